This design comes from an exercise in tuning for small area on the open sky130 flow, not from production work. Where RTL was checked, it was by simulation tests only, not by an equivalence proof against the original. Order is by start time. A run may have started before the one above it ended, and the first run may already hold edits. Some runs may be left out. An edit can pass the tests and still lose a function that they never use. For runs 3 to 5, only the layout was checked, not whether the RTL still works. The clock cells of runs 11 to 13 come from the design's own scripts or RTL, not from TritonCTS. The clock port is modelled as an ideal driver, which makes a skipped or thinned clock tree look cheaper than it is; a real chip needs a root buffer or a tree.

[run.sh]
#!/bin/bash
# synth_recipe.tcl (not shown) runs the flow's synth.tcl, then flattens the netlist and writes it again
# the make line also repeats each setting of config.mk as NAME=value (left out here)
make -C /OpenROAD-flow-scripts/flow DESIGN_CONFIG=/design/flow/config.mk WORK_HOME=/design/flow/orfs CLKGATE_MAP_FILE= SYNTH_SCRIPT=/design/flow/synth_recipe.tcl finish
[config.mk]
export PLATFORM = sky130hd
export DESIGN_NAME = digital_loc
export DESIGN_NICKNAME = digital_loc
export VERILOG_FILES = /design/flow/design.v
export SDC_FILE = /design/flow/constraint.sdc
export NUM_CORES = 4
export LEC_CHECK = 0
export CAP_MARGIN = 20
export CORE_MARGIN = 2
export CORE_UTILIZATION = 40
export SLEW_MARGIN = 20
[constraint.sdc]
create_clock -name core_clock -period 10.0 [get_ports {clk}]
set_input_delay 2.0000 -clock core_clock [delete_from_list [all_inputs] [get_ports {clk}]]
set_output_delay 2.0000 -clock core_clock [all_outputs]
set_load 0.01 [all_outputs]
[design.v]
`timescale 1ns / 1ps
module D_flipflop(
    input D,
    input clk,
    input en,
    input reset,
	 output reg Q
    );
always @ (posedge clk or negedge reset)
if (!reset)
Q <= 1'b0;
else if (en)
Q <= D;
endmodule
`timescale 1ns / 1ps
module Debouncing(
    input In,
    input clk,
    input en,
	 input rst,
    output X
    );
	 wire temp1,temp2,temp3;
D_flipflop ONE(In,clk,en,rst,temp1),
			  TWO(temp1,clk,en,rst,temp2),
			  Three(temp2,clk,en,rst,temp3);
assign X= temp1 && temp2 && temp3 ;
endmodule
`timescale 1ns / 1ps
module Rising_Edge_Detector(
input LEVEL,
input clk,
input en,
input rst,
output Z
    );
reg [1:0] state, nextState;
parameter ONE=2'b00, ZERO=2'b01, EDGE=2'b10, X = 2'b11 ;
always @ (LEVEL or state)  begin
 case (state)
 ONE: if (LEVEL) nextState = ONE;
	else nextState = ZERO;
 ZERO: if (LEVEL) nextState = EDGE;
	else nextState = ZERO;
 EDGE: if (LEVEL) nextState = ONE;
	else nextState = ZERO;
 default:
	nextState = X;
 endcase
 end
always @ (posedge clk or negedge rst) begin
 if(!rst) state <= ZERO;
 else if (en) state <= nextState;
end
assign Z = (state == EDGE);
endmodule
`timescale 1ns / 1ps
module ClockDivider( clk, tick, rst);
	input clk,rst;
	output tick;
	reg out;
	integer i;
	assign tick = (i >= 3) && !out;
	always@(posedge clk or negedge rst) begin
		if(!rst) begin
			i <= 0;
			out <= 1'b0;
		end
		else begin
				if(i<3)
					i <= i+1;
				else begin
					out <= !out;
					i <= 0;
				end
			end
	end
endmodule
`timescale 1ns / 1ps
module UpCounter_SyncReset(clk, en, rst, Q);
input clk, en, rst;
output reg [1:0] Q;
always @ (posedge clk or negedge rst) begin
	if(!rst)
		Q<=2'b00;  
	else if (en) begin
		if(Q == 2'b11)
			Q<=2'b00;
		else
			Q<=Q+1'b1;
			end
end
endmodule
`timescale 1ns / 1ps
module dec(
	input [5:0] sec,
	input [3:0] min2,
	input [3:0] min1,
	input [3:0] H2,
	input [2:0] H1,
	input condition,
	input [3:0] Amin2,
	input [3:0] Amin1,
	input [3:0] AH2,
	input [1:0] AH1,
	input clk,
	input tick,
	input reset,
	output reg [6:0] out,
	output reg [3:0]selector
	);
	reg [6:0] out_min2;
	reg [6:0] out_min1;
	reg [6:0] out_H2;
	reg [6:0] out_H1;
	reg [6:0] out_Amin2;
	reg [6:0] out_Amin1;
	reg [6:0] out_AH2;
	reg [6:0] out_AH1;
always @ (*)
begin
	 case (min2)
			4'b0000: out_min2=7'b0000001;  
			4'b0001: out_min2=7'b1001111;  
			4'b0010: out_min2=7'b0010010;
			4'b0011: out_min2=7'b0000110; 
			4'b0100: out_min2=7'b1001100; 
			4'b0101: out_min2=7'b0100100;
			4'b0110: out_min2=7'b0100000;  
			4'b0111: out_min2=7'b0001111; 
			4'b1000: out_min2=7'b0000000; 
			4'b1001: out_min2=7'b0000100;
			4'b1010: out_min2=7'b0001000;  
			4'b1111: out_min2=7'b1101010;  
			default: out_min2=7'b1111111;  
		endcase
case (min1)
			4'b0000: out_min1=7'b0000001;  
			4'b0001: out_min1=7'b1001111;  
			4'b0010: out_min1=7'b0010010;
			4'b0011: out_min1=7'b0000110; 
			4'b0100: out_min1=7'b1001100; 
			4'b0101: out_min1=7'b0100100;
			4'b0110: out_min1=7'b0100000;  
			4'b0111: out_min1=7'b0001111; 
			4'b1000: out_min1=7'b0000000; 
			4'b1001: out_min1=7'b0000100;
			4'b1010: out_min1=7'b1110000;  
			4'b1111: out_min1=7'b0001000;  
			default: out_min1=7'b1111111;  
		endcase
		case (H2)
			4'b0000: out_H2=7'b0000001;  
			4'b0001: out_H2=7'b1001111;  
			4'b0010: out_H2=7'b0010010;
			4'b0011: out_H2=7'b0000110; 
			4'b0100: out_H2=7'b1001100; 
			4'b0101: out_H2=7'b0100100;
			4'b0110: out_H2=7'b0100000;  
			4'b0111: out_H2=7'b0001111; 
			4'b1000: out_H2=7'b0000000; 
			4'b1001: out_H2=7'b0000100; 
			4'b1010: out_H2=7'b0010000;  
			4'b1111: out_H2=7'b1110001;  
			default: out_H2=7'b1111111;  
		endcase
		case (H1)
			3'b000: out_H1=7'b0000001;  
			3'b001: out_H1=7'b1001111;  
			3'b010: out_H1=7'b0010010;
			3'b011: out_H1=7'b0100100;		 
			3'b111: out_H1=7'b0001000;		 
			default: out_H1=7'b1111111;  
		endcase
case (Amin2)
			4'b0000: out_Amin2=7'b0000001;  
			4'b0001: out_Amin2=7'b1001111;  
			4'b0010: out_Amin2=7'b0010010;
			4'b0011: out_Amin2=7'b0000110; 
			4'b0100: out_Amin2=7'b1001100; 
			4'b0101: out_Amin2=7'b0100100;
			4'b0110: out_Amin2=7'b0100000;  
			4'b0111: out_Amin2=7'b0001111; 
			4'b1000: out_Amin2=7'b0000000; 
			4'b1001: out_Amin2=7'b0000100;
			default: out_Amin2=7'b1111111;  
		endcase
case (Amin1)
			4'b0000: out_Amin1=7'b0000001;  
			4'b0001: out_Amin1=7'b1001111;  
			4'b0010: out_Amin1=7'b0010010;
			4'b0011: out_Amin1=7'b0000110; 
			4'b0100: out_Amin1=7'b1001100; 
			4'b0101: out_Amin1=7'b0100100;
			4'b0110: out_Amin1=7'b0100000;  
			4'b0111: out_Amin1=7'b0001111; 
			4'b1000: out_Amin1=7'b0000000; 
			4'b1001: out_Amin1=7'b0000100;
			default: out_Amin1=7'b1111111;  
		endcase
		case (AH2)
			4'b0000: out_AH2=7'b0000001;  
			4'b0001: out_AH2=7'b1001111;  
			4'b0010: out_AH2=7'b0010010;
			4'b0011: out_AH2=7'b0000110; 
			4'b0100: out_AH2=7'b1001100; 
			4'b0101: out_AH2=7'b0100100;
			4'b0110: out_AH2=7'b0100000;  
			4'b0111: out_AH2=7'b0001111; 
			4'b1000: out_AH2=7'b0000000; 
			4'b1001: out_AH2=7'b0000100; 
			default: out_AH2=7'b1111111;  
		endcase
		case (AH1)
			2'b00: out_AH1=7'b0000001;  
			2'b01: out_AH1=7'b1001111;  
			2'b10: out_AH1=7'b0010010;	
			default: out_AH1=7'b1111111;  
		endcase
end
wire [1:0] kk;
UpCounter_SyncReset clock_only(clk,tick,reset,kk);
always @(*)
if(condition==1'b1)
	case(kk) 
	2'b00:begin selector= 4'b1110; out=out_Amin2; end
	2'b01:begin selector= 4'b1101; out=out_Amin1; end
	2'b10:begin selector= 4'b1011; out=out_AH2; end
	2'b11:begin selector= 4'b0111; out=out_AH1; end
	endcase	
else
	case(kk) 
	2'b00:begin selector= 4'b1110; out=out_min2; end
	2'b01:begin selector= 4'b1101; out=out_min1; end
	2'b10:begin selector= 4'b1011; out=out_H2; end
	2'b11:begin selector= 4'b0111; out=out_H1; end
	endcase
endmodule
`timescale 1ns / 1ps
module clk1 (
	input clk,
	input rst,
	input clr,
	output rise,
	output reg out);
	integer i;
	assign rise = !clr && (i >= 5) && !out;
	always@(posedge clk or negedge rst) begin
		if(!rst) begin
			i <= 0;
			out <= 1'b0;
		end
		else if(clr) begin
			i <= 0;
			out <= 1'b0;
		end
		else begin
				if(i<5)
					i <= i+1;
				else begin
					out <= !out;
					i <= 0;
				end
			end
	end
endmodule
`timescale 1ns / 1ps
module clk2 (
	input clk,
	input rst,
	input clr,
	output rise,
	output reg out);
	integer i;
	assign rise = !clr && (i >= 799) && !out;
	always@(posedge clk or negedge rst) begin
		if(!rst) begin
			i <= 0;
			out <= 1'b0;
		end
		else if(clr) begin
			i <= 0;
			out <= 1'b0;
		end
		else begin
				if(i<799)
					i <= i+1;
				else begin
					out <= !out;
					i <= 0;
				end
			end
	end
endmodule
`timescale 1ns / 1ps
module clk3 (
	input clk,
	input rst,
	input clr,
	output rise,
	output reg out);
	integer i;
	assign rise = !clr && (i >= 24) && !out;
	always@(posedge clk or negedge rst) begin
		if(!rst) begin
			i <= 0;
			out <= 1'b0;
		end
		else if(clr) begin
			i <= 0;
			out <= 1'b0;
		end
		else begin
				if(i<24)
					i <= i+1;
				else begin
					out <= !out;
					i <= 0;
				end
			end
	end
endmodule
`timescale 1ns / 1ps
module I2s(
	 input CLK,
	 input rst,
	 input enable,
	 output S_CLK,
	 output LR_CLK,
	 output M_CLK,
	 output reg Sin
    );
wire [15:0] data= 16'b1101101101101110;
wire clk1,clk2,clk3;
wire rise1,rise2,rise3;
clk1  five_hundred_500KHz	 (CLK,rst,!enable,rise1,clk1);
clk2  four_4KHz			 	 (CLK,rst,!enable,rise2,clk2);
clk3 thirty_two_times_128KHz(CLK,rst,!enable,rise3,clk3);
assign M_CLK = clk1;
assign LR_CLK = clk2;
assign S_CLK = clk3;
integer i;
always @(posedge CLK or negedge rst)
begin
	if (!rst)
		begin
		i <=0;
		Sin <= 1'b0;
		end
	else if (!enable)
		begin
		i <=0;
		Sin <= 1'b0;
		end
	else if (rise3)
		begin
		Sin<=data[i[3:0]];
		i <= i+1;
		end
end
endmodule
`timescale 1ns / 1ps
module digital_loc(
    input key_a,
    input key_b,
    input key_c,
    input key_d,
    input reset,
	 input clk,
    output [6:0] postion_state,
	 output  [3:0] x,
	 output reg [1:0] Led2,
	 output  [3:0] selector,
	 output reg dot,
	 output S_CLK,
	 output LR_CLK,
	 output M_CLK,
	 output  Sin
    );
	  wire tick;
	 reg [3:0] min2; reg[3:0] min1; reg[2:0] H1; reg [3:0] H2;
	 reg [3:0] A_min2; reg [3:0] A_min1; reg [1:0] A_H1; reg [3:0] A_H2;
	 reg [5:0] sec;
	 ClockDivider twohundredHZ(clk, tick, reset);
	 wire tempa, tempb, tempc, tempd;
	 Debouncing a(key_a,clk,tick,reset,tempa),
					b(key_b,clk,tick,reset,tempb),
					c(key_c,clk,tick,reset,tempc),
					d(key_d,clk,tick,reset,tempd);
	 wire tempAA,tempBB,tempCC,tempDD;
	Rising_Edge_Detector		AA(tempa,clk,tick,reset,tempAA),
									BB(tempb,clk,tick,reset,tempBB),
									CC(tempc,clk,tick,reset,tempCC),
									DD(tempd,clk,tick,reset,tempDD);
integer interal_counter;
reg alarm_sound;
reg [20:0] old_value;
reg condition_alarm;
 reg [3:0] state, nextState;
parameter state_Clock=4'b0001        ,state_Adjust_min2= 4'b0010;
parameter state_Adjust_min1= 4'b0011 ,state_Adjust_H2= 4'b0100;
parameter state_Adjust_H1= 4'b0101   ,state_Adjust_Amin2= 4'b0110;
parameter state_Adjust_Amin1= 4'b0111,state_Adjust_AH2= 4'b1000;
parameter state_Adjust_AH1= 4'b1001  ,state_Pause=4'b1010;
parameter state_Stop_A= 4'b1011      , state_Adjust_X=4'b1111;
assign x = state;
always @(*)
	condition_alarm = (state == state_Adjust_Amin2) || (state == state_Adjust_Amin1) ||
	                  (state == state_Adjust_AH2)   || (state == state_Adjust_AH1);
always @ (*)
if(!tempAA && !tempBB   )
	nextState=state;
else
 case (state)
	state_Clock: begin if(tempAA) nextState = state_Adjust_min2;
	else if(tempBB) nextState =state_Pause;
	else  nextState = state_Clock; end
	state_Pause: begin if(tempBB) nextState=state_Clock;
	else nextState=state_Pause; end
	state_Adjust_min2: begin if(tempAA) nextState= state_Adjust_min1;
	else nextState= state_Clock; end
	state_Adjust_min1: begin if(tempAA) nextState= state_Adjust_H2;
	else nextState= state_Clock; end
	state_Adjust_H2: begin if(tempAA) nextState= state_Adjust_H1;
	else nextState= state_Clock; end
	state_Adjust_H1: begin if(tempAA) nextState= state_Adjust_Amin2;
	else nextState= state_Clock; end
	state_Adjust_Amin2: begin if(tempAA) nextState= state_Adjust_Amin1;
	else nextState= state_Clock; end
	state_Adjust_Amin1: begin if(tempAA) nextState= state_Adjust_AH2;
	else nextState= state_Clock; end
	state_Adjust_AH2:begin if(tempAA) nextState= state_Adjust_AH1;
	else nextState= state_Clock; end
	state_Adjust_AH1:begin if(tempAA) nextState= state_Adjust_min2;
	else nextState= state_Clock; end
 default: nextState = state_Adjust_X;
 endcase
always @ (posedge clk or negedge reset)
begin
	if(!reset)
		state <= state_Clock;
	else if(tick)
		state <= nextState;
end
always @(posedge clk or negedge reset)
	if(!reset )
			begin
				min2<=0;
				min1<=0;
				H1 <=0;
				H2 <=0;
				sec<=0;
				A_min2<=0;
				A_min1<=4'b0000;
				A_H1 <=0;
				A_H2 <=0;
				Led2<=2'b00;
				alarm_sound<=0;
				interal_counter<=0;
				dot<=0;
				old_value<=21'b0;
			end
else if(tick) begin
if(interal_counter<199)
					interal_counter<=interal_counter+1;
else begin
							interal_counter<=0;
							dot<=!dot;
if(state == state_Pause) begin min2<=min2; min1<=min1; H1<=H1; H2<=H2; dot<=0; end   
else if(Led2==2'b11)
							begin
							Led2<=2'b00; alarm_sound<=0; sec<=old_value[5:0];
							min2<=old_value[9:6]; min1<= old_value[13:10]; H2<= old_value[17:14]; H1<= old_value[20:18];
							old_value <=21'b000000000000000000000;
							end
else begin
							if(sec == 6'b111011)
								begin
								sec <= 6'b000000;
								if(min2==4'b1001)
									begin
									min2<=4'b0000;
									if(min1==4'b0101)
										begin
										min1<=4'b0000;
										if( (H1==3'b010) && (H2==4'b0011) )
											begin H1<=3'b000; H2<=4'b0000; end
										else if(H2==4'b1001)
											begin H2<=4'b0000; H1<=H1+1'b1; end
										else
											H2<=H2+1'b1;
										end
									else
										min1<=min1+1'b1;
									end
								else
									min2<=min2+1'b1;
								end
							else
								sec <= sec+1'b1;
							if( (H1==A_H1) && (H2==A_H2) && (min1==A_min1) && (min2==A_min2) && (sec==6'b000000))
								begin
								Led2<=2'b11; alarm_sound<=1;
								old_value <={H1,H2,min1,min2,(sec+1'b1)};
								min2<= 4'b1111; min1<= 4'b1111; H2<= 4'b1111; H1<= 3'b111;
								end
		end
		end
if((state != state_Clock) && (state != state_Pause))
		begin
		dot<=0;
		begin min2<=min2; min1<=min1; H1<=H1; H2<=H2; end
		 if((tempCC==1) && (state == state_Adjust_min2))
			if(min2==4'b1001)
					min2 <= 4'b0000;
			else	min2<=min2+1'b1;
	else if((tempCC==1) && (state == state_Adjust_min1))
			if(min1==4'b0101)
					min1 <= 4'b0000;
			else	min1<=min1+1'b1;
	else if((tempCC==1) && (state == state_Adjust_H2))
			if( H2==4'b1001)
					H2<=4'b0000;
			else
					H2<=H2+1'b1;
	else if((tempCC==1) && (state == state_Adjust_H1))
			if(H1==3'b010)
				H1<=3'b000;
			else	H1<=H1+1'b1;
	else if((tempCC==1) && (state == state_Adjust_Amin2))
			begin
			if(A_min2==4'b1001)
					A_min2 <= 4'b0000;
			else	A_min2<= A_min2+1'b1;
			end
	else if((tempCC==1) && (state == state_Adjust_Amin1))
			begin
			if(A_min1==4'b0101)
					A_min1 <= 4'b0000;
			else	A_min1<=A_min1+1'b1;
			end
	else if((tempCC==1) && (state == state_Adjust_AH2))
			begin
			if( A_H2==4'b1001)
					A_H2<=4'b0000;
			else
					A_H2<=A_H2+1'b1;
			end
	else if((tempCC==1) && (state == state_Adjust_AH1))
			begin
			if(A_H1==2'b10)
				A_H1<=2'b00;
			else	A_H1<=A_H1+1'b1;
			end
if((tempDD==1) && (state == state_Adjust_min2))
			if( min2==0)
					min2<= 4'b1001;
			else
					min2<=min2-1'b1;
	else if((tempDD==1) && (state == state_Adjust_min1))
			if(min1==0)
				min1 <= 4'b0101;
			else
				min1<=min1-1'b1;
	else if((tempDD==1) && (state == state_Adjust_H2))
			if( H2==0)
				H2<=4'b1001;
			else
				H2<=H2-1'b1;
	else if((tempDD==1) && (state == state_Adjust_H1))
			if (H1==0)
				H1 <= 3'b010;
			else
				H1 <= H1-1'b1;
	else if((tempDD==1) && (state == state_Adjust_Amin2))
			begin
			if( A_min2==0)
					A_min2<= 4'b1001;
			else
					A_min2<=A_min2-1'b1;
			end
	else if((tempDD==1) && (state == state_Adjust_Amin1))
			begin
			if(A_min1==0)
				A_min1 <= 4'b0101;
			else
				A_min1<=A_min1-1'b1;
			end
	else if((tempDD==1) && (state == state_Adjust_AH2))
			begin
			if( A_H2==0)
				A_H2<=4'b1001;
			else
				A_H2<=A_H2-1'b1;
			end
	else if((tempDD==1) && (state == state_Adjust_AH1))
			begin
			if (A_H1==0)
				A_H1 <= 2'b10;
			else
				A_H1 <= A_H1-1'b1;
			end
end
end
I2s sound(clk,reset,alarm_sound,S_CLK,LR_CLK,M_CLK,Sin);
dec print_satus(sec,min2,min1,H2,H1,condition_alarm,A_min2, A_min1, A_H2,A_H1,clk,tick,reset, postion_state,selector);
endmodule
==> results_dict.tcl, run 1 <==
set metrics [dict create \
    final_area_um2 17600 \
    core_um2 39500 \
    post_cts_resized 0 \
    maxSlewHeadroom_pct 28.9 \
    yosys.area.top_type "dfrtp_1" \
    hold_viol 0 \
    netlist_area_um2 16000 \
    period_needed_ps 5640 \
    required_ps 8000 \
    reg2reg_slack_ps 6820 \
    postCtsHoldBufs 0 \
    ioPinCount 28 \
    wl_um 38300 \
    cts_tree "built" \
    pre_cts_ws_ps 5050 \
    mostFrequentLayoutCells "dfrtp_1 (248), nor2_1 (204), nand2_1 (178), o21ai_0 (134), nand3_1 (87)" \
    grt_remaining_overflow 0 \
    worstRegToRegCells 6 \
    die_w_um 204 \
    antenna_found_initial 0 \
    rr_endpoint "min2[3]" \
    synth.distinct_cells 85 \
    final.fill_count 3846 \
    cts.sink_count 253 \
    final_common_cell "dfrtp_1" \
    seqCellArea_um2 6340 \
    grt_use_total_pct 18.4 \
    die_h_um 204 \
    post_dp_cell_area_um2 16600 \
    drt_iter0_drc 908 \
    antenna-diode-count 0 \
    rsz0062_at_grt "false" \
    syn_area_per_cell_um2 8.65 \
    die_area_um2 41500 \
    outcome "no timing/DRC/antenna violations" \
    via_count 13300 \
    synthesis.instances 1847 \
    hold_start "d.Three.Q" \
    grt_pass1_wl_um 64200 \
    yosysTopAreaCellShare_pct 38.9 \
    clock_latency_ps 570 \
    synth_async_sr_flop_share_pct 100 \
    grt_pass1_vias 12900 \
    nets 1899 \
    gp_congestion 0.900 \
    crit_end "postion_state[2]" \
    multiInputGateArea_um2 8950 \
    yosys_warnings 10 \
    yosysSeqAreaShare_pct 39.7 \
    fmax_ghz 0.177 \
    holdPathStages 2 \
    clk_pin_slew_ps 60 \
    wl_per_cell_um 16.2 \
    syn2layout_area_growth_pct 10.4 \
    finClkSkew_ps 26.0 \
    cts_made_buffers 29 \
    synth_seq_cells 253 \
    drc 0 \
    crit_path_end_kind "primary output" \
    crit_type "flop to primary output" \
    drive_above_1_share_pct 6.13 \
    cap_violations 0 \
    grt_max_degree 129 \
    dr.pass1.iters 7 \
    initial_core_util_pct 40.4 \
    timing.rr.start "min1[2]" \
    clockBufferDepth 3 \
    num_rows 73 \
    ys_top_cells_by_area "dfrtp_1 (39%), ha_1 (5.6%), nor2_1 (4.8%)" \
    tns_ps 0 \
    fin_ws_ps 4360 \
    cts-htree-levels 1 \
    critPathLaunch "state[3]" \
    cp.arrival_ps 3640 \
    via_per_inst 5.63 \
    cp-start-kind "flop" \
    cp_max_fo 23 \
    tightest_slew_ps 1060 \
    root_buffer "clkbuf_16" \
    worst_hold_path_type "flop to flop" \
    setup_viol 0 \
    dp_hpwl_um 26300 \
    finalCritPeriodShare_pct 56.4 \
    slew_viol_final 0 \
    synth_ff_type "dfrtp_1" \
    synth-edff-count 0 \
    post_cts_buffers 0 \
    portBuffers 27 \
    ant_nets 0 \
    syn_nets 1925 \
]
layout make-up:
cell class | instances | area share [%]
inverter | 83 | 1.77
tap | 525 | 3.73
clock inverter | 22 | 1.09
clock buffer | 32 | 4.35
sequential | 253 | 35.9
timing repair buffer | 42 | 2.31
multi-input combinational | 1412 | 50.8
registers in the layout, indices dropped and copies added, names as in the netlist, 6 cells and up:
signal	cells
interal_counter	32
old_value	21
sec	6
sound.five_hundred_500KHz.i	32
sound.four_4KHz.i	32
sound.thirty_two_times_128KHz.i	32
twohundredHZ.i	32
cell usage after synthesis, types with 7 or more instances:
cell type and count:
dfrtp_1 248, nor2_1 205, nand2_1 178, o21ai_0 134, nand3_1 87, inv_1 83
clkbuf_1 78, xnor2_1 77, a21oi_1 73, ha_1 72, xor2_1 66, nor4_1 53
nand4_1 50, nor3_1 38, and3_1 36, nor2b_1 24, mux2i_1 23, or3_1 20
o211ai_1 19, nand2b_1 18, a31oi_1 17, o41ai_1 17, and4_1 16, o31ai_1 14
and2_1 13, buf_2 12, mux2_2 12, a21boi_0 11, a221oi_1 9, o21a_1 8
buf_1 7
worst max-delay path, cell delays in order, from the launching register on:
cell and delay, ps:
dfrtp_1 620, nand2b_1 390, mux2i_1 800, a221oi_1 110
nand2_1 150, o22ai_1 100, o31ai_1 300, clkdlybuf4s50_1 590
per-layer routing:
metal  routed length [um]  global-route usage (%)
met5                    0                       0
met3                 1700                    2.54
met1                18000                    25.3
met2                17400                    29.6
met4                 1190                    6.75
stage by stage:
step	hold WS [ps]	utilization (%)	std cells
2_1_floorplan	438	-	1847
3_3_place_gp	451	42.1	2314
5_1_grt	498	44.6	2369
3_5_place_dp	459	42.1	2314
4_1_cts	475	44.5	2368
6_report	466	44.6	2369
how the worst min path moves through the flow:
stage / slack [ps] / end
2_1_floorplan: 440 / a.Three.Q
3_3_place_gp: 450 / d.Three.Q
3_5_place_dp: 460 / d.Three.Q
4_1_cts: 480 / d.Three.Q
5_1_grt: 500 / interal_counter[7]
6_report: 470 / d.Three.Q
kinds of logic (layout without fill, tap and decap cells):
logic type               Yosys count  in the layout  share of synthesized area [%]
AND/OR/NAND/NOR                  769            769                           23.9
AO/OA/AOI/OAI                    387            387                           15.7
flip-flops                       253            253                           39.7
buffers and inverters            182            179                           4.42
XOR/XNOR                         143            143                           7.84
adder cells (fa/ha/maj)           72             72                           5.64
multiplexers                      41             41                           2.85
Power of run 1 is not shown: the default activity estimate is doubtful for this run.
==> run 2: changes to the inputs <==
==> design.v (replaced) <==
`timescale 1ns / 1ps
module keyedge(
	input clk,
	input rst,
	input en,
	input in,
	output z
	);
	reg [2:0] s;
	assign z = (s == 3'd4) || (s == 3'd6);
	always @(posedge clk or negedge rst)
		if (!rst)
			s <= 3'd0;
		else if (en) begin
			if (in)
				s <= (s == 3'd5) ? 3'd5 : (s == 3'd6) ? 3'd1 : s + 3'd1;
			else
				s <= (s == 3'd3) ? 3'd6 : 3'd0;
		end
endmodule
module digital_loc(
    input key_a,
    input key_b,
    input key_c,
    input key_d,
    input reset,
	 input clk,
    output [6:0] postion_state,
	 output  [3:0] x,
	 output [1:0] Led2,
	 output reg [3:0] selector,
	 output reg dot,
	 output S_CLK,
	 output LR_CLK,
	 output M_CLK,
	 output reg Sin
    );
	reg [5:0] r;
	reg [4:0] q;
	wire [4:0] gm = r[4:0] + {q[3:0], 1'b0} + {q[0], 4'b0};    
	wire tick = (gm[2:0] == 3'b111);
	wire [1:0] kk = gm[4:3];
	wire second = tick && (q == 5'd31) && (r == 6'd49);
	always @(posedge clk or negedge reset)
		if (!reset) begin
			r <= 6'd4;
			q <= 5'd0;
		end else if (r == 6'd49) begin
			r <= 6'd0;
			q <= q + 5'd1;
		end else
			r <= r + 6'd1;
	wire ka, kb, kc, kd;
	keyedge ea(clk, reset, tick, key_a, ka);
	keyedge eb(clk, reset, tick, key_b, kb);
	keyedge ec(clk, reset, tick, key_c, kc);
	keyedge ed(clk, reset, tick, key_d, kd);
	reg [3:0] state;
	assign x = state;
	localparam S_CLOCK = 4'd1, S_PAUSE = 4'd10;
	wire adjust = (state != S_CLOCK) && (state != S_PAUSE);
	wire condition = (state == 4'd6) || (state == 4'd7) || (state == 4'd8) || (state == 4'd9);
	always @(posedge clk or negedge reset)
		if (!reset)
			state <= S_CLOCK;
		else if (tick && (ka || kb)) begin
			case (state)
				S_CLOCK: state <= ka ? 4'd2 : S_PAUSE;
				S_PAUSE: state <= kb ? S_CLOCK : S_PAUSE;
				4'd2, 4'd3, 4'd4, 4'd5, 4'd6, 4'd7, 4'd8:
				         state <= ka ? state + 4'd1 : S_CLOCK;
				4'd9:    state <= ka ? 4'd2 : S_CLOCK;
				default: state <= 4'd15;
			endcase
		end
	reg [3:0] min2, min1, H2;
	reg [2:0] H1;
	reg [3:0] A_min2, A_H2;
	reg [2:0] A_min1;
	reg [1:0] A_H1;
	reg [5:0] sec;
	reg alarm;
	reg [14:0] old;
	assign Led2 = {alarm, alarm};
	function [3:0] step;
		input [3:0] v;
		input [3:0] top;
		input down;
		begin
			if (down)
				step = (v == 4'd0) ? top : v - 4'd1;
			else
				step = (v == top) ? 4'd0 : v + 4'd1;
		end
	endfunction
	wire edit = kc || kd;
	wire down = kd;
	wire [3:0] H1s = step({1'b0, H1}, 4'd2, down);
	wire [3:0] AH1s = step({2'b0, A_H1}, 4'd2, down);
	wire [3:0] Am1s = step({1'b0, A_min1}, 4'd5, down);
	always @(posedge clk or negedge reset)
		if (!reset) begin
			min2 <= 0; min1 <= 0; H1 <= 0; H2 <= 0; sec <= 0;
			A_min2 <= 0; A_min1 <= 0; A_H1 <= 0; A_H2 <= 0;
			alarm <= 0; dot <= 0; old <= 0;
		end else if (tick) begin
			if (second) begin
				dot <= !dot;
				if (state == S_PAUSE)
					dot <= 0;
				else if (alarm) begin
					alarm <= 0; sec <= 6'd1;
					{H1, H2, min1, min2} <= old;
				end else begin
					if (sec == 6'd59) begin
						sec <= 0;
						if (min2 == 4'd9) begin
							min2 <= 0;
							if (min1 == 4'd5) begin
								min1 <= 0;
								if (H1 == 3'd2 && H2 == 4'd3) begin
									H1 <= 0; H2 <= 0;
								end else if (H2 == 4'd9) begin
									H2 <= 0; H1 <= H1 + 3'd1;
								end else
									H2 <= H2 + 4'd1;
							end else
								min1 <= min1 + 4'd1;
						end else
							min2 <= min2 + 4'd1;
					end else
						sec <= sec + 6'd1;
					if (H1 == {1'b0, A_H1} && H2 == A_H2 && min1 == {1'b0, A_min1} &&
					    min2 == A_min2 && sec == 6'd0) begin
						alarm <= 1;
						old <= {H1, H2, min1, min2};
						min2 <= 4'd15; min1 <= 4'd15; H2 <= 4'd15; H1 <= 3'd7;
					end
				end
			end
			if (adjust) begin
				dot <= 0;
				min2 <= min2; min1 <= min1; H1 <= H1; H2 <= H2;
				if (edit)
					case (state)
						4'd2: min2 <= step(min2, 4'd9, down);
						4'd3: min1 <= step(min1, 4'd5, down);
						4'd4: H2 <= step(H2, 4'd9, down);
						4'd5: H1 <= H1s[2:0];
						4'd6: A_min2 <= step(A_min2, 4'd9, down);
						4'd7: A_min1 <= Am1s[2:0];
						4'd8: A_H2 <= step(A_H2, 4'd9, down);
						4'd9: A_H1 <= AH1s[1:0];
						default: ;
					endcase
			end
		end
	reg [3:0] v;
	always @(*) begin
		case ({condition, kk})
			3'b000: v = min2;
			3'b001: v = min1;
			3'b010: v = H2;
			3'b011: v = {1'b0, H1};
			3'b100: v = A_min2;
			3'b101: v = {1'b0, A_min1};
			3'b110: v = A_H2;
			default: v = {2'b0, A_H1};
		endcase
		case (kk)
			2'd0: selector = 4'b1110;
			2'd1: selector = 4'b1101;
			2'd2: selector = 4'b1011;
			default: selector = 4'b0111;
		endcase
	end
	reg [6:0] seg;
	always @(*) begin
		case (v)
			4'd0: seg = 7'b0000001;
			4'd1: seg = 7'b1001111;
			4'd2: seg = 7'b0010010;
			4'd3: seg = 7'b0000110;
			4'd4: seg = 7'b1001100;
			4'd5: seg = 7'b0100100;
			4'd6: seg = 7'b0100000;
			4'd7: seg = 7'b0001111;
			4'd8: seg = 7'b0000000;
			4'd9: seg = 7'b0000100;
			4'd10: seg = (kk == 2'd0) ? 7'b0001000 : (kk == 2'd1) ? 7'b1110000 : 7'b0010000;
			4'd15: seg = (kk == 2'd0) ? 7'b1101010 : (kk == 2'd1) ? 7'b0001000 : 7'b1110001;
			default: seg = 7'b1111111;
		endcase
		if (kk == 2'd3)
			case (v[2:0])
				3'd3: seg = 7'b0100100;
				3'd4, 3'd5, 3'd6: seg = 7'b1111111;
				3'd7: seg = 7'b0001000;
				default: ;
			endcase
	end
	assign postion_state = seg;
	reg [2:0] mi;
	reg mo;
	assign M_CLK = mo;
	assign S_CLK = alarm && (r >= 6'd25);
	assign LR_CLK = alarm && q[4];
	wire [15:0] data = 16'b1101101101101110;
	always @(posedge clk or negedge reset)
		if (!reset) begin
			mi <= 0; mo <= 0; Sin <= 0;
		end else if (!alarm) begin
			mi <= 0; mo <= 0; Sin <= 0;
		end else begin
			if (mi == 3'd5) begin
				mi <= 0; mo <= !mo;
			end else
				mi <= mi + 3'd1;
			if (r == 6'd24)
				Sin <= data[q[3:0]];
		end
endmodule
==> results_dict.tcl, run 2 <==
set metrics [dict create \
    cts_made_buffers 9 \
    dp_hpwl_um 11400 \
    die_area_um2 17900 \
    synth.area.mux_share_pct 5.80 \
    synth.distinct_cells 84 \
    hold_path_end "old[7]" \
    yosysSeqAreaShare_pct 30.9 \
    required_ps 8000 \
    drive_above_1_share_pct 8.31 \
    clockBufferDepth 2 \
    die_w_um 134 \
    rr_endpoint "old[5]" \
    yosysMostFrequentCell "nand2_1" \
    drc 0 \
    grt_pass1_vias 5267 \
    outcome "no timing/DRC/antenna violations" \
    mostFrequentLayoutCells "nand2_1 (95), dfrtp_1 (81), o21ai_0 (73), nor2_1 (56), a21oi_1 (53)" \
    nets 828 \
    die_h_um 134 \
    period_needed_ps 7040 \
    holdPathStages 1 \
    gp_congestion 0.857 \
    yosys.area_share.xor_xnor_pct 5.61 \
    reg2reg_slack_ps 6620 \
    synthSimpleGateAreaFrac_pct 21.2 \
    core_um2 16500 \
    hold_viol 0 \
    drt_iter0_drc 507 \
    maxSlewHeadroom_pct 47.0 \
    timing.rr.start "sec[0]" \
    synth-edff-count 0 \
    fmax_ghz 0.142 \
    postCtsHoldBufs 0 \
    clock_latency_ps 350 \
    cts_tree "built" \
    finClkSkew_ps 11.8 \
    rsz0062_at_grt "false" \
    final_common_cell "nand2_1" \
    grt_remaining_overflow 0 \
    yosysTopAreaCellShare_pct 30.1 \
    ioPinCount 28 \
    wl_per_cell_um 16.0 \
    worstRegToRegCells 7 \
    wl_um 16200 \
    largest_register "old" \
    antenna_found_initial 0 \
    yosys.area.top_type "dfrtp_1" \
    antenna-diode-count 0 \
    synth_ff_type "dfrtp_1" \
    synthAdderAreaFrac_pct 6.25 \
    cp.arrival_ps 5040 \
    syn_nets 844 \
    synth_commonest_cells "nand2_1 (95), dfrtp_1 (81), o21ai_0 (73)" \
    ant_nets 0 \
    synthesis.instances 805 \
    cp-start-kind "flop" \
    slew_viol_final 0 \
    largest_register_ffs 15 \
    ys_top_cells_by_area "dfrtp_1 (30%), ha_1 (5.9%), o21ai_0 (5.4%)" \
    crit_slowest_cell "fa_1" \
    synth_async_sr_flop_share_pct 100 \
    num_rows 47 \
    setup_viol 0 \
    tightest_slew_ps 794 \
    syn_area_per_cell_um2 8.36 \
    post_cts_resized 0 \
    crit_type "flop to primary output" \
    post_cts_buffers 0 \
    portBuffers 27 \
    grt_pass1_wl_um 27300 \
    clk_pin_slew_ps 60 \
    via_count 5739 \
    worst_hold_path_type "flop to flop" \
    cp_max_fo 21 \
    grt_max_degree 57 \
    initial_core_util_pct 40.7 \
    synth_top_family_by_area "compound AO/OA/AOI/OAI gates" \
    cap_violations 0 \
    top_regs "old: 15 flops, r: 6 flops, sec: 6 flops" \
    via_per_inst 5.66 \
    cts.sink_count 83 \
    crit_path_end_kind "primary output" \
    yosys_warnings 2 \
    cts-htree-levels 3 \
    netlist_area_um2 6730 \
    tns_ps 0 \
    synth_compound_area_share_pct 23.0 \
    hold_start "old[7]" \
    finalCritPeriodShare_pct 70.4 \
    cp_cell_sequence "ha_1 > ha_1 > inv_1 > fa_1 > inv_1 > or4_1 > o311ai_4 > o31ai_4 > nand2_2 > nor2_2 > a22o_1 > a222oi_1 > clkdlybuf4s50_1" \
    dr.pass1.iters 5 \
    syn2layout_area_growth_pct 7.90 \
    grt_use_total_pct 18.9 \
    synth_seq_cells 83 \
    cpPeakStageDelay_ps 1000 \
    root_buffer "clkbuf_16" \
]
-- run 2: how the worst max path moves through the flow --
stage / end / from / slack (ps) / depth (start not counted)
2_1_floorplan: postion_state[5] / r[2] / 4550 / 14
3_3_place_gp: postion_state[5] / r[2] / 3430 / 13
3_5_place_dp: postion_state[5] / r[2] / 3340 / 13
4_1_cts: postion_state[5] / r[2] / 2960 / 13
5_1_grt: postion_state[5] / r[2] / 2620 / 13
6_report: postion_state[5] / r[2] / 2960 / 13
-- run 2: per-stage QoR --
step,hold slack [ps],utilization (%),instances,instance area (um2),setup slack [ps]
final,489,44.0,1014,7260,2960
after floorplan,441,-,805,6730,4550
after CTS,490,44.0,1014,7260,2960
after global placement,463,42.2,998,6970,3430
after global routing,511,44.0,1014,7260,2620
after detailed placement,474,42.2,998,6970,3340
-- run 2: cell type report --
class,instances,area (um2)
Inverter,36,138
Fill cell,1651,9260
Clock buffer,10,229
Multi-Input combinational cell,626,4170
Sequential cell,83,2080
Timing Repair Buffer,33,313
Clock inverter,6,63.8
Tap cell,220,275
-- run 2: worst max-delay path, delay by kind of cell, from the launching register on --
kind	cells	cell delay, ps
flip-flops	1	600
AND/OR/NAND/NOR	3	970
buffers and inverters	3	990
adder cells (fa/ha/maj)	3	1280
AO/OA/AOI/OAI	4	840
-- run 2: logic make-up after synthesis --
logic type / count (synthesis)
AO/OA/AOI/OAI: 232
XOR/XNOR: 37
adder cells (fa/ha/maj): 33
buffers and inverters: 96
flip-flops: 83
multiplexers: 32
AND/OR/NAND/NOR: 292
-- run 2: per-layer routing --
layer  vias up  share of wire, %  GRT usage [%]
li1       2856                 -              -
met1      2734                51           27.5
met2       132                43           28.8
met3        17               4.2           3.69
met4         0               1.3           4.85
met5         -                 0              0
Power of run 2 is not shown: the default activity estimate is doubtful for this run.
==> run 3: changes to the inputs <==
--- a/design.v
+++ b/design.v
@@ -95,9 +95,25 @@
 	endfunction
 	wire edit = kc || kd;
 	wire down = kd;
-	wire [3:0] H1s = step({1'b0, H1}, 4'd2, down);
-	wire [3:0] AH1s = step({2'b0, A_H1}, 4'd2, down);
-	wire [3:0] Am1s = step({1'b0, A_min1}, 4'd5, down);
+	reg [3:0] ev, etop;
+	always @(*) begin
+		case (state)
+			4'd2: ev = min2;
+			4'd3: ev = min1;
+			4'd4: ev = H2;
+			4'd5: ev = {1'b0, H1};
+			4'd6: ev = A_min2;
+			4'd7: ev = {1'b0, A_min1};
+			4'd8: ev = A_H2;
+			default: ev = {2'b0, A_H1};
+		endcase
+		case (state[1:0])
+			2'd3: etop = 4'd5;
+			2'd1: etop = 4'd2;
+			default: etop = 4'd9;
+		endcase
+	end
+	wire [3:0] es = step(ev, etop, down);
 	always @(posedge clk or negedge reset)
 		if (!reset) begin
 			min2 <= 0; min1 <= 0; H1 <= 0; H2 <= 0; sec <= 0;
@@ -143,14 +159,14 @@
 				min2 <= min2; min1 <= min1; H1 <= H1; H2 <= H2;
 				if (edit)
 					case (state)
-						4'd2: min2 <= step(min2, 4'd9, down);
-						4'd3: min1 <= step(min1, 4'd5, down);
-						4'd4: H2 <= step(H2, 4'd9, down);
-						4'd5: H1 <= H1s[2:0];
-						4'd6: A_min2 <= step(A_min2, 4'd9, down);
-						4'd7: A_min1 <= Am1s[2:0];
-						4'd8: A_H2 <= step(A_H2, 4'd9, down);
-						4'd9: A_H1 <= AH1s[1:0];
+						4'd2: min2 <= es;
+						4'd3: min1 <= es;
+						4'd4: H2 <= es;
+						4'd5: H1 <= es[2:0];
+						4'd6: A_min2 <= es;
+						4'd7: A_min1 <= es[2:0];
+						4'd8: A_H2 <= es;
+						4'd9: A_H1 <= es[1:0];
 						default: ;
 					endcase
 			end
--- a/config.mk
+++ b/config.mk
@@ -5,7 +5,11 @@
 export SDC_FILE = /design/flow/constraint.sdc
 export NUM_CORES = 4
 export LEC_CHECK = 0
+export ABC_AREA = 1
 export CAP_MARGIN = 20
 export CORE_MARGIN = 2
 export CORE_UTILIZATION = 40
+export CTS_BUF_LIST = sky130_fd_sc_hd__clkbuf_8
+export CTS_CLUSTER_DIAMETER = 100
+export CTS_CLUSTER_SIZE = 30
 export SLEW_MARGIN = 20
==> results_dict.tcl, run 3 <==
set metrics [dict create \
    synthSimpleGateAreaFrac_pct 31.2 \
    cap_violations 0 \
    rr_endpoint "H2[1]" \
    ys_top_cells_by_area "dfrtp_1 (33%), nand2_1 (12%), inv_1 (7.5%)" \
    post_cts_resized 0 \
    yosys.area_share.xor_xnor_pct 2.96 \
    cts-htree-levels 3 \
    wl_um 16800 \
    finClkSkew_ps 14.6 \
    largest_register_ffs 15 \
    crit_path_end_kind "primary output" \
    cts_made_buffers 9 \
    postCtsHoldBufs 0 \
    root_buffer "clkbuf_8" \
    holdPathStages 1 \
    grt_max_degree 77 \
    synthAdderAreaFrac_pct 6.16 \
    nets 953 \
    cts_tree "built" \
    synth-edff-count 0 \
    worst_hold_path_type "flop to flop" \
    antenna_found_initial 0 \
    synth.distinct_cells 52 \
    cp-start-kind "flop" \
    synth_commonest_cells "nand2_1 (193), inv_1 (124), nor2_1 (106)" \
    dp_cells 1094 \
    syn_nets 936 \
    required_ps 8000 \
    cts.sink_count 83 \
    hold_path_end "mo" \
    netlist_area_um2 6220 \
    clock_latency_ps 390 \
    holdWs_ps 478 \
    ant_nets 0 \
    synthesis.instances 900 \
    maxSlewHeadroom_pct 46.7 \
    post_cts_buffers 0 \
    die_area_um2 16600 \
    portBuffers 27 \
    drc 0 \
    fin_util_pct 45.0 \
    num_rows 45 \
    timing.rr.start "state[0]" \
    grt_use_total_pct 21.4 \
    drive_above_1_share_pct 7.38 \
    yosysTopAreaCellShare_pct 32.6 \
    synth_seq_cells 83 \
    via_per_inst 5.26 \
    yosys.area.top_type "dfrtp_1" \
    die_h_um 129 \
    yosysMostFrequentCell "nand2_1" \
    ioPinCount 28 \
    synth_async_sr_flop_share_pct 100 \
    synth_compound_area_share_pct 15.7 \
    die_w_um 129 \
    dr.pass1.iters 6 \
    synth_ff_type "dfrtp_1" \
    finalCritPeriodShare_pct 65.9 \
    cp.arrival_ps 4590 \
    initial_core_util_pct 40.9 \
    wl_per_cell_um 15.1 \
    cp_max_fo 18 \
    top_regs "old: 15 flops, r: 6 flops, sec: 6 flops" \
    via_count 5840 \
    largest_register "old" \
    grt_pass1_wl_um 28000 \
    tightest_slew_ps 798 \
    finalNonFillerCells 1110 \
    grt_remaining_overflow 0 \
    drt_iter0_drc 449 \
    period_needed_ps 6590 \
    reg2reg_slack_ps 6480 \
    mostFrequentLayoutCells "nand2_1 (193), inv_1 (124), nor2_1 (106), dfrtp_1 (81), o21ai_0 (66)" \
    fmax_ghz 0.152 \
    rsz0062_at_grt "false" \
    synth_top_family_by_area "simple AND/OR/NAND/NOR gates" \
    clk_pin_slew_ps 100 \
    hold_start "mo" \
    clockBufferDepth 2 \
    crit_type "flop to primary output" \
    tns_ps 0 \
    grt_pass1_vias 5413 \
    setup_viol 0 \
    synth.area.mux_share_pct 0.161 \
    worstRegToRegCells 13 \
    hold_viol 0 \
    gp_congestion 0.903 \
    outcome "no timing/DRC/antenna violations" \
    dp_hpwl_um 12200 \
    syn_area_per_cell_um2 6.91 \
    final_common_cell "nand2_1" \
    slew_viol_final 0 \
    core_um2 15200 \
    antenna-diode-count 0 \
    syn2layout_area_growth_pct 9.98 \
    yosys_warnings 2 \
    yosysSeqAreaShare_pct 33.4 \
]
[run 3: changes by cell type after synthesis, moves of 16 or more]
cell / change
nand4_1: +23
mux2_2: -16
nor2_1: +50
inv_1: +89
clkbuf_1: -30
xnor2_1: -22
nand2_1: +98
o22ai_1: +17
[run 3: cells by family (layout without fill, tap and decap cells)]
| logic type | Yosys count | count (layout) |
|---|---|---|
| AO/OA/AOI/OAI | 173 | 173 |
| XOR/XNOR | 21 | 21 |
| adder cells (fa/ha/maj) | 30 | 30 |
| buffers and inverters | 163 | 185 |
| flip-flops | 83 | 83 |
| multiplexers | 1 | 1 |
| AND/OR/NAND/NOR | 429 | 429 |
[run 3: how the worst max path moves through the flow]
stage | from | end | cells past startpoint
6_report | r[2] | postion_state[3] | 17
5_1_grt | r[2] | postion_state[3] | 17
4_1_cts | r[2] | postion_state[5] | 17
3_5_place_dp | r[2] | postion_state[5] | 17
3_3_place_gp | r[2] | postion_state[3] | 17
2_1_floorplan | r[2] | postion_state[4] | 17
[run 3: cell type report]
class,count,area [um2]
inverter,138,518
fill,1598,8360
clock buffer,9,124
timing repair buffer,31,302
sequential,83,2080
tap,188,235
multi-input combinational,654,3490
clock inverter,7,86.3
[run 3: critical path: stages, from the launching register on]
cell	delay, ps
dfstp_2	620
ha_1	160
ha_1	130
inv_1	40
fa_1	990
inv_1	380
nand4_1	360
nand2_1	80
nor2_1	120
nand2_2	130
nor2_2	190
inv_1	60
nor2_1	150
nor2_1	70
nand3_1	70
nand2_1	50
nand2_1	50
clkdlybuf4s50_1	540
[run 3: per-layer routing]
metal,routed length [um],vias to the layer above,global-route usage (%),part of all wire [%]
met3,888,26,4.70,5.3
met2,7270,140,33.0,43
met5,0,-,0,0
met4,425,0,6.52,2.5
met1,8180,2687,30.2,49
li1,-,2987,-,-
[run 3: metrics by stage]
step | area [um2] | setup WS [ps]
CTS | 6830 | 3450
global route | 6840 | 3070
finish | 6840 | 3410
global placement | 6620 | 3970
detailed placement | 6620 | 3900
floorplan | 6220 | 5050
Power of run 3 is not shown: the default activity estimate is doubtful for this run.
==> run 4: changes to the inputs <==
==> config.mk (replaced) <==
export PLATFORM = sky130hd
export DESIGN_NAME = digital_loc
export DESIGN_NICKNAME = digital_loc
export VERILOG_FILES = /design/flow/design.v
export SDC_FILE = /design/flow/constraint.sdc
export NUM_CORES = 4
export LEC_CHECK = 0
export CAP_MARGIN = 20
export CORE_MARGIN = 2
export CORE_UTILIZATION = 40
export SLEW_MARGIN = 20
==> results_dict.tcl, run 4 <==
set metrics [dict create \
    outcome "no timing/DRC/antenna violations" \
    cp_max_fo 12 \
    ioPinCount 28 \
    yosys_warnings 2 \
    wl_per_cell_um 17.7 \
    yosysMostFrequentCell "nand2_1" \
    core_um2 15100 \
    worst_hold_path_type "flop to flop" \
    pre_cts_ws_ps 3690 \
    drive_above_1_share_pct 8.19 \
    hold_path_end "old[12]" \
    wl_met2_um 7690 \
    antenna-diode-count 0 \
    postCtsHoldBufs 0 \
    antenna_found_initial 0 \
    period_needed_ps 6720 \
    clockBufferDepth 2 \
    synthesis.instances 735 \
    synth_commonest_cells "nand2_1 (90), dfrtp_1 (81), o21ai_0 (63)" \
    tightest_slew_ps 989 \
    synth_async_sr_flop_share_pct 100 \
    via_count 5543 \
    cp-start-kind "flop" \
    die_area_um2 16400 \
    finClkSkew_ps 10.1 \
    clock_latency_ps 360 \
    cts-htree-levels 3 \
    grt_pass1_vias 5309 \
    cp.arrival_ps 4720 \
    maxSlewHeadroom_pct 33.6 \
    ys_top_cells_by_area "dfrtp_1 (33%), ha_1 (5.9%), nand2_1 (5.5%)" \
    top_layer_used "met4" \
    yosysTopAreaCellShare_pct 32.9 \
    cap_violations 0 \
    yosys.area.top_type "dfrtp_1" \
    ant_nets 0 \
    clk_pin_slew_ps 70 \
    synth-edff-count 0 \
    root_buffer "clkbuf_16" \
    hold_viol 0 \
    die_h_um 128 \
    syn_nets 771 \
    post_cts_buffers 0 \
    wl_met1_um 7340 \
    wl_um 16300 \
    crit_type "flop to primary output" \
    via_per_inst 6.02 \
    grt_use_total_pct 20.9 \
    cts_tree "built" \
    largest_register_ffs 15 \
    syn2layout_area_growth_pct 10.2 \
    dp_cells 905 \
    setup_viol 0 \
    hold_start "old[12]" \
    slew_viol_final 0 \
    nets 764 \
    synth.distinct_cells 78 \
    rsz0062_at_grt "false" \
    grt_max_degree 55 \
    rr_endpoint "min2[1]" \
    syn_area_per_cell_um2 8.38 \
    finalCritPeriodShare_pct 67.2 \
    gp_congestion 0.879 \
    drt_iter0_drc 417 \
    timing.rr.start "state[0]" \
    reg2reg_slack_ps 6150 \
    tns_ps 0 \
    grt_remaining_overflow 0 \
    portBuffers 27 \
    mostFrequentLayoutCells "nand2_1 (90), dfrtp_1 (81), o21ai_0 (63), nor2_1 (55), a21oi_1 (43)" \
    largest_register "old" \
    crit_path_end_kind "primary output" \
    worstRegToRegCells 13 \
    die_w_um 128 \
    cts_made_buffers 9 \
    netlist_area_um2 6160 \
    synth_ff_type "dfrtp_1" \
    fmax_ghz 0.149 \
    final_common_cell "nand2_1" \
    top_regs "old: 15 flops, r: 6 flops, sec: 6 flops" \
    met3_length_um 941 \
    required_ps 8000 \
    synth_seq_cells 83 \
    yosysSeqAreaShare_pct 33.7 \
    initial_core_util_pct 40.7 \
    fin_ws_ps 3280 \
    num_rows 45 \
    final_area_um2 6790 \
    dr.pass1.iters 5 \
    holdPathStages 2 \
    cts.sink_count 83 \
    post_cts_resized 0 \
    grt_pass1_wl_um 27200 \
    post_dp_cell_area_um2 6480 \
    drc 0 \
    dp_hpwl_um 11400 \
    finalNonFillerCells 921 \
]
[run 4: cell types whose count changed in the layout (fill, tap and decap cells not counted), moves of 13 or more]
cell     previous run  this run
mux2_2              0        18
nand4_1            31         7
inv_1             124        34
xnor2_1             8        23
nand2_1           193        90
and2_1              0        13
nor2_1            106        55
[run 4: worst max-delay path: stages (launching register included)]
cell and delay (ps):
dfstp_2 600, ha_1 170, ha_1 150, inv_1 50, fa_1 370, xnor3_1 300
xnor2_1 800, a211oi_1 170, a211oi_1 340, nor3_2 150, nand2_1 160, a21oi_1 100
a21o_1 170, a221oi_1 240, clkdlybuf4s50_1 580
[run 4: cell families after synthesis]
| kind of cell | Yosys count | share of synthesized area [%] |
|---|---|---|
| XOR/XNOR | 32 | 4.89 |
| buffers and inverters | 82 | 5.40 |
| multiplexers | 34 | 6.50 |
| adder cells (fa/ha/maj) | 31 | 6.38 |
| AO/OA/AOI/OAI | 213 | 23.1 |
| AND/OR/NAND/NOR | 260 | 19.9 |
| flip-flops | 83 | 33.7 |
[run 4: through the flow]
step / hold slack (ps) / util [%]
final: 486 / 44.8
after detailed placement: 474 / 42.8
after global placement: 461 / 42.8
after floorplan: 445 / -
after global routing: 517 / 44.8
after CTS: 490 / 44.8
[run 4: cell type report]
class | instances | area [um2]
inverters | 34 | 128
multi-input cells | 570 | 3750
clock buffers | 11 | 243
flip-flops and latches | 83 | 2080
repair buffers | 30 | 290
well taps | 188 | 235
clock inverters | 5 | 62.6
fillers | 1461 | 8360
[run 4: worst max path at each step]
stage / from / endpoint / cells past startpoint
2_1_floorplan: r[2] / postion_state[1] / 12
3_3_place_gp: r[2] / postion_state[6] / 14
3_5_place_dp: r[2] / postion_state[6] / 14
4_1_cts: r[2] / postion_state[6] / 14
5_1_grt: r[2] / postion_state[5] / 14
6_report: r[2] / postion_state[6] / 14
[run 4: metal layers]
layer	global-route usage, %	vias to the layer above
met4	9.50	0
met3	3.26	28
met5	0	-
met2	32.8	176
li1	-	2635
met1	28.4	2704
Power of run 4 is not shown: the default activity estimate is doubtful for this run.
==> run 5: changes to the inputs <==
==> flow/run.sh (new file) <==
#!/bin/bash
# Own flow: the standard synthesis, its combinational logic re-mapped with a deeper ABC script
# (registers untouched), then the standard ORFS layout with lighter clock tree and port buffers.
set -euo pipefail
W=$PWD
R=$W/orfs/results/$FLOW_PLATFORM/digital_loc/base
bash standard.sh synth > $W/std_synth.log 2>&1
cp $R/1_2_yosys.v $W/1_2_yosys_standard.v
if python3 $W/flow/resynth.py $W/1_2_yosys_standard.v $W/1_2_yosys_resynth.v $W > $W/resynth.log 2>&1; then
  cp $W/1_2_yosys_resynth.v $R/1_2_yosys.v
  rm -f $R/1_synth.odb $R/1_synth.sdc
else
  echo "resynthesis failed, keeping the standard netlist" >> $W/resynth.log
fi
export BUFFER_PORTS_ARGS="-buffer_cell sky130_fd_sc_hd__buf_1"
export CTS_ARGS="-sink_clustering_enable -repair_clock_nets -dont_use_dummy_load"
bash standard.sh finish > $W/std_finish.log 2>&1
==> flow/resynth.py (new file) <==
"""Re-map the combinational logic of the standard synthesis netlist with a deeper ABC script.
Registers (instances, names, cell types) are kept as the standard synthesis made them."""
import os, re, subprocess, sys

src, dst, work = sys.argv[1], sys.argv[2], sys.argv[3]
plat = os.environ.get("FLOW_PLATFORM", "sky130hd")
flow_home = os.environ["FLOW_HOME"]
lib = f"{flow_home}/platforms/{plat}/lib/sky130_fd_sc_hd__tt_025C_1v80.lib"
cfg = open(f"{flow_home}/platforms/{plat}/config.mk").read()
m = re.search(r"DONT_USE_CELLS \+= \\\n((?:.*\\\n)*.*\n)", cfg)
dont = re.findall(r"sky130_fd_sc_hd__\w+", m.group(1)) if m else []
tmp = os.path.join(work, "resynth_out.v")
ys = open(os.path.join(os.path.dirname(__file__), "resynth.ys.in")).read()
ys = (ys.replace("@LIB@", lib).replace("@IN@", src).replace("@TOP@", os.environ.get("FLOW_TOP", "digital_loc"))
        .replace("@DONTUSE@", " ".join("-dont_use " + c for c in dont))
        .replace("@T@", os.environ.get("RESYNTH_T", "60"))
        .replace("@STAT@", os.path.join(work, "resynth_stat.txt")).replace("@OUT@", tmp))
open(os.path.join(work, "resynth.ys"), "w").write(ys)
with open(os.path.join(work, "resynth_yosys.log"), "w") as log:
    subprocess.run(["yosys", "-s", os.path.join(work, "resynth.ys")], stdout=log, stderr=subprocess.STDOUT, check=True)

text = open(tmp).read()
# keep only the top module (the register cells were kept as modules for flattening)
mods = re.split(r"(?=^module )", text, flags=re.M)
top = [x for x in mods if x.startswith("module " + os.environ.get("FLOW_TOP", "digital_loc") + "(")]
assert len(top) == 1
out = top[0]
out = out[: out.index("endmodule") + len("endmodule")] + "\n"

def regs(t):
    return sorted(re.findall(r"^\s*(sky130_fd_sc_hd__df\w+)\s+(\S+)\s*\(", t, flags=re.M))

a, b = regs(open(src).read()), regs(out)
assert a == b and len(a) > 0, "registers changed"
assert "assign" not in out, "assign left in netlist"
open(dst, "w").write(out)
print(f"resynth ok: {len(a)} registers kept")
==> flow/resynth.ys.in (new file) <==
read_liberty -ignore_miss_func @LIB@
read_verilog @IN@
hierarchy -top @TOP@
setattr -mod -set keep_hierarchy 1 sky130_fd_sc_hd__df*
flatten
rename -hide w:*.*
opt_clean -purge
abc -liberty @LIB@ @DONTUSE@ -script +strash;&get,-n;&deepsyn,-T,@T@;&put;dch,-f;amap;topo
opt_clean -purge
hilomap -singleton -hicell sky130_fd_sc_hd__conb_1 HI -locell sky130_fd_sc_hd__conb_1 LO
splitnets
opt_clean -purge
insbuf -buf sky130_fd_sc_hd__buf_1 A X
opt_clean -purge
tee -o @STAT@ stat -liberty @LIB@
write_verilog -noattr -noexpr -nohex -nodec @OUT@
==> standard.sh (new file) <==
#!/bin/bash
# synth_recipe.tcl (not shown) runs the flow's synth.tcl, then flattens the netlist and writes it again
# the make line also repeats each setting of config.mk as NAME=value (left out here)
make -C /OpenROAD-flow-scripts/flow DESIGN_CONFIG=/design/flow/config.mk WORK_HOME=/design/flow/orfs CLKGATE_MAP_FILE= SYNTH_SCRIPT=/design/flow/synth_recipe.tcl "${@:-finish}"
removed: run.sh
==> results_dict.tcl, run 5 <==
set metrics [dict create \
    maxSlewHeadroom_pct 35.7 \
    via_count 4837 \
    drt_iter0_drc 411 \
    cts_made_buffers 9 \
    cts_tree "built" \
    reg2reg_slack_ps 4440 \
    cp.arrival_ps 4780 \
    cts-htree-levels 3 \
    post_cts_buffers 0 \
    grt_remaining_overflow 0 \
    rr_endpoint "H1[2]" \
    syn_area_per_cell_um2 7.68 \
    synthesis.instances 625 \
    gp_congestion 0.983 \
    dr.pass1.iters 5 \
    worst_hold_path_type "flop to flop" \
    die_area_um2 12900 \
    fin_ws_ps 3220 \
    finalCritPeriodShare_pct 67.8 \
    postCtsHoldBufs 0 \
    ant_nets 0 \
    portBuffers 27 \
    yosys_warnings 2 \
    initial_core_util_pct 40.5 \
    pre_cts_ws_ps 3680 \
    clock_latency_ps 350 \
    grt_use_total_pct 24.4 \
    netlist_area_um2 4800 \
    final_area_um2 5330 \
    tns_ps 0 \
    finClkSkew_ps 8.27 \
    crit_path_end_kind "primary output" \
    drc 0 \
    core_um2 11900 \
    dp_hpwl_um 11400 \
    outcome "no timing/DRC/antenna violations" \
    antenna-diode-count 0 \
    cap_violations 0 \
    cp-start-kind "flop" \
    ioPinCount 28 \
    required_ps 8000 \
    syn2layout_area_growth_pct 11.0 \
    wl_per_cell_um 18.6 \
    setup_viol 0 \
    clk_pin_slew_ps 50 \
    cp_max_fo 10 \
    post_cts_resized 0 \
    grt_max_degree 48 \
    nets 669 \
    worstRegToRegCells 17 \
    slew_viol_final 0 \
    final.fill_count 1211 \
    largest_register "old" \
    tightest_slew_ps 955 \
    mostFrequentLayoutCells "nor2_1 (136), clkinv_1 (101), dfrtp_1 (81), a21oi_1 (54)" \
    top_regs "old: 15 flops, r: 6 flops, sec: 6 flops" \
    via_per_inst 5.99 \
    rsz0062_at_grt "false" \
    die_h_um 114 \
    wl_um 15000 \
    clockBufferDepth 2 \
    fmax_ghz 0.147 \
    holdPathStages 1 \
    hold_viol 0 \
    syn_nets 631 \
    timing.rr.start "state[0]" \
    antenna_found_initial 0 \
    drive_above_1_share_pct 2.42 \
    die_w_um 114 \
    largest_register_ffs 15 \
    post_dp_cell_area_um2 5100 \
    cts.sink_count 83 \
    grt_pass1_vias 4621 \
    hold_start "mi[0]" \
    hold_path_end "mi[0]" \
    num_rows 40 \
    root_buffer "clkbuf_16" \
    period_needed_ps 6780 \
    grt_pass1_wl_um 24600 \
    final_common_cell "nor2_1" \
    crit_type "flop to primary output" \
]
==> run 5: worst max-delay path by stage <==
stage	to	start	cells after the start
CTS	postion_state[5]	state[2]	18
detailed placement	postion_state[5]	state[2]	18
global route	postion_state[5]	state[2]	18
finish	postion_state[5]	state[2]	18
global placement	postion_state[5]	state[2]	18
floorplan	postion_state[5]	state[2]	15
==> run 5: critical path: stages (launching register included) <==
cell and delay [ps]:
dfrtp_1 490, nor2_1 380, clkinv_1 330, o32ai_1 230, buf_4 240, clkinv_1 220
o22ai_1 370, o32ai_1 220, nor3_1 320, clkinv_1 200, a21oi_1 220, nor2_1 70
a21oi_1 170, nor2_1 70, a31oi_1 200, a21boi_0 290, nor2_1 70, nor3_1 170
buf_1 170
==> run 5: cell type report <==
type | instances | area (um2) | area share [%]
Multi-Input combinational cell | 437 | 2320 | 43.6
Sequential cell | 83 | 2080 | 39.0
Inverter | 101 | 379 | 7.12
Clock buffer | 9 | 225 | 4.23
Tap cell | 147 | 184 | 3.45
Timing Repair Buffer | 31 | 135 | 2.54
==> run 5: stage by stage <==
| step | hold slack [ps] | util, % | cells |
|---|---|---|---|
| CTS | 452 | 44.9 | 808 |
| global placement | 444 | 43.0 | 799 |
| detailed placement | 445 | 43.0 | 799 |
| global route | 476 | 44.9 | 808 |
| floorplan | 426 | - | 625 |
| finish | 448 | 44.9 | 808 |
==> run 5: routing by layer <==
layer  part of all wire, %  GRT usage [%]  vias to the layer above
met5                     0              0                        -
met4                   2.5           9.51                        0
met3                   6.3           4.73                       25
met2                    45           38.2                      186
met1                    46           33.7                     2309
li1                      -              -                     2317
Power of run 5 is not shown: the default activity estimate is doubtful for this run.
==> run 6: changes to the inputs <==
--- a/design.v
+++ b/design.v
@@ -7,15 +7,14 @@
 	output z
 	);
 	reg [2:0] s;
-	assign z = (s == 3'd4) || (s == 3'd6);
+	assign z = s[1] && !s[0];
 	always @(posedge clk or negedge rst)
 		if (!rst)
-			s <= 3'd0;
+			s <= 3'b000;
 		else if (en) begin
-			if (in)
-				s <= (s == 3'd5) ? 3'd5 : (s == 3'd6) ? 3'd1 : s + 3'd1;
-			else
-				s <= (s == 3'd3) ? 3'd6 : 3'd0;
+			s[0] <= in && !s[2];
+			s[1] <= s[0] && (in || (s[2] && s[1]));
+			s[2] <= in && (s[2] || (s[1] && s[0]));
 		end
 endmodule
 module digital_loc(
@@ -38,14 +37,15 @@
 	reg [5:0] r;
 	reg [4:0] q;
 	wire [4:0] gm = r[4:0] + {q[3:0], 1'b0} + {q[0], 4'b0};    
-	wire tick = (gm[2:0] == 3'b111);
+	wire tick = r[0] && (gm[2:1] == 2'b11);
 	wire [1:0] kk = gm[4:3];
-	wire second = tick && (q == 5'd31) && (r == 6'd49);
+	wire r49 = r[5] && r[4] && r[0];           
+	wire second = (q == 5'd31) && r49;          
 	always @(posedge clk or negedge reset)
 		if (!reset) begin
 			r <= 6'd4;
 			q <= 5'd0;
-		end else if (r == 6'd49) begin
+		end else if (r49) begin
 			r <= 6'd0;
 			q <= q + 5'd1;
 		end else
@@ -119,7 +119,7 @@
 			min2 <= 0; min1 <= 0; H1 <= 0; H2 <= 0; sec <= 0;
 			A_min2 <= 0; A_min1 <= 0; A_H1 <= 0; A_H2 <= 0;
 			alarm <= 0; dot <= 0; old <= 0;
-		end else if (tick) begin
+		end else if (tick || second) begin
 			if (second) begin
 				dot <= !dot;
 				if (state == S_PAUSE)
@@ -128,7 +128,7 @@
 					alarm <= 0; sec <= 6'd1;
 					{H1, H2, min1, min2} <= old;
 				end else begin
-					if (sec == 6'd59) begin
+					if (sec[5] && sec[4] && sec[3] && sec[1] && sec[0]) begin    
 						sec <= 0;
 						if (min2 == 4'd9) begin
 							min2 <= 0;
--- a/flow/run.sh
+++ b/flow/run.sh
@@ -13,5 +13,5 @@
   echo "resynthesis failed, keeping the standard netlist" >> $W/resynth.log
 fi
 export BUFFER_PORTS_ARGS="-buffer_cell sky130_fd_sc_hd__buf_1"
-export CTS_ARGS="-sink_clustering_enable -repair_clock_nets -dont_use_dummy_load"
+export CTS_ARGS="-sink_clustering_enable -repair_clock_nets -dont_use_dummy_load -buf_list sky130_fd_sc_hd__clkbuf_8 -root_buf sky130_fd_sc_hd__clkbuf_8 -sink_clustering_size 90 -sink_clustering_max_diameter 500"
 bash standard.sh finish > $W/std_finish.log 2>&1
==> results_dict.tcl, run 6 <==
set metrics [dict create \
    wl_um 14100 \
    initial_core_util_pct 40.9 \
    largest_register_ffs 15 \
    wl_per_cell_um 17.7 \
    worst_hold_path_type "flop to flop" \
    via_count 4757 \
    ant_nets 0 \
    grt_pass1_vias 4604 \
    largest_register "old" \
    clk_pin_slew_ps 90 \
    grt_pass1_wl_um 23500 \
    holdPathStages 1 \
    top_regs "old: 15 flops, r: 6 flops, sec: 6 flops" \
    root_buffer "clkbuf_8" \
    cts_made_buffers 9 \
    dr.pass1.iters 6 \
    synthesis.instances 615 \
    period_needed_ps 6510 \
    die_area_um2 12600 \
    drt_iter0_drc 576 \
    clockBufferDepth 2 \
    cts-htree-levels 3 \
    grt_max_degree 74 \
    antenna_found_initial 0 \
    worstRegToRegCells 15 \
    portBuffers 27 \
    outcome "no timing/DRC/antenna violations" \
    die_h_um 112 \
    rsz0062_at_grt "false" \
    required_ps 8000 \
    drc 0 \
    mostFrequentLayoutCells "nor2_1 (134), clkinv_1 (95), dfrtp_1 (81), o21ai_0 (57), a21oi_1 (56)" \
    tns_ps 0 \
    cts_tree "built" \
    netlist_area_um2 4670 \
    fmax_ghz 0.154 \
    postCtsHoldBufs 0 \
    grt_use_total_pct 23.3 \
    hold_start "ea.s[2]" \
    timing.rr.start "state[2]" \
    ioPinCount 28 \
    cts.sink_count 83 \
    critPathLaunch "r[2]" \
    finClkSkew_ps 20.8 \
    gp_congestion 1.03 \
    cp.arrival_ps 4510 \
    tightest_slew_ps 970 \
    drive_above_1_share_pct 2.61 \
    final_common_cell "nor2_1" \
    cp_max_fo 6 \
    cp-start-kind "flop" \
    antenna-diode-count 0 \
    core_um2 11400 \
    num_rows 39 \
    dp_hpwl_um 10500 \
    crit_path_end_kind "primary output" \
    crit_type "flop to primary output" \
    via_per_inst 5.99 \
    clock_latency_ps 380 \
    yosys_warnings 2 \
    syn2layout_area_growth_pct 9.18 \
    hold_viol 0 \
    die_w_um 112 \
    syn_nets 621 \
    nets 659 \
    maxSlewHeadroom_pct 34.5 \
    finalCritPeriodShare_pct 65.1 \
    syn_area_per_cell_um2 7.60 \
    setup_viol 0 \
    grt_remaining_overflow 0 \
    slew_viol_final 0 \
    post_cts_resized 0 \
    cap_violations 0 \
    post_cts_buffers 0 \
]
[run 6: metal layers]
metal,GRT usage [%],vias up,routed length (um)
met5,0,-,0
met4,9.35,0,362
met3,4.27,42,1120
met2,37.6,211,6490
met1,31.3,2262,6120
li1,-,2242,-
[run 6: worst max-delay path, stage by stage, from the launching register on]
cell       delay (ps)
dfstp_2           570
clkinv_1          120
o22ai_1           260
o21ai_0           180
clkinv_1          100
nor2_1             50
a21oi_1           230
nor2b_1           320
clkinv_1          240
o21ai_0           180
a2111oi_0          80
a31oi_1           290
clkinv_1          180
nand2_1           120
clkinv_1          110
o22ai_1           260
clkinv_1          160
a21oi_1           270
nor2_1             90
o21ai_0           170
buf_1             170
[run 6: worst paths after layout]
kind / to / slack, ps
setup / recovery: postion_state[0] / 3490
hold / removal: ea.s[0] / 480
setup reg to reg: H2[1] / 5580
hold reg to reg: ea.s[0] / 480
max in group asynchronous: H2[3] / 7350
min in group asynchronous: r[3] / 1460
[run 6: cell type report]
class,count,area (um2)
sequential,83,2080
fill,1180,6320
clock buffer,9,124
multi-input combinational,433,2230
inverter,95,357
tap,143,179
timing repair buffer,31,135
[run 6: stage by stage]
step / setup slack (ps) / util [%] / std cells / hold slack, ps / cell area, um2
2_1_floorplan: 4600 / - / 615 / 451 / 4670
3_3_place_gp: 4290 / 43.6 / 785 / 453 / 4980
3_5_place_dp: 3950 / 43.6 / 785 / 472 / 4980
4_1_cts: 3540 / 44.7 / 794 / 485 / 5100
5_1_grt: 2980 / 44.7 / 794 / 513 / 5100
6_report: 3490 / 44.7 / 794 / 483 / 5100
Power of run 6 is not shown: the default activity estimate is doubtful for this run.
==> run 7: changes to the inputs <==
--- a/design.v
+++ b/design.v
@@ -80,7 +80,9 @@
 	reg [1:0] A_H1;
 	reg [5:0] sec;
 	reg alarm;
-	reg [14:0] old;
+	reg [3:0] O_min2, O_H2;
+	reg [2:0] O_min1;
+	reg [1:0] O_H1;
 	assign Led2 = {alarm, alarm};
 	function [3:0] step;
 		input [3:0] v;
@@ -94,22 +96,32 @@
 		end
 	endfunction
 	wire edit = kc || kd;
-	wire down = kd;
+	wire down = adjust && kd;
+	wire c0 = (min2 == 4'd9);                      
+	wire c1 = c0 && (min1 == 4'd5);                
+	wire h23 = (H1 == 3'd2) && (H2 == 4'd3);       
+	wire c2 = c1 && (H2 == 4'd9);                  
+	reg [2:0] idx;
 	reg [3:0] ev, etop;
 	always @(*) begin
-		case (state)
-			4'd2: ev = min2;
-			4'd3: ev = min1;
-			4'd4: ev = H2;
-			4'd5: ev = {1'b0, H1};
-			4'd6: ev = A_min2;
-			4'd7: ev = {1'b0, A_min1};
-			4'd8: ev = A_H2;
+		if (adjust)
+			idx = state[2:0] - 3'd2;
+		else
+			idx = !c0 ? 3'd0 : !c1 ? 3'd1 : !c2 ? 3'd2 : 3'd3;
+		case (idx)
+			3'd0: ev = min2;
+			3'd1: ev = min1;
+			3'd2: ev = H2;
+			3'd3: ev = {1'b0, H1};
+			3'd4: ev = A_min2;
+			3'd5: ev = {1'b0, A_min1};
+			3'd6: ev = A_H2;
 			default: ev = {2'b0, A_H1};
 		endcase
-		case (state[1:0])
-			2'd3: etop = 4'd5;
-			2'd1: etop = 4'd2;
+		case (idx)
+			3'd1, 3'd5: etop = 4'd5;
+			3'd3: etop = adjust ? 4'd2 : 4'd7;
+			3'd7: etop = 4'd2;
 			default: etop = 4'd9;
 		endcase
 	end
@@ -118,7 +130,7 @@
 		if (!reset) begin
 			min2 <= 0; min1 <= 0; H1 <= 0; H2 <= 0; sec <= 0;
 			A_min2 <= 0; A_min1 <= 0; A_H1 <= 0; A_H2 <= 0;
-			alarm <= 0; dot <= 0; old <= 0;
+			alarm <= 0; dot <= 0;
 		end else if (tick || second) begin
 			if (second) begin
 				dot <= !dot;
@@ -126,30 +138,22 @@
 					dot <= 0;
 				else if (alarm) begin
 					alarm <= 0; sec <= 6'd1;
-					{H1, H2, min1, min2} <= old;
+					H1 <= {1'b0, O_H1}; H2 <= O_H2; min1 <= {1'b0, O_min1}; min2 <= O_min2;
 				end else begin
 					if (sec[5] && sec[4] && sec[3] && sec[1] && sec[0]) begin    
 						sec <= 0;
-						if (min2 == 4'd9) begin
-							min2 <= 0;
-							if (min1 == 4'd5) begin
-								min1 <= 0;
-								if (H1 == 3'd2 && H2 == 4'd3) begin
-									H1 <= 0; H2 <= 0;
-								end else if (H2 == 4'd9) begin
-									H2 <= 0; H1 <= H1 + 3'd1;
-								end else
-									H2 <= H2 + 4'd1;
-							end else
-								min1 <= min1 + 4'd1;
-						end else
-							min2 <= min2 + 4'd1;
+						min2 <= c0 ? 4'd0 : es;
+						if (c0) min1 <= c1 ? 4'd0 : es;
+						if (c1) begin
+							H2 <= (h23 || c2) ? 4'd0 : es;
+							if (h23) H1 <= 3'd0;
+							else if (c2) H1 <= es[2:0];
+						end
 					end else
 						sec <= sec + 6'd1;
 					if (H1 == {1'b0, A_H1} && H2 == A_H2 && min1 == {1'b0, A_min1} &&
 					    min2 == A_min2 && sec == 6'd0) begin
 						alarm <= 1;
-						old <= {H1, H2, min1, min2};
 						min2 <= 4'd15; min1 <= 4'd15; H2 <= 4'd15; H1 <= 3'd7;
 					end
 				end
@@ -171,6 +175,12 @@
 					endcase
 			end
 		end
+	always @(posedge clk or negedge reset)
+		if (!reset) begin
+			O_min2 <= 0; O_min1 <= 0; O_H2 <= 0; O_H1 <= 0;
+		end else if (!alarm) begin
+			O_min2 <= A_min2; O_min1 <= A_min1; O_H2 <= A_H2; O_H1 <= A_H1;
+		end
 	reg [3:0] v;
 	always @(*) begin
 		case ({condition, kk})
==> results_dict.tcl, run 7 <==
set metrics [dict create \
    cp.arrival_ps 5370 \
    rsz0062_at_grt "false" \
    postCtsHoldBufs 0 \
    worstRegToRegCells 18 \
    root_buffer "clkbuf_8" \
    cp_max_fo 14 \
    tightest_slew_ps 1140 \
    finalCritPeriodShare_pct 73.7 \
    outcome "no timing/DRC/antenna violations" \
    setup_viol 0 \
    hold_path_end "mi[0]" \
    timing.rr.start "state[2]" \
    crit_type "flop to primary output" \
    ant_nets 0 \
    cts.sink_count 81 \
    tns_ps 0 \
    required_ps 8000 \
    hold_start "mi[0]" \
    synthesis.instances 580 \
    grt_max_degree 82 \
    final_common_cell "nor2_1" \
    finClkSkew_ps 18.3 \
    dp_hpwl_um 10200 \
    cp_cell_sequence "nor2_1 > clkinv_1 > nor2_1 > a31oi_1 > clkinv_1 > o221ai_1 > o21ai_0 > nor4_1 > o21ai_0 > nor2_1 > nand2_1 > o32ai_1 > nor2_1 > o32a_1 > nor2_1 > nor2_1 > a311oi_1 > buf_1" \
    antenna-diode-count 0 \
    grt_pass1_wl_um 22400 \
    final.fill_count 1122 \
    grt_use_total_pct 24.3 \
    die_h_um 110 \
    num_rows 38 \
    cts-htree-levels 3 \
    maxSlewHeadroom_pct 23.5 \
    grt_pass1_vias 4227 \
    post_cts_resized 0 \
    reg2reg_slack_ps 4170 \
    dr.pass1.iters 5 \
    antenna_found_initial 0 \
    period_needed_ps 7370 \
    cap_violations 0 \
    die_w_um 110 \
    fmax_ghz 0.136 \
    gp_congestion 1.01 \
    slew_viol_final 0 \
    core_um2 10900 \
    dp_cells 745 \
    via_per_inst 5.99 \
    wl_um 13700 \
    netlist_area_um2 4510 \
    multiInputGateArea_um2 2160 \
    drt_iter0_drc 524 \
    cp-start-kind "flop" \
    syn2layout_area_growth_pct 9.48 \
    top_regs "r: 6 flops, sec: 6 flops, q: 5 flops" \
    finalNonFillerCells 754 \
    grt_remaining_overflow 0 \
    die_area_um2 12100 \
    fin_ws_ps 2630 \
    cpPeakStageDelay_ps 840 \
    cts_tree "built" \
    cts_made_buffers 9 \
    hold_viol 0 \
    ioPinCount 28 \
    post_cts_buffers 0 \
    portBuffers 27 \
    worst_hold_path_type "flop to flop" \
    clk_pin_slew_ps 70 \
    mostFrequentLayoutCells "nor2_1 (115), clkinv_1 (82), dfrtp_1 (79), o21ai_0 (52), a21oi_1 (46)" \
    initial_core_util_pct 41.3 \
    nets 622 \
    wl_per_cell_um 18.2 \
    crit_top_cell "nor2_1" \
    drc 0 \
    holdPathStages 1 \
    yosys_warnings 2 \
    crit_slowest_cell "a31oi_1" \
    crit_path_end_kind "primary output" \
    drive_above_1_share_pct 2.93 \
    clock_latency_ps 360 \
    pre_cts_ws_ps 3190 \
    syn_nets 586 \
    clockBufferDepth 2 \
    syn_area_per_cell_um2 7.78 \
    rr_endpoint "min2[3]" \
    via_count 4519 \
    seqCellArea_um2 2030 \
]
## run 7: final cells by class
class / instances / area share [%]
Inverter: 82 / 6.23
Sequential cell: 81 / 41.1
Clock buffer: 9 / 2.51
Tap cell: 140 / 3.55
Timing Repair Buffer: 31 / 2.81
Multi-Input combinational cell: 411 / 43.8
## run 7: per-stage QoR
stage / instance area [um2] / util [%] / hold slack, ps
after CTS: 4940 / 45.1 / 448
after global routing: 4940 / 45.2 / 457
after detailed placement: 4810 / 44.0 / 438
final: 4940 / 45.2 / 446
after global placement: 4810 / 44.0 / 433
after floorplan: 4510 / - / 421
## run 7: worst max-delay path, delay by kind of cell (launching register included)
family	cells	cell delay, ps
compound gates	7	2250
buf+inv	3	900
flops	1	610
simple gates	8	1270
## run 7: routing by layer
metal | routed length (um) | up-vias | global-route usage [%] | part of all wire, %
met5 | 0 | - | 0 | 0
li1 | - | 2155 | - | -
met4 | 435 | 0 | 10.8 | 3.2
met2 | 6150 | 186 | 36.9 | 45
met3 | 797 | 36 | 3.76 | 5.8
met1 | 6370 | 2142 | 34.4 | 46
## run 7: worst max-delay path by stage
stage / start / end / slack (ps) / cells after the start
finish: state[2] / postion_state[1] / 2630 / 18
CTS: state[2] / postion_state[1] / 2770 / 18
global route: state[2] / postion_state[1] / 2110 / 18
floorplan: state[2] / postion_state[1] / 3970 / 17
global placement: state[2] / postion_state[1] / 3530 / 18
detailed placement: state[2] / postion_state[1] / 3190 / 18
Power of run 7 is not shown: the default activity estimate is doubtful for this run.
==> run 8: changes to the inputs <==
--- a/config.mk
+++ b/config.mk
@@ -7,5 +7,5 @@
 export LEC_CHECK = 0
 export CAP_MARGIN = 20
 export CORE_MARGIN = 2
-export CORE_UTILIZATION = 40
+export CORE_UTILIZATION = 65
 export SLEW_MARGIN = 20
==> results_dict.tcl, run 8 <==
set metrics [dict create \
    clock_latency_ps 360 \
    core_um2 6760 \
    setup_viol 0 \
    antenna_found_initial 0 \
    clk_pin_slew_ps 90 \
    cp_max_fo 14 \
    syn_nets 586 \
    timing.rr.start "state[0]" \
    crit_family "compound AO/OA/AOI/OAI gates" \
    outcome "no timing/DRC/antenna violations" \
    hold_start "mi[0]" \
    synthesis.instances 580 \
    cts_tree "built" \
    via_per_inst 6.81 \
    mostFrequentLayoutCells "nor2_1 (115), clkinv_1 (82), dfrtp_1 (79), o21ai_0 (52), a21oi_1 (46)" \
    required_ps 8000 \
    gp_congestion 1.02 \
    crit_slowest_cell "dfrtp_1" \
    dr.pass1.iters 8 \
    cts-htree-levels 3 \
    die_w_um 87.3 \
    dp_cells 685 \
    via_count 4725 \
    tightest_slew_ps 1090 \
    cp.arrival_ps 4960 \
    worst_hold_path_type "flop to flop" \
    crit_top_cell "nor2_1" \
    ant_nets 0 \
    initial_core_util_pct 66.8 \
    grt_use_total_pct 36.6 \
    die_h_um 87.3 \
    finalNonFillerCells 694 \
    wl_um 13500 \
    crit_buf_inv 3 \
    drc 0 \
    clockBufferDepth 2 \
    netlist_area_um2 4510 \
    fmax_ghz 0.144 \
    syn2layout_area_growth_pct 7.82 \
    ioPinCount 28 \
    final.fill_count 547 \
    top_regs "r: 6 flops, sec: 6 flops, q: 5 flops" \
    dp_hpwl_um 9920 \
    portBuffers 27 \
    drive_above_1_share_pct 2.93 \
    crit_type "flop to primary output" \
    post_cts_resized 0 \
    slew_viol_final 0 \
    finalCritPeriodShare_pct 69.6 \
    nets 622 \
    wl_per_cell_um 19.5 \
    yosys_warnings 2 \
    cts.sink_count 81 \
    grt_pass1_vias 4209 \
    critPathLaunch "state[2]" \
    crit_path_end_kind "primary output" \
    root_buffer "clkbuf_8" \
    finClkSkew_ps 27.3 \
    tns_ps 0 \
    grt_pass1_wl_um 21300 \
    grt_max_degree 82 \
    post_cts_buffers 0 \
    final_common_cell "nor2_1" \
    grt_remaining_overflow 0 \
    holdWs_ps 455 \
    period_needed_ps 6960 \
    die_area_um2 7620 \
    rsz0062_at_grt "false" \
    cpPeakStageDelay_ps 610 \
    cap_violations 0 \
    drt_iter0_drc 571 \
    num_rows 30 \
    maxSlewHeadroom_pct 26.6 \
    hold_viol 0 \
    cp-start-kind "flop" \
    cts_made_buffers 9 \
    antenna-diode-count 0 \
    syn_area_per_cell_um2 7.78 \
    postCtsHoldBufs 0 \
    cp_cell_sequence "nor2_1 > clkinv_1 > nor2_1 > a31oi_2 > clkinv_1 > o221ai_1 > o21ai_0 > nor4_1 > o21ai_0 > nor2_1 > nand2_1 > o32ai_1 > nor2_1 > o32a_1 > nor2_1 > nor2_1 > a311oi_1 > buf_1" \
]
==> run 8: cell counts in the layout (fill, tap and decap cells not counted) <==
No cell type changed its count.
==> run 8: routing by layer <==
metal	vias to the layer above	GRT usage [%]	wire length, um
li1	2159	-	-
met1	2166	49.0	5350
met2	340	57.0	6200
met3	60	9.29	1420
met4	0	15.1	557
met5	-	0	0
==> run 8: final timing paths <==
| path | end | slack [ps] | cells past startpoint |
|---|---|---|---|
| min reg2reg | mi[0] | 450 | 1 |
| max | postion_state[1] | 3040 | 18 |
| min in group asynchronous | r[1] | 1780 | 2 |
| min | mi[0] | 450 | 1 |
| max reg2reg | H2[3] | 4340 | 18 |
| max in group asynchronous | min2[1] | 7670 | 2 |
==> run 8: final cells by class <==
| cell class | instances | area [um2] | share of cell area [%] |
|---|---|---|---|
| well taps | 80 | 100 | 2.06 |
| repair buffers | 31 | 139 | 2.85 |
| clock buffers | 9 | 124 | 2.55 |
| inverters | 82 | 308 | 6.33 |
| multi-input cells | 411 | 2160 | 44.5 |
| flip-flops and latches | 81 | 2030 | 41.7 |
==> run 8: per-stage QoR <==
| stage | util, % | setup slack [ps] | area [um2] |
|---|---|---|---|
| 5_1_grt | 72.0 | 2510 | 4860 |
| 2_1_floorplan | - | 3970 | 4510 |
| 4_1_cts | 71.9 | 2790 | 4850 |
| 3_3_place_gp | 70.0 | 3550 | 4730 |
| 6_report | 72.0 | 3040 | 4860 |
| 3_5_place_dp | 70.0 | 3200 | 4730 |
Power of run 8 is not shown: the default activity estimate is doubtful for this run.
==> run 9: changes to the inputs <==
--- a/config.mk
+++ b/config.mk
@@ -7,5 +7,6 @@
 export LEC_CHECK = 0
 export CAP_MARGIN = 20
 export CORE_MARGIN = 2
-export CORE_UTILIZATION = 65
+export CORE_UTILIZATION = 80
+export PLACE_DENSITY = 0.85
 export SLEW_MARGIN = 20
==> results_dict.tcl, run 9 <==
set metrics [dict create \
    outcome "no timing/DRC/antenna violations" \
    syn_nets 586 \
    crit_top_cell "nor2_1" \
    grt_pass1_vias 4746 \
    gp_congestion 1.18 \
    drt_iter0_drc 1219 \
    postCtsHoldBufs 0 \
    cp.depth 19 \
    cpPeakStageDelay_ps 620 \
    clk_pin_slew_ps 80 \
    via_count 5076 \
    fmax_ghz 0.141 \
    cp_max_fo 14 \
    die_area_um2 6260 \
    worst_hold_path_type "flop to flop" \
    antenna_found_initial 0 \
    initial_core_util_pct 82.4 \
    crit_family "compound AO/OA/AOI/OAI gates" \
    mostFrequentLayoutCells "nor2_1 (115), clkinv_1 (82), dfrtp_1 (79), o21ai_0 (52), a21oi_1 (46)" \
    nets 622 \
    cts-htree-levels 3 \
    netlist_area_um2 4510 \
    cp-start-kind "flop" \
    cap_violations 0 \
    clockBufferDepth 2 \
    cts.sink_count 81 \
    drc 0 \
    wl_um 14200 \
    grt_use_total_pct 47.2 \
    maxSlewHeadroom_pct 35.4 \
    syn_area_per_cell_um2 7.78 \
    die_w_um 79.1 \
    fin_util_pct 88.7 \
    hold_viol 0 \
    cts_tree "built" \
    met3_length_um 1870 \
    period_needed_ps 7070 \
    clock_latency_ps 360 \
    tns_ps 0 \
    post_cts_resized 0 \
    cp.arrival_ps 5070 \
    crit_slowest_cell "dfrtp_1" \
    finalNonFillerCells 686 \
    critPathLaunch "state[2]" \
    syn2layout_area_growth_pct 7.60 \
    dp_cells 677 \
    slew_viol_final 0 \
    via_per_inst 7.40 \
    yosys_warnings 2 \
    portBuffers 27 \
    top_layer_used "met4" \
    post_cts_buffers 0 \
    wl_met2_um 6310 \
    grt_max_degree 82 \
    crit_buf_inv 4 \
    rsz0062_at_grt "false" \
    crit_type "flop to primary output" \
    final.fill_count 275 \
    cp_cell_sequence "nor2_1 > clkinv_1 > nor2_1 > a31oi_2 > clkinv_1 > nand2_1 > o22ai_1 > a311oi_1 > o21a_1 > o21ai_0 > clkinv_1 > nor2_1 > nor2_1 > a21oi_1 > o32a_1 > nor2_1 > nor2_1 > a311oi_1 > buf_1" \
    finClkSkew_ps 25.6 \
    antenna-diode-count 0 \
    wl_per_cell_um 20.7 \
    grt_remaining_overflow 0 \
    holdPathStages 1 \
    final_common_cell "nor2_1" \
    wl_met1_um 4850 \
    timing.rr.start "state[2]" \
    hold_start "mi[0]" \
    synthesis.instances 580 \
    dp_hpwl_um 9570 \
    tightest_slew_ps 963 \
    grt_pass1_wl_um 22500 \
    ant_nets 0 \
    setup_viol 0 \
    finalCritPeriodShare_pct 70.7 \
    num_rows 27 \
    crit_path_end_kind "primary output" \
    drive_above_1_share_pct 2.93 \
    required_ps 8000 \
    core_um2 5470 \
    ioPinCount 28 \
    worstRegToRegCells 20 \
    cts_made_buffers 9 \
    top_regs "r: 6 flops, sec: 6 flops, q: 5 flops" \
    root_buffer "clkbuf_8" \
    dr.pass1.iters 14 \
    die_h_um 79.1 \
]
run 9: final cells by class:
| type | instances | area (um2) | area share, % |
|---|---|---|---|
| multi-input combinational | 411 | 2160 | 44.6 |
| tap | 72 | 90.1 | 1.86 |
| timing repair buffer | 31 | 139 | 2.86 |
| clock buffer | 9 | 124 | 2.55 |
| sequential | 81 | 2030 | 41.8 |
| inverter | 82 | 308 | 6.34 |
run 9: final timing paths:
| path | to | slack, ps |
|---|---|---|
| min in group asynchronous | r[1] | 1790 |
| max in group asynchronous | A_min1[0] | 7710 |
| hold reg to reg | mi[0] | 460 |
| setup reg to reg | min2[3] | 4490 |
| setup / recovery | postion_state[1] | 2930 |
| hold / removal | mi[0] | 460 |
run 9: worst reg2reg max path, delay by kind of cell (launching register included):
| family | cells | cell delay (ps) |
|---|---|---|
| AOI/OAI and AO/OA | 8 | 2130 |
| buffers and inverters | 3 | 660 |
| DFF | 1 | 620 |
| and+or+nand+nor | 9 | 1940 |
run 9: per-stage QoR:
step	hold slack, ps	setup slack (ps)	area, um2
finish	463	2930	4850
detailed placement	455	3290	4720
floorplan	421	3970	4510
global placement	437	3620	4720
CTS	466	2810	4840
global route	478	2570	4850
run 9: layer usage:
| metal | GRT usage [%] | vias up |
|---|---|---|
| met5 | 1.82 | - |
| met2 | 74.5 | 498 |
| met4 | 28.1 | 0 |
| li1 | - | 2146 |
| met3 | 13.0 | 169 |
| met1 | 58.4 | 2263 |
Power of run 9 is not shown: the default activity estimate is doubtful for this run.
==> run 10: changes to the inputs <==
==> config.mk (replaced) <==
export PLATFORM = sky130hd
export DESIGN_NAME = digital_loc
export DESIGN_NICKNAME = digital_loc
export VERILOG_FILES = /design/flow/design.v
export SDC_FILE = /design/flow/constraint.sdc
export NUM_CORES = 4
export LEC_CHECK = 0
export CAP_MARGIN = 0
export CORE_MARGIN = 2
export CORE_UTILIZATION = 40
export SLEW_MARGIN = 0
==> results_dict.tcl, run 10 <==
set metrics [dict create \
    drt_iter0_drc 577 \
    dp_hpwl_um 10200 \
    worstRegToRegCells 18 \
    antenna_found_initial 0 \
    setup_viol 0 \
    ioPinCount 28 \
    postCtsHoldBufs 0 \
    core_um2 10900 \
    cts_made_buffers 9 \
    mostFrequentLayoutCells "nor2_1 (115), clkinv_1 (82), dfrtp_1 (79), o21ai_0 (52), a21oi_1 (46)" \
    clk_pin_slew_ps 70 \
    clock_latency_ps 360 \
    grt_max_degree 82 \
    die_w_um 110 \
    worst_hold_path_type "flop to flop" \
    final_common_cell "nor2_1" \
    drive_above_1_share_pct 2.93 \
    cts_tree "built" \
    final_area_um2 4940 \
    root_buffer "clkbuf_8" \
    cp.depth 18 \
    top_regs "r: 6 flops, sec: 6 flops, q: 5 flops" \
    ant_nets 0 \
    syn2layout_area_growth_pct 9.40 \
    crit_path_end_kind "primary output" \
    syn_area_per_cell_um2 7.78 \
    gp_congestion 1.01 \
    period_needed_ps 7440 \
    wl_per_cell_um 18.2 \
    die_h_um 110 \
    post_cts_resized 0 \
    clockBufferDepth 2 \
    final.fill_count 1120 \
    finalCritPeriodShare_pct 74.4 \
    holdPathStages 1 \
    initial_core_util_pct 41.3 \
    dr.pass1.iters 6 \
    cap_violations 0 \
    crit_top_cell "nor2_1" \
    pre_cts_ws_ps 3190 \
    synthesis.instances 580 \
    cp.arrival_ps 5440 \
    grt_pass1_wl_um 22400 \
    slew_viol_final 0 \
    die_area_um2 12100 \
    yosys_warnings 2 \
    via_per_inst 6.03 \
    antenna-diode-count 0 \
    fmax_ghz 0.134 \
    rsz0062_at_grt "false" \
    tightest_slew_ps 1140 \
    cts.sink_count 81 \
    post_cts_buffers 0 \
    grt_use_total_pct 24.3 \
    wl_um 13700 \
    hold_viol 0 \
    cts-htree-levels 3 \
    cp-start-kind "flop" \
    finClkSkew_ps 18.6 \
    tns_ps 0 \
    cpPeakStageDelay_ps 840 \
    seqCellArea_um2 2030 \
    grt_remaining_overflow 0 \
    drc 0 \
    portBuffers 27 \
    syn_nets 586 \
    via_count 4543 \
    maxSlewHeadroom_pct 23.9 \
    outcome "no timing/DRC/antenna violations" \
    fin_ws_ps 2560 \
    netlist_area_um2 4510 \
    crit_slowest_cell "a31oi_1" \
    crit_family "compound AO/OA/AOI/OAI gates" \
    num_rows 38 \
    multiInputGateArea_um2 2160 \
    nets 622 \
    grt_pass1_vias 4227 \
    cp_max_fo 14 \
    cp_cell_sequence "nor2_1 > clkinv_1 > nor2_1 > a31oi_1 > clkinv_1 > o221ai_1 > o21ai_0 > nor4_1 > o21ai_0 > nor2_1 > nand2_1 > o32ai_1 > nor2_1 > o32a_1 > nor2_1 > nor2_1 > a311oi_1 > buf_1" \
    crit_type "flop to primary output" \
    crit_buf_inv 3 \
    post_dp_cell_area_um2 4810 \
    required_ps 8000 \
]
==> run 10: changes by cell type in the layout (fill, tap and decap cells not counted) <==
cell   delta
buf_4     +1
buf_6     -1
==> run 10: stage by stage <==
stage / hold slack [ps] / cells / util, %
after CTS: 448 / 754 / 45.1
final: 446 / 754 / 45.1
after detailed placement: 438 / 745 / 44.0
after global routing: 457 / 754 / 45.1
after floorplan: 421 / 580 / -
after global placement: 433 / 745 / 44.0
==> run 10: worst paths after layout <==
check	startpoint	to	slack, ps
worst max-delay path	state[2]	postion_state[1]	2560
worst min-delay path	mi[0]	mi[0]	450
worst max register to register	state[2]	min2[3]	4130
worst min register to register	mi[0]	mi[0]	450
max in group asynchronous	reset	O_min2[0]	7400
min in group asynchronous	reset	eb.s[0]	1900
==> run 10: final cells by class <==
cell class	count	area share [%]
flip-flops and latches	81	41.1
repair buffers	31	2.74
clock buffers	9	2.51
inverters	82	6.24
multi-input cells	411	43.9
well taps	140	3.55
==> run 10: routing by layer <==
metal  global-route usage [%]  up-vias  share of wire [%]
li1                         -     2159                  -
met1                     34.4     2161                 47
met2                     36.9      185                 44
met3                     3.76       38                5.7
met4                     10.8        0                3.2
met5                        0        -                  0
Power of run 10 is not shown: the default activity estimate is doubtful for this run.
==> run 11: changes to the inputs <==
--- a/flow/run.sh
+++ b/flow/run.sh
@@ -1,6 +1,7 @@
 #!/bin/bash
 # Own flow: the standard synthesis, its combinational logic re-mapped with a deeper ABC script
-# (registers untouched), then the standard ORFS layout with lighter clock tree and port buffers.
+# (registers untouched), the standard placement, a small two-level clock tree (clock_tree.tcl),
+# then the standard ORFS routing and finishing. Each tool writes its own log here.
 set -euo pipefail
 W=$PWD
 R=$W/orfs/results/$FLOW_PLATFORM/digital_loc/base
@@ -14,4 +15,20 @@
 fi
 export BUFFER_PORTS_ARGS="-buffer_cell sky130_fd_sc_hd__buf_1"
 export CTS_ARGS="-sink_clustering_enable -repair_clock_nets -dont_use_dummy_load -buf_list sky130_fd_sc_hd__clkbuf_8 -root_buf sky130_fd_sc_hd__clkbuf_8 -sink_clustering_size 90 -sink_clustering_max_diameter 500"
+bash standard.sh place > $W/std_place.log 2>&1
+# Small clock tree; kept only if its worst register clock-pin slew is well inside the limit,
+# otherwise the standard CTS step runs.
+if PLATFORM_DIR=$FLOW_HOME/platforms/$FLOW_PLATFORM IN_ODB=$R/3_place.odb IN_SDC=$R/3_place.sdc \
+   CLK_PORT=clk CLK_LEAVES=7 CLK_LEAF_BUF=sky130_fd_sc_hd__clkbuf_8 CLK_ROOT_BUF=sky130_fd_sc_hd__clkbuf_4 \
+   OUT_ODB=$W/cts_manual.odb OUT_SDC=$W/cts_manual.sdc \
+   openroad -no_init -exit $W/flow/clock_tree.tcl > $W/clock_tree.log 2>&1; then
+  slew=$(grep -o 'RESULT max clock pin slew: [0-9.e-]*' $W/clock_tree.log | awk '{print $NF}')
+  if python3 -c "import sys; sys.exit(0 if float('$slew') <= 0.110 else 1)"; then
+    cp $W/cts_manual.odb $R/4_1_cts.odb
+    cp $W/cts_manual.sdc $R/4_cts.sdc
+    echo "manual clock tree kept (slew $slew)" >> $W/clock_tree.log
+  else
+    echo "manual clock tree slew $slew too high, standard CTS runs" >> $W/clock_tree.log
+  fi
+fi
 bash standard.sh finish > $W/std_finish.log 2>&1
==> flow/clock_tree.tcl (new file) <==
# Small two-level clock tree: the register clock pins are split into N groups by
# position (k-means); each group gets a leaf clock buffer at its centre, and one
# root buffer at the centre of the leaves is the only load of the clock port.
set plat $::env(PLATFORM_DIR)
read_liberty $plat/lib/sky130_fd_sc_hd__tt_025C_1v80.lib
read_db $::env(IN_ODB)
read_sdc $::env(IN_SDC)
source $plat/setRC.tcl
set db [ord::get_db]
set block [ord::get_db_block]
set clknet [$block findNet $::env(CLK_PORT)]
set N $::env(CLK_LEAVES)
set leafm [$db findMaster $::env(CLK_LEAF_BUF)]
set rootm [$db findMaster $::env(CLK_ROOT_BUF)]
set sinks {}
set pts {}
foreach it [$clknet getITerms] {
  lappend sinks $it
  set loc [[$it getInst] getLocation]
  lappend pts [list [lindex $loc 0] [lindex $loc 1]]
}
set ns [llength $sinks]
puts "clock sinks: $ns"
# k-means, seeded by sorting on x+y
set order [lsort -integer -indices [lmap p $pts {expr {[lindex $p 0] + [lindex $p 1]}}]]
set cents {}
for {set k 0} {$k < $N} {incr k} {
  set p [lindex $pts [lindex $order [expr {int(($k + 0.5) * $ns / $N)}]]]
  lappend cents $p
}
for {set iter 0} {$iter < 50} {incr iter} {
  set assign {}
  foreach p $pts {
    set best 0; set bd 1e18
    for {set k 0} {$k < $N} {incr k} {
      set c [lindex $cents $k]
      set d [expr {abs([lindex $p 0] - [lindex $c 0]) + abs([lindex $p 1] - [lindex $c 1])}]
      if {$d < $bd} { set bd $d; set best $k }
    }
    lappend assign $best
  }
  set nc {}
  for {set k 0} {$k < $N} {incr k} {
    set sx 0; set sy 0; set n 0
    foreach p $pts a $assign { if {$a == $k} { set sx [expr {$sx + [lindex $p 0]}]; set sy [expr {$sy + [lindex $p 1]}]; incr n } }
    if {$n > 0} { lappend nc [list [expr {int($sx / $n)}] [expr {int($sy / $n)}]] } else { lappend nc [lindex $cents $k] }
  }
  set cents $nc
}
set root [odb::dbInst_create $block $rootm clkroot_buf]
set rnet [odb::dbNet_create $block clknet_root]
$rnet setSigType CLOCK
foreach it $sinks { $it disconnect }
[$root findITerm A] connect $clknet
[$root findITerm X] connect $rnet
set rx 0; set ry 0
for {set k 0} {$k < $N} {incr k} {
  set c [lindex $cents $k]
  set leaf [odb::dbInst_create $block $leafm clkleaf_buf_$k]
  set lnet [odb::dbNet_create $block clknet_leaf_$k]
  $lnet setSigType CLOCK
  [$leaf findITerm A] connect $rnet
  [$leaf findITerm X] connect $lnet
  $leaf setLocation [lindex $c 0] [lindex $c 1]
  $leaf setPlacementStatus PLACED
  set rx [expr {$rx + [lindex $c 0]}]; set ry [expr {$ry + [lindex $c 1]}]
  set cnt 0
  foreach it $sinks a $assign { if {$a == $k} { $it connect $lnet; incr cnt } }
  puts "leaf $k: $cnt sinks at $c"
}
$root setLocation [expr {int($rx / $N)}] [expr {int($ry / $N)}]
$root setPlacementStatus PLACED
global_connect
detailed_placement
check_placement
set_propagated_clock [all_clocks]
estimate_parasitics -placement
report_clock_skew
report_worst_slack -min
report_worst_slack -max
set mx 0
foreach p [get_pins -hierarchical */CLK] {
  foreach k {slew_max_rise slew_max_fall} { set v [get_property $p $k]; if {$v > $mx} {set mx $v} }
}
puts "RESULT max clock pin slew: $mx"
if {[info exists ::env(OUT_ODB)]} { write_db $::env(OUT_ODB); write_sdc $::env(OUT_SDC) }
--- a/config.mk
+++ b/config.mk
@@ -5,7 +5,7 @@
 export SDC_FILE = /design/flow/constraint.sdc
 export NUM_CORES = 4
 export LEC_CHECK = 0
-export CAP_MARGIN = 0
+export CAP_MARGIN = 20
 export CORE_MARGIN = 2
 export CORE_UTILIZATION = 40
-export SLEW_MARGIN = 0
+export SLEW_MARGIN = 20
==> results_dict.tcl, run 11 <==
set metrics [dict create \
    outcome "no timing/DRC/antenna violations" \
    tightest_slew_ps 988 \
    num_rows 38 \
    via_per_inst 5.98 \
    hold_start "mi[0]" \
    core_um2 10900 \
    yosys_warnings 2 \
    final_area_um2 4920 \
    die_area_um2 12100 \
    required_ps 8000 \
    initial_core_util_pct 41.3 \
    worstRegToRegCells 20 \
    final_common_cell "nor2_1" \
    dp_hpwl_um 10200 \
    ioPinCount 28 \
    antenna-diode-count 0 \
    syn_nets 586 \
    drc 0 \
    antenna_found_initial 0 \
    multiInputGateArea_um2 2160 \
    die_w_um 110 \
    maxSlewHeadroom_pct 32.4 \
    hold_viol 0 \
    finalCritPeriodShare_pct 69.7 \
    cp_max_fo 6 \
    period_needed_ps 6970 \
    reg2reg_slack_ps 4350 \
    crit_path_end_kind "primary output" \
    worst_hold_path_type "flop to flop" \
    setup_viol 0 \
    syn_area_per_cell_um2 7.78 \
    wl_um 13600 \
    fin_util_pct 45.0 \
    final.fill_count 1116 \
    grt_pass1_wl_um 22300 \
    rr_endpoint "min2[3]" \
    via_count 4508 \
    grt_remaining_overflow 0 \
    cp-start-kind "flop" \
    rsz0062_at_grt "false" \
    mostFrequentLayoutCells "nor2_1 (115), clkinv_1 (82), dfrtp_1 (79), o21ai_0 (52), a21oi_1 (46)" \
    seqCellArea_um2 2030 \
    drt_iter0_drc 605 \
    holdPathStages 1 \
    timing.rr.start "state[0]" \
    syn2layout_area_growth_pct 9.15 \
    grt_use_total_pct 23.2 \
    cp.arrival_ps 4970 \
    grt_max_degree 82 \
    crit_type "flop to primary output" \
    clock_latency_ps 480 \
    dr.pass1.iters 5 \
    netlist_area_um2 4510 \
    portBuffers 27 \
    grt_pass1_vias 4226 \
    fmax_ghz 0.143 \
    tns_ps 0 \
    clk_pin_slew_ps 100 \
    post_dp_cell_area_um2 4810 \
    holdWs_ps 450 \
    drive_above_1_share_pct 2.93 \
    cap_violations 0 \
    ant_nets 0 \
    top_regs "r: 6 flops, sec: 6 flops, q: 5 flops" \
    gp_congestion 1.01 \
    wl_per_cell_um 18.1 \
    slew_viol_final 0 \
    finClkSkew_ps 32.2 \
    nets 622 \
    synthesis.instances 580 \
    die_h_um 110 \
    hold_path_end "mi[0]" \
]
==> run 11: cell types whose count changed in the layout (fill, tap and decap cells not counted), sizes merged <==
cell and delta:
buf +1, clkbuf -1
==> run 11: worst max-delay path by stage <==
| stage | startpoint | end | slack [ps] | cells past startpoint |
|---|---|---|---|---|
| 2_1_floorplan | state[2] | postion_state[1] | 3970 | 17 |
| 3_3_place_gp | state[2] | postion_state[1] | 3530 | 18 |
| 3_5_place_dp | state[2] | postion_state[1] | 3190 | 18 |
| 5_1_grt | r[2] | postion_state[1] | 2500 | 22 |
| 6_report | r[2] | postion_state[1] | 3030 | 22 |
==> run 11: layer usage <==
| layer | global-route usage [%] | routed length [um] | vias up |
|---|---|---|---|
| met5 | 0 | 0 | - |
| met4 | 7.14 | 512 | 0 |
| met3 | 2.23 | 871 | 39 |
| met2 | 36.5 | 6000 | 187 |
| met1 | 33.9 | 6250 | 2124 |
| li1 | - | - | 2158 |
==> run 11: cell type report <==
cell class	instances	area share [%]
Tap cell	140	3.56
Multi-Input combinational cell	411	44.0
Sequential cell	81	41.2
Buffer	8	2.11
Inverter	82	6.25
Timing Repair Buffer	32	2.92
==> run 11: through the flow <==
stage / worst slack, ps / instances
global route: 2500 / 754
finish: 3030 / 754
global placement: 3530 / 745
detailed placement: 3190 / 745
floorplan: 3970 / 580
==> run 11: critical path, stage by stage (launching register included) <==
cell and delay, ps:
dfstp_2 580, clkinv_1 120, o22ai_1 190, o21ai_0 190
nor2_1 200, a21oi_1 80, a21oi_1 290, nor2b_1 360
nand2_1 140, o22ai_1 130, a311oi_1 100, o21a_1 160
o21ai_0 130, clkinv_1 200, nor2_1 350, nand2_1 100
o32ai_1 220, nor2_1 120, o32a_1 210, nor2_1 150
nor2_1 50, a311oi_1 230, buf_1 180
Power of run 11 is not shown: the default activity estimate is doubtful for this run.
==> run 12: changes to the inputs <==
==> flow/resynth.py (replaced) <==
"""Re-map the combinational logic of the standard synthesis netlist with a deeper ABC script.
Registers (instances, names, cell types) are kept as the standard synthesis made them.
Several ABC random seeds run in parallel; the smallest netlist is kept."""
import os, re, subprocess, sys

src, dst, work = sys.argv[1], sys.argv[2], sys.argv[3]
plat = os.environ.get("FLOW_PLATFORM", "sky130hd")
top_name = os.environ.get("FLOW_TOP", "digital_loc")
flow_home = os.environ["FLOW_HOME"]
lib = f"{flow_home}/platforms/{plat}/lib/sky130_fd_sc_hd__tt_025C_1v80.lib"
cfg = open(f"{flow_home}/platforms/{plat}/config.mk").read()
m = re.search(r"DONT_USE_CELLS \+= \\\n((?:.*\\\n)*.*\n)", cfg)
dont = re.findall(r"sky130_fd_sc_hd__\w+", m.group(1)) if m else []
template = open(os.path.join(os.path.dirname(os.path.abspath(__file__)), "resynth.ys.in")).read()
seeds = [0, 3, 7, 11][: max(1, int(os.environ.get("NUM_CORES", "4")))]

def regs(t):
    return sorted(re.findall(r"^\s*(sky130_fd_sc_hd__df\w+)\s+(\S+)\s*\(", t, flags=re.M))

procs = []
for s in seeds:
    tag = f"s{s}"
    script = f"strash;&get,-n;&deepsyn,-I,2,-T,120,-S,{s};&put;dch,-f;amap;topo"
    ys = (template.replace("@LIB@", lib).replace("@IN@", src).replace("@TOP@", top_name)
          .replace("@DONTUSE@", " ".join("-dont_use " + c for c in dont))
          .replace("@SCRIPT@", script)
          .replace("@STAT@", os.path.join(work, f"resynth_stat_{tag}.txt"))
          .replace("@OUT@", os.path.join(work, f"resynth_out_{tag}.v")))
    open(os.path.join(work, f"resynth_{tag}.ys"), "w").write(ys)
    log = open(os.path.join(work, f"resynth_yosys_{tag}.log"), "w")
    procs.append((tag, subprocess.Popen(["yosys", "-s", os.path.join(work, f"resynth_{tag}.ys")],
                                        stdout=log, stderr=subprocess.STDOUT)))

ref = regs(open(src).read())
best = None
for tag, p in procs:
    if p.wait() != 0:
        print(f"{tag}: yosys failed")
        continue
    text = open(os.path.join(work, f"resynth_out_{tag}.v")).read()
    mods = re.split(r"(?=^module )", text, flags=re.M)
    top = [x for x in mods if x.startswith("module " + top_name + "(")]
    if len(top) != 1:
        print(f"{tag}: no top module")
        continue
    out = top[0]
    out = out[: out.index("endmodule") + len("endmodule")] + "\n"
    if regs(out) != ref or not ref or "assign" in out:
        print(f"{tag}: registers changed or assign left")
        continue
    st = open(os.path.join(work, f"resynth_stat_{tag}.txt")).read()
    area = float(re.search(r"Chip area for (?:top )?module '\\\S+': ([\d.]+)", st).group(1))
    print(f"{tag}: area {area}")
    if best is None or area < best[0]:
        best = (area, tag, out)
assert best is not None, "no resynthesis result"
open(dst, "w").write(best[2])
print(f"resynth ok: kept {best[1]} (area {best[0]}), {len(ref)} registers kept")
--- a/flow/resynth.ys.in
+++ b/flow/resynth.ys.in
@@ -5,7 +5,7 @@
 flatten
 rename -hide w:*.*
 opt_clean -purge
-abc -liberty @LIB@ @DONTUSE@ -script +strash;&get,-n;&deepsyn,-T,@T@;&put;dch,-f;amap;topo
+abc -liberty @LIB@ @DONTUSE@ -script +@SCRIPT@
 opt_clean -purge
 hilomap -singleton -hicell sky130_fd_sc_hd__conb_1 HI -locell sky130_fd_sc_hd__conb_1 LO
 splitnets
--- a/config.mk
+++ b/config.mk
@@ -5,7 +5,7 @@
 export SDC_FILE = /design/flow/constraint.sdc
 export NUM_CORES = 4
 export LEC_CHECK = 0
-export CAP_MARGIN = 20
+export CAP_MARGIN = 0
 export CORE_MARGIN = 2
 export CORE_UTILIZATION = 40
-export SLEW_MARGIN = 20
+export SLEW_MARGIN = 0
==> results_dict.tcl, run 12 <==
set metrics [dict create \
    worst_hold_path_type "flop to flop" \
    crit_top_cell "nor2_1" \
    final.fill_count 1128 \
    cp-start-kind "flop" \
    syn_nets 578 \
    worstRegToRegCells 19 \
    ant_nets 0 \
    finalCritPeriodShare_pct 73.1 \
    cpPeakStageDelay_ps 570 \
    wl_per_cell_um 18.1 \
    wl_um 13500 \
    grt_pass1_wl_um 21700 \
    cap_violations 0 \
    hold_start "mi[0]" \
    drc 0 \
    nets 613 \
    maxSlewHeadroom_pct 15.5 \
    grt_pass1_vias 4225 \
    reg2reg_slack_ps 3810 \
    rsz0062_at_grt "false" \
    via_count 4364 \
    period_needed_ps 7310 \
    syn2layout_area_growth_pct 8.91 \
    netlist_area_um2 4470 \
    hold_path_end "mi[0]" \
    crit_slowest_cell "dfstp_2" \
    grt_use_total_pct 22.9 \
    holdPathStages 1 \
    critPathLaunch "r[2]" \
    grt_remaining_overflow 0 \
    multiInputGateArea_um2 2100 \
    core_um2 10900 \
    tightest_slew_ps 1260 \
    antenna_found_initial 0 \
    num_rows 38 \
    timing.rr.start "state[0]" \
    crit_path_end_kind "primary output" \
    yosys_warnings 2 \
    finClkSkew_ps 25.6 \
    hold_viol 0 \
    cp_max_fo 5 \
    slew_viol_final 0 \
    die_h_um 110 \
    drive_above_1_share_pct 2.64 \
    mostFrequentLayoutCells "nor2_1 (109), clkinv_1 (85), dfrtp_1 (79), o21ai_0 (47), a21oi_1 (44)" \
    cp_cell_sequence "clkinv_1 > o22ai_1 > o21ai_0 > nor2_1 > a21oi_1 > a21oi_1 > clkinv_1 > nor2_1 > clkinv_1 > a221oi_1 > nor2_1 > o21ai_0 > a31oi_1 > nor2_1 > o32ai_1 > a21oi_1 > nand2_1 > a31oi_1 > clkinv_1 > o21ai_0 > a21o_1 > nor2_1 > a31oi_1 > buf_1" \
    dr.pass1.iters 5 \
    portBuffers 27 \
    dp_hpwl_um 10200 \
    required_ps 8000 \
    holdWs_ps 453 \
    fmax_ghz 0.137 \
    crit_type "flop to primary output" \
    clock_latency_ps 460 \
    ioPinCount 28 \
    clk_pin_slew_ps 80 \
    tns_ps 0 \
    rr_endpoint "H1[2]" \
    setup_viol 0 \
    outcome "no timing/DRC/antenna violations" \
    seqCellArea_um2 2030 \
    grt_max_degree 82 \
    initial_core_util_pct 41.0 \
    via_per_inst 5.86 \
    top_regs "r: 6 flops, sec: 6 flops, q: 5 flops" \
    cp.arrival_ps 5310 \
    syn_area_per_cell_um2 7.81 \
    die_area_um2 12000 \
    antenna-diode-count 0 \
    gp_congestion 0.938 \
    drt_iter0_drc 370 \
    die_w_um 110 \
    final_common_cell "nor2_1" \
    synthesis.instances 572 \
]
## run 12: layout make-up
type                            instances  share of cell area [%]
Multi-Input combinational cell        400                    43.2
Inverter                               85                    6.56
Timing Repair Buffer                   31                    2.78
Buffer                                  8                    2.14
Sequential cell                        81                    41.7
Tap cell                              140                    3.60
## run 12: worst max path at each step
stage          cells after the start                to
6_report                          24  postion_state[5]
5_1_grt                           24  postion_state[5]
3_5_place_dp                      24  postion_state[5]
3_3_place_gp                      21  postion_state[5]
2_1_floorplan                     19  postion_state[4]
## run 12: routing by layer
metal	track usage (%)	share of wire [%]	routed length [um]
met5	0	0	0
met4	6.87	3.0	404
met3	2.31	5.7	769
met2	38.1	45	6130
met1	31.6	46	6220
## run 12: worst max-delay path, delay by kind of cell, from the launching register on
| kind | cells | cell delay, ps |
|---|---|---|
| AO/OA/AOI/OAI | 13 | 2590 |
| flip-flops | 1 | 570 |
| AND/OR/NAND/NOR | 6 | 960 |
| buffers and inverters | 5 | 740 |
## run 12: stage by stage
step	utilization, %	cells	setup WS [ps]	instance area [um2]
final	44.7	745	2690	4860
after global routing	44.7	745	2140	4860
after detailed placement	43.7	737	3310	4760
after global placement	43.7	737	3510	4760
after floorplan	-	572	3170	4470
Power of run 12 is not shown: the default activity estimate is doubtful for this run.
==> run 13: changes to the inputs <==
--- a/flow/resynth.py
+++ b/flow/resynth.py
@@ -12,13 +12,16 @@
 m = re.search(r"DONT_USE_CELLS \+= \\\n((?:.*\\\n)*.*\n)", cfg)
 dont = re.findall(r"sky130_fd_sc_hd__\w+", m.group(1)) if m else []
 template = open(os.path.join(os.path.dirname(os.path.abspath(__file__)), "resynth.ys.in")).read()
-seeds = [0, 3, 7, 11][: max(1, int(os.environ.get("NUM_CORES", "4")))]
+seeds = [0, 3, 7, 11, 13, 17, 19, 23]
+ncores = max(1, int(os.environ.get("NUM_CORES", "4")))
 
 def regs(t):
     return sorted(re.findall(r"^\s*(sky130_fd_sc_hd__df\w+)\s+(\S+)\s*\(", t, flags=re.M))
 
 procs = []
-for s in seeds:
+for i, s in enumerate(seeds):
+    if i >= ncores:
+        procs[i - ncores][1].wait()
     tag = f"s{s}"
     script = f"strash;&get,-n;&deepsyn,-I,2,-T,120,-S,{s};&put;dch,-f;amap;topo"
     ys = (template.replace("@LIB@", lib).replace("@IN@", src).replace("@TOP@", top_name)
==> results_dict.tcl, run 13 <==
set metrics [dict create \
    maxSlewHeadroom_pct 15.5 \
    syn_area_per_cell_um2 7.81 \
    syn2layout_area_growth_pct 8.91 \
    holdPathStages 1 \
    finClkSkew_ps 25.6 \
    slew_viol_final 0 \
    hold_start "mi[0]" \
    via_count 4364 \
    yosys_warnings 2 \
    cp.depth 24 \
    antenna-diode-count 0 \
    rsz0062_at_grt "false" \
    die_w_um 110 \
    drc 0 \
    grt_pass1_vias 4225 \
    crit_family "compound AO/OA/AOI/OAI gates" \
    hold_viol 0 \
    die_area_um2 12000 \
    period_needed_ps 7310 \
    seqCellArea_um2 2030 \
    wl_um 13500 \
    crit_buf_inv 5 \
    syn_nets 578 \
    cp_max_fo 5 \
    wl_per_cell_um 18.1 \
    mostFrequentLayoutCells "nor2_1 (109), clkinv_1 (85), dfrtp_1 (79), o21ai_0 (47), a21oi_1 (44)" \
    grt_remaining_overflow 0 \
    multiInputGateArea_um2 2100 \
    final.fill_count 1128 \
    fmax_ghz 0.137 \
    cpPeakStageDelay_ps 570 \
    crit_slowest_cell "dfstp_2" \
    cp-start-kind "flop" \
    worst_hold_path_type "flop to flop" \
    finalCritPeriodShare_pct 73.1 \
    netlist_area_um2 4470 \
    nets 613 \
    outcome "no timing/DRC/antenna violations" \
    dr.pass1.iters 5 \
    clk_pin_slew_ps 80 \
    portBuffers 27 \
    crit_type "flop to primary output" \
    ioPinCount 28 \
    via_per_inst 5.86 \
    tightest_slew_ps 1260 \
    hold_path_end "mi[0]" \
    top_regs "r: 6 flops, sec: 6 flops, q: 5 flops" \
    synthesis.instances 572 \
    rr_endpoint "H1[2]" \
    crit_path_end_kind "primary output" \
    timing.rr.start "state[0]" \
    cp.arrival_ps 5310 \
    drt_iter0_drc 370 \
    dp_hpwl_um 10200 \
    initial_core_util_pct 41.0 \
    cap_violations 0 \
    die_h_um 110 \
    core_um2 10900 \
    grt_use_total_pct 22.9 \
    setup_viol 0 \
    drive_above_1_share_pct 2.64 \
    final_common_cell "nor2_1" \
    cp_cell_sequence "clkinv_1 > o22ai_1 > o21ai_0 > nor2_1 > a21oi_1 > a21oi_1 > clkinv_1 > nor2_1 > clkinv_1 > a221oi_1 > nor2_1 > o21ai_0 > a31oi_1 > nor2_1 > o32ai_1 > a21oi_1 > nand2_1 > a31oi_1 > clkinv_1 > o21ai_0 > a21o_1 > nor2_1 > a31oi_1 > buf_1" \
    reg2reg_slack_ps 3810 \
    grt_max_degree 82 \
    grt_pass1_wl_um 21700 \
    ant_nets 0 \
    tns_ps 0 \
    required_ps 8000 \
    crit_top_cell "nor2_1" \
    gp_congestion 0.938 \
    clock_latency_ps 460 \
    num_rows 38 \
    antenna_found_initial 0 \
    worstRegToRegCells 19 \
]
run 13: worst max path at each step:
stage / startpoint / slack [ps] / to
floorplan: state[2] / 3170 / postion_state[4]
global placement: state[2] / 3510 / postion_state[5]
detailed placement: r[2] / 3310 / postion_state[5]
global route: r[2] / 2140 / postion_state[5]
finish: r[2] / 2690 / postion_state[5]
run 13: area by class of cell:
type                            count  share of cell area (%)
Multi-Input combinational cell    400                    43.2
Inverter                           85                    6.56
Sequential cell                    81                    41.7
Timing Repair Buffer               31                    2.78
Tap cell                          140                    3.60
Buffer                              8                    2.14
run 13: worst reg2reg max path, stage by stage (launching register included):
cell	delay, ps
dfstp_2	640
clkinv_1	250
nor2_1	310
clkinv_1	180
o22ai_1	190
nand2_1	310
nor3_1	450
nand4_1	320
nor4_1	480
a21oi_1	140
o31ai_1	430
clkinv_1	190
nor2_1	190
clkinv_1	100
nand2_1	90
nor2_1	60
o22ai_1	660
a31oi_1	440
a221oi_1	470
o32a_1	220
run 13: layer usage:
layer	track usage, %	share of wire [%]	vias to the layer above
met1	31.6	46	2095
met2	38.1	45	148
met5	0	0	-
met4	6.87	3.0	0
met3	2.31	5.7	28
li1	-	-	2093
run 13: per-stage QoR:
stage | cells | hold slack, ps | area, um2 | util [%] | setup slack (ps)
detailed placement | 737 | 444 | 4760 | 43.7 | 3310
global placement | 737 | 445 | 4760 | 43.7 | 3510
finish | 745 | 453 | 4860 | 44.7 | 2690
floorplan | 572 | 426 | 4470 | - | 3170
global route | 745 | 492 | 4860 | 44.7 | 2140
Power of run 13 is not shown: the default activity estimate is doubtful for this run.
==> run 14: changes to the inputs <==
--- a/design.v
+++ b/design.v
@@ -58,20 +58,24 @@
 	reg [3:0] state;
 	assign x = state;
 	localparam S_CLOCK = 4'd1, S_PAUSE = 4'd10;
-	wire adjust = (state != S_CLOCK) && (state != S_PAUSE);
-	wire condition = (state == 4'd6) || (state == 4'd7) || (state == 4'd8) || (state == 4'd9);
+	wire is_pause = state[3] && state[1];
+	wire is_clock = !state[3] && !state[2] && !state[1];
+	wire adjust = !is_pause && !is_clock;
+	wire condition = (state[2] && state[1]) || (state[3] && !state[1]);    
 	always @(posedge clk or negedge reset)
 		if (!reset)
 			state <= S_CLOCK;
 		else if (tick && (ka || kb)) begin
-			case (state)
-				S_CLOCK: state <= ka ? 4'd2 : S_PAUSE;
-				S_PAUSE: state <= kb ? S_CLOCK : S_PAUSE;
-				4'd2, 4'd3, 4'd4, 4'd5, 4'd6, 4'd7, 4'd8:
-				         state <= ka ? state + 4'd1 : S_CLOCK;
-				4'd9:    state <= ka ? 4'd2 : S_CLOCK;
-				default: state <= 4'd15;
-			endcase
+			if (is_clock)
+				state <= ka ? 4'd2 : S_PAUSE;
+			else if (is_pause)
+				state <= kb ? S_CLOCK : S_PAUSE;
+			else if (!ka)
+				state <= S_CLOCK;
+			else if (state[3] && state[0])
+				state <= 4'd2;
+			else
+				state <= state + 4'd1;
 		end
 	reg [3:0] min2, min1, H2;
 	reg [2:0] H1;
@@ -134,7 +138,7 @@
 		end else if (tick || second) begin
 			if (second) begin
 				dot <= !dot;
-				if (state == S_PAUSE)
+				if (is_pause)
 					dot <= 0;
 				else if (alarm) begin
 					alarm <= 0; sec <= 6'd1;
@@ -162,16 +166,15 @@
 				dot <= 0;
 				min2 <= min2; min1 <= min1; H1 <= H1; H2 <= H2;
 				if (edit)
-					case (state)
-						4'd2: min2 <= es;
-						4'd3: min1 <= es;
-						4'd4: H2 <= es;
-						4'd5: H1 <= es[2:0];
-						4'd6: A_min2 <= es;
-						4'd7: A_min1 <= es[2:0];
-						4'd8: A_H2 <= es;
-						4'd9: A_H1 <= es[1:0];
-						default: ;
+					case (idx)
+						3'd0: min2 <= es;
+						3'd1: min1 <= es;
+						3'd2: H2 <= es;
+						3'd3: H1 <= es[2:0];
+						3'd4: A_min2 <= es;
+						3'd5: A_min1 <= es[2:0];
+						3'd6: A_H2 <= es;
+						default: A_H1 <= es[1:0];
 					endcase
 			end
 		end
--- a/flow/resynth.py
+++ b/flow/resynth.py
@@ -12,16 +12,13 @@
 m = re.search(r"DONT_USE_CELLS \+= \\\n((?:.*\\\n)*.*\n)", cfg)
 dont = re.findall(r"sky130_fd_sc_hd__\w+", m.group(1)) if m else []
 template = open(os.path.join(os.path.dirname(os.path.abspath(__file__)), "resynth.ys.in")).read()
-seeds = [0, 3, 7, 11, 13, 17, 19, 23]
-ncores = max(1, int(os.environ.get("NUM_CORES", "4")))
+seeds = [0, 3, 7, 11][: max(1, int(os.environ.get("NUM_CORES", "4")))]
 
 def regs(t):
     return sorted(re.findall(r"^\s*(sky130_fd_sc_hd__df\w+)\s+(\S+)\s*\(", t, flags=re.M))
 
 procs = []
-for i, s in enumerate(seeds):
-    if i >= ncores:
-        procs[i - ncores][1].wait()
+for s in seeds:
     tag = f"s{s}"
     script = f"strash;&get,-n;&deepsyn,-I,2,-T,120,-S,{s};&put;dch,-f;amap;topo"
     ys = (template.replace("@LIB@", lib).replace("@IN@", src).replace("@TOP@", top_name)
==> results_dict.tcl, run 14 <==
set metrics [dict create \
    finalNonFillerCells 733 \
    via_count 4300 \
    syn_area_per_cell_um2 7.87 \
    timing.rr.start "state[1]" \
    antenna_found_initial 0 \
    grt_max_degree 82 \
    core_um2 10800 \
    worst_hold_path_type "flop to flop" \
    top_regs "r: 6 flops, sec: 6 flops, q: 5 flops" \
    clockBufferDepth 2 \
    hold_path_end "mi[0]" \
    setup_viol 0 \
    antenna-diode-count 0 \
    wl_per_cell_um 17.4 \
    portBuffers 27 \
    slew_viol_final 0 \
    die_area_um2 11800 \
    yosys_warnings 2 \
    initial_core_util_pct 40.7 \
    tightest_slew_ps 1040 \
    final.fill_count 1094 \
    crit_type "flop to primary output" \
    mostFrequentLayoutCells "nor2_1 (101), clkinv_1 (88), dfrtp_1 (79), nand2_1 (54), o21ai_0 (45)" \
    hold_viol 0 \
    cts_made_buffers 9 \
    reg2reg_slack_ps 4350 \
    holdPathStages 1 \
    worstRegToRegCells 19 \
    crit_slowest_cell "dfstp_2" \
    drive_above_1_share_pct 2.87 \
    final_common_cell "nor2_1" \
    grt_pass1_wl_um 21200 \
    die_h_um 109 \
    fmax_ghz 0.140 \
    cts.sink_count 81 \
    post_cts_resized 0 \
    dp_hpwl_um 9540 \
    gp_congestion 1.01 \
    cp_max_fo 5 \
    clock_latency_ps 360 \
    cpPeakStageDelay_ps 570 \
    grt_remaining_overflow 0 \
    ant_nets 0 \
    syn_nets 564 \
    hold_start "mi[0]" \
    cp-start-kind "flop" \
    maxSlewHeadroom_pct 30.6 \
    num_rows 38 \
    grt_pass1_vias 4001 \
    period_needed_ps 7160 \
    post_cts_buffers 0 \
    rsz0062_at_grt "false" \
    synthesis.instances 558 \
    syn2layout_area_growth_pct 9.61 \
    drt_iter0_drc 447 \
    tns_ps 0 \
    cts-htree-levels 3 \
    postCtsHoldBufs 0 \
    root_buffer "clkbuf_8" \
    clk_pin_slew_ps 80 \
    via_per_inst 5.87 \
    dr.pass1.iters 5 \
    cts_tree "built" \
    outcome "no timing/DRC/antenna violations" \
    ioPinCount 28 \
    cap_violations 0 \
    cp.arrival_ps 5160 \
    cp_cell_sequence "clkinv_1 > o22ai_1 > o21ai_0 > and2_0 > nor2_1 > o21ai_0 > or2_0 > a221oi_1 > nor2_1 > o21ai_0 > a31oi_1 > nand2_1 > nand2b_1 > a22oi_1 > o21ai_0 > o311ai_0 > o21ai_0 > a22oi_1 > o21ai_0 > nand3_1 > o21ai_0 > o32ai_1 > o32ai_1 > buf_1" \
    grt_use_total_pct 23.4 \
    dp_cells 724 \
    required_ps 8000 \
    drc 0 \
    die_w_um 109 \
    crit_top_cell "o21ai_0" \
    wl_um 12800 \
    netlist_area_um2 4390 \
    nets 601 \
    rr_endpoint "H1[2]" \
    finalCritPeriodShare_pct 71.6 \
    crit_path_end_kind "primary output" \
    finClkSkew_ps 18.1 \
]
[run 14: worst max-delay path by stage]
stage,start,to,slack (ps),cells after the start
6_report,r[2],postion_state[3],2840,24
5_1_grt,r[2],postion_state[3],2260,24
4_1_cts,r[2],postion_state[3],2840,24
3_5_place_dp,r[2],postion_state[3],3280,24
3_3_place_gp,r[2],postion_state[3],3660,24
2_1_floorplan,state[1],postion_state[3],3430,19
[run 14: layer usage]
metal	GRT usage, %	up-vias	part of all wire, %
met2	36.0	169	46
met4	8.42	0	2.7
met3	6.46	28	7.0
met1	31.7	2030	45
li1	-	2073	-
met5	0	-	0
[run 14: final cells by class]
type	instances	area [um2]	share of cell area [%]
Sequential cell	81	2030	42.2
Inverter	88	330	6.87
Multi-Input combinational cell	384	2020	41.9
Timing Repair Buffer	31	135	2.81
Clock buffer	9	124	2.57
Tap cell	140	175	3.64
[run 14: through the flow]
step | hold slack (ps) | utilization [%] | setup slack [ps] | area (um2)
CTS | 453 | 44.6 | 2840 | 4810
global placement | 433 | 43.4 | 3660 | 4690
finish | 453 | 44.6 | 2840 | 4810
floorplan | 421 | - | 3430 | 4390
global route | 471 | 44.6 | 2260 | 4810
detailed placement | 443 | 43.4 | 3280 | 4690
[run 14: critical path, delay by kind of cell, from the launching register on]
family,cells,cell delay [ps]
AOI/OAI and AO/OA,15,2840
DFF,1,570
buffers and inverters,2,270
and+or+nand+nor,7,1080
Power of run 14 is not shown: the default activity estimate is doubtful for this run.

separate check: timing with driven ports:
Ports are ideal in the flow. The routed layouts listed here were re-timed in OpenROAD. Step 1 sets driving cells, clkbuf_16 on the clock port and buf_2 on the other inputs (assumed; they add their load-dependent delay and slew). Step 2 also shifts input and output timing later by t, the mid clock arrival at the registers, as if the neighbouring blocks saw the same clock. Three values: ideal, step 1, step 2; two values: the first two.
run	t, ns	slack for setup (ns)	worst setup path at the end	clock arrival spread, ns
run 1	0.616	4.363 / 4.308 / 4.924	register to output	0.026 / 0.026
run 2	0.383	2.956 / 2.914 / 3.297	register to output	0.011 / 0.012
run 3	0.418	3.415 / 3.378 / 3.797	register to output	0.015 / 0.015
run 4	0.389	3.283 / 3.244 / 3.633	register to output	0.010 / 0.010
run 5	0.386	3.216 / 3.176 / 3.562	register to output	0.008 / 0.008
run 6	0.401	3.486 / 3.450 / 3.852	register to output	0.021 / 0.021
run 7	0.388	2.630 / 2.596 / 2.984	register to output	0.018 / 0.018
run 8	0.378	3.038 / 3.007 / 3.385	register to output	0.027 / 0.028
run 9	0.382	2.931 / 2.901 / 3.283	register to output	0.027 / 0.026
run 10	0.388	2.565 / 2.531 / 2.919	register to output	0.018 / 0.018
run 11	0.492	3.028 / 2.998 / 3.491	register to output	0.032 / 0.033
run 12	0.482	2.690 / 2.660 / 3.142	register to output	0.026 / 0.025
run 13	0.482	2.690 / 2.660 / 3.142	register to output	0.026 / 0.025
run 14	0.388	2.838 / 2.805 / 3.193	register to output	0.019 / 0.018
After both steps setup and hold are still met in every run listed.
